From an optimization exercise on the open Yosys and OpenROAD flow, aimed at small area; shortcuts taken in it are not production practice.
The RTL was checked by simulation tests, not by an equivalence proof against the original design.
Order is by start time. A run may have started before the one above it ended, and the first run may already hold edits.
The series may have gaps, and a smaller design here may also do less where the tests do not look.
Power is estimated from default activity; no workload was simulated.

**config.mk**
```make
export PLATFORM = sky130hd
export DESIGN_NAME = top
export DESIGN_NICKNAME = top
export VERILOG_FILES = /design/flow/design.v
export SDC_FILE = /design/flow/constraint.sdc
export NUM_CORES = 4
export LEC_CHECK = 0
export CAP_MARGIN = 20
export CORE_MARGIN = 2
export CORE_UTILIZATION = 40
export SLEW_MARGIN = 20
```
**constraint.sdc**
```tcl
create_clock -name core_clock -period 10.0 [get_ports {clk}]
set_input_delay 2.0000 -clock core_clock [delete_from_list [all_inputs] [get_ports {clk}]]
set_output_delay 2.0000 -clock core_clock [all_outputs]
set_load 0.01 [all_outputs]
```
**design.v**
```verilog
module top (
	input clk, reset, button, button1, button2, button3,
	output [23:0] HDMI_TX_D, 
	output HDMI_TX_VS,  
	output HDMI_TX_HS, 
	output HDMI_TX_DE, 
	output HDMI_TX_CLK, 
	input HDMI_TX_INT,
	input HDMI_I2C_SDA_I,
	output HDMI_I2C_SDA_O,
	output HDMI_I2C_SCL,
	output READY        
	);
	wire [9:0] x,y;
	wire tick;
	wire [23:0] rgb_paddle1, rgb_paddle2, rgb_ball;
	wire ball_on, paddle1_on, paddle2_on;
	wire [9:0] x_paddle1, x_paddle2, y_paddle1, y_paddle2;
	wire [3:0] p1_score, p2_score;
	wire [1:0] game_state;
	vgaHdmi vgaHdmi (
		.clock      (clk),
		.reset      (~reset),
		.pixelH(x),
		.pixelV(y),
		.hsync      (HDMI_TX_HS),
		.vsync      (HDMI_TX_VS),
		.dataEnable (HDMI_TX_DE),
		.vgaClock   (HDMI_TX_CLK)
	);	
	render r1	(.clk(clk), .reset(reset), .x(x), .y(y), .video_on(HDMI_TX_DE), .rgb(HDMI_TX_D), .clk_1ms(tick),
					.paddle1_on(paddle1_on), .paddle2_on(paddle2_on), .ball_on(ball_on), 
					.rgb_paddle1(rgb_paddle1), .rgb_paddle2(rgb_paddle2), .rgb_ball(rgb_ball),
					.game_state(game_state));
	clock_divider c1 (.clk(clk), .reset(reset), .tick(tick));
	ball b1 	(.clk(clk), .tick(tick), .reset(reset), .x(x), .y(y),  .ball_on(ball_on), .rgb_ball(rgb_ball),
				.x_paddle1(x_paddle1), .x_paddle2(x_paddle2), .y_paddle1(y_paddle1), .y_paddle2(y_paddle2),
				.p1_score(p1_score), .p2_score(p2_score), .game_state(game_state));
	paddle p1	(.clk(clk), .tick(tick), .reset(reset), .x(x), .y(y),
					 .button(button), .button1(button1),  .button2(button2), .button3(button3),
					.paddle1_on(paddle1_on), .rgb_paddle1(rgb_paddle1), .paddle2_on(paddle2_on), .rgb_paddle2(rgb_paddle2),
					.x_paddle1(x_paddle1), .x_paddle2(x_paddle2), .y_paddle1(y_paddle1), .y_paddle2(y_paddle2) );
	game_state gs1 (.clk(clk), .reset(reset), .p1_score(p1_score), .p2_score(p2_score), .game_state(game_state));
	I2C_HDMI_Config #(
	.CLK_Freq (50000000), 
	.I2C_Freq (500000)    
	)
	I2C_HDMI_Config (
	.iCLK        (clk),
	.iRST_N      (reset),
	.I2C_SCLK    (HDMI_I2C_SCL),
	.I2C_SDAO    (HDMI_I2C_SDA_O),
	.I2C_SDAI    (HDMI_I2C_SDA_I),
	.HDMI_TX_INT (HDMI_TX_INT),
	.READY       (READY)
	);
endmodule
module vgaHdmi(
  input clock, reset,
  output reg [9:0]pixelH, pixelV,
  output reg hsync, vsync,
  output reg dataEnable,
  output reg vgaClock
);
wire pixEn = vgaClock;
always @(posedge clock) begin
  if(reset) begin
    hsync  <= 1;
    vsync  <= 1;
    pixelH <= 0;
    pixelV <= 0;
  end
  else if(pixEn) begin
    if(pixelH==0 && pixelV!=524) begin
      pixelH<=pixelH+1'b1;
      pixelV<=pixelV+1'b1;
    end
    else if(pixelH==0 && pixelV==524) begin
      pixelH <= pixelH + 1'b1;
      pixelV <= 0;  
    end
    else if(pixelH<=640) pixelH <= pixelH + 1'b1;
    else if(pixelH<=656) pixelH <= pixelH + 1'b1;
    else if(pixelH<=752) begin
      pixelH <= pixelH + 1'b1;
      hsync  <= 0;
    end
    else if(pixelH<799) begin
      pixelH <= pixelH+1'b1;
      hsync  <= 1;
    end
    else pixelH<=0;  
    if(pixelV == 491 || pixelV == 492)
      vsync <= 0;
    else
      vsync <= 1;
  end
end
always @(posedge clock) begin
  if(reset) dataEnable<= 0;
  else if(pixEn) begin
    if(pixelH >= 0 && pixelH <640 && pixelV >= 0 && pixelV < 480)
      dataEnable <= 1;
    else
      dataEnable <= 0;
  end
end
always @(posedge clock) begin
  if(reset) vgaClock <= 0;
  else      vgaClock <= ~vgaClock;
end
endmodule
module render(
	input clk, reset,
	input [9:0] x, y,
	input video_on,
	output [23:0]rgb,
	input clk_1ms,
	input paddle1_on, paddle2_on, ball_on, 
	input [23:0]rgb_paddle1, rgb_paddle2, rgb_ball,
	input [1:0] game_state
	);
	reg [23:0] rgb_reg;
	always @(posedge clk)
	begin
	if (!reset)
		rgb_reg <= 0;
	else
		begin
			if (game_state == 2'b01)
			begin
				if (paddle1_on)
					rgb_reg <= rgb_paddle1;
				else if (paddle2_on)
					rgb_reg <= rgb_paddle2;
				else if (ball_on)
					rgb_reg <= rgb_ball;
				else
					rgb_reg <= 24'b0;
			end
			else if (game_state == 2'b10)
				rgb_reg <= rgb_paddle1;
			else if (game_state == 2'b11)
				rgb_reg <= rgb_paddle2;
			else rgb_reg <= 0;
		end
	end
	assign rgb = (video_on) ? rgb_reg : 8'b0;
endmodule
module clock_divider(
    input clk, reset,
    output tick
    );
    localparam DIV = 127;
    reg clk_1ms;
    reg [27:0] i;
    assign tick = (i == DIV) && !clk_1ms;
	 always @ (posedge clk)
    begin
        if (!reset)
        begin
            i <= 0;
            clk_1ms <= 0;
        end
        else if (i == DIV)
        begin
            i <= 0;
            clk_1ms <= ~clk_1ms;
        end
        else i <= i+1;
    end
endmodule
module ball(
	input clk,tick,reset,
	input [9:0] x, y,
	output ball_on,
	output [23:0] rgb_ball,
	input [9:0] x_paddle1, x_paddle2, y_paddle1, y_paddle2,
	output reg [3:0]  p1_score, p2_score,
	input [1:0] game_state
	);
	localparam H_ACTIVE	= 640;
	localparam V_ACTIVE	= 480;
	localparam ball_width = 16;  
	localparam ball_height = 16; 
	localparam paddlewidth = 16;
	localparam paddleheight = 80;
	integer dx, dy;
	reg [9:0] x_ball, y_ball;
	always @ (posedge clk)
	begin
		if(!reset)
		begin
			x_ball <= H_ACTIVE/2;
			y_ball <= V_ACTIVE/2;
			p1_score <= 0;
			p2_score <= 0;	
			dx = 1;
			dy = 1;
		end
		else if (tick && game_state == 2'b01)
		begin
			if (y_ball == (ball_height/2)+1) 
				dy = dy*-1;
			if (y_ball == (V_ACTIVE-(ball_height/2)-1)) 
				dy = dy*-1;
			if (x_ball > (x_paddle2-ball_width/2) && y_ball > (y_paddle2 - paddleheight/2) && y_ball < (y_paddle2 + paddleheight/2))
				dx = dx*-1;
			if (x_ball < (x_paddle1+ball_width/2) && y_ball > (y_paddle1 - paddleheight/2) && y_ball < (y_paddle1 + paddleheight/2))
				dx = dx*-1;
			if (x_ball == (H_ACTIVE -ball_width/2)) 
			begin 
				x_ball <= H_ACTIVE/2;
				y_ball <= V_ACTIVE/2;
				dy = dy*-1;
				dx = dx*-1; 
				p1_score <= p1_score+1;
			end
			else if (x_ball == 0) 
			begin 
				x_ball <= H_ACTIVE/2;
				y_ball <= V_ACTIVE/2;
				dy = dy*-1;
				dx = dx*-1;
				p2_score <= p2_score+1;
			end
			else
			begin
				x_ball <= x_ball + dx;
				y_ball <= y_ball - dy;	
			end
		end
		else  
		begin
			x_ball <= x_ball;
			y_ball <= y_ball;
		end	
	end
	assign ball_on = (x >= x_ball-(ball_width/2) && x <= x_ball+(ball_width/2) && y >= y_ball-(ball_height/2) && y <= y_ball+(ball_height/2))?1:0;
	assign rgb_ball = 24'b111111111111111111111111; 
endmodule
module paddle(
	input clk, tick, reset,
	input button, button1, button2, button3,
	input [9:0] x, y,
	output paddle1_on,paddle2_on,
	output [23:0] rgb_paddle1, rgb_paddle2,
	output reg [9:0] x_paddle1,
	output reg [9:0] y_paddle1,
	output reg [9:0] x_paddle2,
	output reg [9:0] y_paddle2
	);
	localparam H_active = 640;
	localparam V_active = 480;
	localparam paddlewidth = 16;
	localparam paddleheight = 80;
	localparam L_position = 20;
	localparam R_position = 20;
	always @ (posedge clk)
	begin
		if(!reset)
		begin	
			x_paddle1 <= L_position + (paddlewidth/2);
			y_paddle1 <= V_active/2;
		end
		else if (tick && !button && y_paddle1-(paddleheight/2) > 0)
			y_paddle1 <= y_paddle1-1;
		else if (tick && !button1 && y_paddle1+(paddleheight/2) < V_active)
			y_paddle1 <= y_paddle1+1;
		else y_paddle1 <= y_paddle1;
	end
	assign paddle1_on = (x >= x_paddle1-(paddlewidth/2) && x <= x_paddle1+(paddlewidth/2) && y >= y_paddle1-(paddleheight/2) && y < y_paddle1+(paddleheight/2))?1:0;
	assign rgb_paddle1 = 24'b111111110000000000000000; 
	always @ (posedge clk)
	begin
		if(!reset)
		begin	
			x_paddle2 <= H_active-(R_position + (paddlewidth/2));
			y_paddle2 <= V_active/2;
		end
		else if (tick && !button2 && y_paddle2-(paddleheight/2) > 0)
			y_paddle2 <= y_paddle2-1;
		else if (tick && !button3 && y_paddle2+(paddleheight/2) < V_active )
			y_paddle2 <= y_paddle2+1;
		else y_paddle2 <= y_paddle2;
	end
	assign paddle2_on = (x >= x_paddle2-(paddlewidth/2) && x <= x_paddle2+(paddlewidth/2) && y >= y_paddle2-(paddleheight/2) && y < y_paddle2+(paddleheight/2))?1:0;
	assign rgb_paddle2 = 24'b000000000000000011111111;  
endmodule
module game_state(
	input clk, reset,
	input [3:0] p1_score, p2_score,
	output reg [1:0] game_state
	);
	localparam [3:0] win = 4'b0101;  
	always @ (posedge clk)
	begin
		if (!reset)
			game_state <= 0;
		else 
		begin
			if ( p1_score == win)
				game_state <= 2'b10; 
			else if ( p2_score == win)
				game_state <= 2'b11; 
			else 
				game_state <= 2'b01; 
		end
	end
endmodule
module I2C_HDMI_Config (	 
					iCLK,
					iRST_N,
					I2C_SCLK,
					I2C_SDAO,
					I2C_SDAI,
					HDMI_TX_INT,
					READY
					 );
input				iCLK;
input				iRST_N;
output			I2C_SCLK;
output			I2C_SDAO;
input				I2C_SDAI;
input				HDMI_TX_INT;
output READY ; 
reg	[15:0]	mI2C_CLK_DIV;
reg	[23:0]	mI2C_DATA;
reg				mI2C_CTRL_CLK;
reg				mI2C_GO;
wire				mI2C_END;
wire				mI2C_ACK;
reg	[15:0]	LUT_DATA;
reg	[5:0]		LUT_INDEX;
reg	[3:0]		mSetup_ST;
reg READY ; 
wire				mI2C_EN;
parameter	CLK_Freq	=	50000000;	 
parameter	I2C_Freq	=	20000;		 
parameter	LUT_SIZE	=	31;
assign	mI2C_EN = !mI2C_CTRL_CLK && !( mI2C_CLK_DIV	< (CLK_Freq/I2C_Freq) );
always@(posedge iCLK)
begin
	if(!iRST_N)
	begin
		mI2C_CTRL_CLK	<=	0;
		mI2C_CLK_DIV	<=	0;
	end
	else
	begin
		if( mI2C_CLK_DIV	< (CLK_Freq/I2C_Freq) )
			mI2C_CLK_DIV	<=	mI2C_CLK_DIV+1'b1;
		else
		begin
			mI2C_CLK_DIV	<=	0;
			mI2C_CTRL_CLK	<=	~mI2C_CTRL_CLK;
		end
	end
end
I2C_Controller 	u0	(	.CLOCK(iCLK),
						.EN(mI2C_EN),						 
						.I2C_SCLK(I2C_SCLK),				 
						.I2C_SDAO(I2C_SDAO),				 
						.I2C_SDAI(I2C_SDAI),				 
						.W_R(1'b0),
						.I2C_DATA(mI2C_DATA),			 
						.GO(mI2C_GO),						 
						.END(mI2C_END),					 
						.ACK(mI2C_ACK),					 
						.RESET(iRST_N)	);
always@(posedge iCLK)
begin
	if(!iRST_N)
	begin
	READY<=0;
		LUT_INDEX	<=	0;
		mSetup_ST	<=	0;
		mI2C_GO		<=	0;
	end
	else if(mI2C_EN)
	begin
		if(LUT_INDEX<LUT_SIZE)
		begin
		READY<=0;
			case(mSetup_ST)
			0:	begin
					mI2C_DATA	<=	{8'h72,LUT_DATA};
					mI2C_GO		<=	1;
					mSetup_ST	<=	1;
				end
			1:	begin
					if(mI2C_END)
					begin
						if(!mI2C_ACK)
						mSetup_ST	<=	2;
						else
						mSetup_ST	<=	0;							
						mI2C_GO		<=	0;
					end
				end
			2:	begin
					LUT_INDEX	<=	LUT_INDEX+1'b1;
					mSetup_ST	<=	0;
				end
			endcase
		end
		else
		begin
		  READY<=1; 
		  if(!HDMI_TX_INT)
		  begin
		    LUT_INDEX <= 0;
		  end
		  else
		    LUT_INDEX <= LUT_INDEX;
		end
	end
end
always @*
begin
	case(LUT_INDEX)
	0	:	LUT_DATA	=	16'h9803;   
	1	:	LUT_DATA	=	16'h0100;   
	2	:	LUT_DATA	=	16'h0218;   
	3	:	LUT_DATA	=	16'h0300;   
	4	:	LUT_DATA	=	16'h1470;   
	5	:	LUT_DATA	=	16'h1520;   
	6	:	LUT_DATA	=	16'h1630;   
	7	:	LUT_DATA	=	16'h1846;   
	8	:	LUT_DATA	=	16'h4080;   
	9	:	LUT_DATA	=	16'h4110;   
	10	:	LUT_DATA	=	16'h49A8;   
	11	:	LUT_DATA	=	16'h5510;   
	12	:	LUT_DATA	=	16'h5608;   
	13	:	LUT_DATA	=	16'h96F6;   
	14	:	LUT_DATA	=	16'h7307;   
	15	:	LUT_DATA	=	16'h761f;   
	16	:	LUT_DATA	=	16'h9803;   
	17	:	LUT_DATA	=	16'h9902;   
	18	:	LUT_DATA	=	16'h9ae0;   
	19	:	LUT_DATA	=	16'h9c30;   
	20	:	LUT_DATA	=	16'h9d61;   
	21	:	LUT_DATA	=	16'ha2a4;   
	22	:	LUT_DATA	=	16'ha3a4;   
	23	:	LUT_DATA	=	16'ha504;   
	24	:	LUT_DATA	=	16'hab40;   
	25	:	LUT_DATA	=	16'haf16;   
	26	:	LUT_DATA	=	16'hba60;   
	27	:	LUT_DATA	=	16'hd1ff;   
	28	:	LUT_DATA	=	16'hde10;   
	29	:	LUT_DATA	=	16'he460;   
	30	:	LUT_DATA	=	16'hfa7d;   
	default:		LUT_DATA	=	16'h9803;
	endcase
end
endmodule
module I2C_Controller (
	input  CLOCK,
	input  EN,
	input  [23:0]I2C_DATA,	
	input  GO,
	input  RESET,	
	input  W_R,
	input  I2C_SDAI,
	output I2C_SDAO,
	output I2C_SCLK,
	output END,	
	output ACK
);
I2C_WRITE_WDATA  wrd(
   .RESET_N  ( RESET),
	.PT_CK    ( CLOCK),
	.EN       ( EN   ),
	.GO       ( GO   ),
	.END_OK   ( END  ),
	.ACK_OK   ( ACK  ),
	.BYTE_NUM ( 8'd2 ),   
	.SDAI     ( I2C_SDAI ), 
	.SDAO     ( I2C_SDAO ), 
	.SCLO     ( I2C_SCLK ),	
	.SLAVE_ADDRESS( I2C_DATA[23:16] ),
	.REG_DATA     ( I2C_DATA[15:0]  ),
	.ST(), .CNT(), .BYTE()
);	
endmodule
module I2C_WRITE_WDATA  (
   input  				RESET_N ,
	input      		  	PT_CK,
	input      		  	EN,
	input      		  	GO,
	input      [15:0] REG_DATA,
	input      [7:0] 	SLAVE_ADDRESS,	
	input            	SDAI,
	output reg       	SDAO,
	output reg       	SCLO,
	output reg       	END_OK,
	output reg [7:0] 	ST ,
	output reg [7:0] 	CNT,
	output reg [7:0] 	BYTE,
	output reg       	ACK_OK,
   input      [7:0]  BYTE_NUM   
);
reg   [8:0]A ;
always @( posedge  PT_CK )begin
if (!RESET_N  ) begin
	  ST     <=0;
	  SDAO   <=1;
	  SCLO   <=1;
	  ACK_OK <=0;
	  CNT    <=0;
	  END_OK <=1;
	  BYTE   <=0;
	end
else if (EN)
	  case (ST)
	    0: begin   
		      SDAO   <=1; 
	         SCLO   <=1;
	         ACK_OK <=0;
	         CNT    <=0;
	         END_OK <=1;
	         BYTE   <=0;	
	         if (GO) ST  <=30 ;  
		    end	  
	    1: begin   
		      ST <=2 ; 
			   { SDAO,  SCLO } <= 2'b01; 
				A <= {SLAVE_ADDRESS ,1'b1 }; 
		    end
	    2: begin   
		      ST <=3 ; 
			   { SDAO,  SCLO } <= 2'b00; 
		    end
	    3: begin  
		      ST <=4 ; 
			   { SDAO, A } <= { A ,1'b0 }; 
		    end
	    4: begin  
		      ST <=5 ; 
			   SCLO <= 1'b1 ; 
				CNT <= CNT +1'b1 ;
		    end
	    5: begin  
			   SCLO <= 1'b0 ; 
			   if (CNT==9) begin
				     if ( BYTE == BYTE_NUM )  ST <= 6 ; 
					  else  begin 
					           CNT <=0 ; 
					           ST <= 2 ;
					                if ( BYTE ==0 ) begin BYTE <=1  ; A <= {REG_DATA[15:8] ,1'b1 }; end 
					           else if ( BYTE ==1 ) begin BYTE <=2  ; A <= {REG_DATA[7:0] ,1'b1 }; end 
							  end
					  if (SDAI ) ACK_OK <=1 ; 
				 end
				 else ST <= 2;
		    end
	    6: begin           
		      ST <=7 ; 
			   { SDAO,  SCLO } <= 2'b00; 
         end
	    7: begin           
		      ST <=8 ; 
			   { SDAO,  SCLO } <= 2'b01; 
         end
	    8: begin           
		      ST <=9 ; 
			   { SDAO,  SCLO } <= 2'b11; 
         end 
		9:	begin
		      ST     <= 30; 
				SDAO   <=1; 
	         SCLO   <=1;
	         CNT    <=0;
	         END_OK <=1;
	         BYTE   <=0;
		     end
		   30: begin
            if (!GO) ST  <=31;
          end			
		   31: begin  
		      END_OK<=0;
				ACK_OK<=0;
				ST    <=1;	
			end	
	  endcase 
 end
endmodule
```
**run.sh**
```bash
#!/bin/bash
# synth_recipe.tcl (not shown) runs the flow's synth.tcl, then flattens the netlist and writes it again
# the make line also repeats each setting of config.mk as NAME=value (left out here)
make -C /OpenROAD-flow-scripts/flow DESIGN_CONFIG=/design/flow/config.mk WORK_HOME=/design/flow/orfs CLKGATE_MAP_FILE= SYNTH_SCRIPT=/design/flow/synth_recipe.tcl finish
```
==> key figures, run 1 <==
Status
  – Status: finished clean

Die
  – # IOs: 39
  – Die width: 194.5 um
  – DIE HEIGHT: 194.5 um
  – Initial Utilization: 0.4073
  – Core region area: 35660 sq um
  – Die Area: 37840 sq um
  – FP Rows: 69

Placed design
  – Post-DP Area: 15070 sq um
  – GP Congestion: 0.8873
  – Final HPWL DP: 25250 um
  – Port-buffer cells: 38
  – Dpl ws: 4865 ps

Logic synthesis
  – Seq/Total Area, Yosys: 0.2861
  – Top-area cell type share of the netlist area: 0.2344
  – Synthesis Warnings: 8
  – Yosys reg bits: 195
  – Primary FF master, synth: dfxtp_1
  – Synth area leader: dfxtp_1
  – Cell variety after synth: 83
  – Mean Syn Cell Area: 8.081 sq um
  – Async SR Flop Fraction: 0
  – Mapped Cells: 1797
  – Synth top cells by count: nor2_1, dfxtp_1, ha_1
  – Cell with the most instances after synthesis: nor2_1
  – Largest cells by area after synthesis: dfxtp_1, ha_1, edfxtp_1, nor2_1, xor2_1
  – Post-synth EDFFs: 25
  – Mapped cell area: 14520 sq um

Route
  – DR iter-0 viols: 787
  – DRC Markers: 0
  – Routed vias/inst: 5.559
  – WL final: 35260 um
  – Routed Antenna Nets: 0
  – Pre-antenna DRT Iters: 5
  – Via count: 12419
  – DR WL/cell: 15.78 um

Pwr
  – Logic pwr share: 0.145
  – Peak VDD IR: 0.0001065 V
  – Cell-internal power: 1.299 mW
  – P_sw: 0.6029 mW
  – Flop pwr share: 0.467
  – P_leak: 6.170 nW
  – Clock group share of total power: 0.388
  – Pwr dens: 121.0 nW/um^2
  – Switch share: 0.3170

STA
  – Final setup margin: 4770 ps
  – RSZ-0062 raised after global routing: no
  – Final setup violation count: 0
  – Max_slew headroom: 0.3674
  – Slew of the pin with the lowest slew margin: 945.4 ps
  – Min cycle time layout: 5230 ps
  – Final slew viol count: 0
  – Period utilization: 0.5230
  – Max Clock Skew: 14.67 ps
  – Max Freq: 0.1912 GHz
  – Hold Fails Final Rpt: 0
  – Total negative slack: 0 ps

GRT
  – First-pass GRT wire length: 58390 um
  – Total GRT Usage: 0.1877
  – Largest net degree at the start of global routing: 54
  – Antenna violations before repair: 0
  – Number of global-route vias before repair: 11350
  – GRT overflow: 0

Finish
  – # diodes: 0
  – Final Instance Area: 15710 sq um
  – Top Registers: c1.i: 28 flops, I2C_HDMI_Config.mI2C_CLK_DIV: 16 flops, I2C_HDMI_Config.mI2C_DATA: 16 flops
  – Max reg flops: 28
  – # nets final: 1926
  – Top reg by flops: c1.i
  – Layout cells sized above 1: 0.03892
  – Synth-to-layout area growth: 8.211%

CTS
  – Root buf cell: clkbuf_16
  – CTS resizes: 0
  – CTS sink cnt: 195
  – H-tree depth: 4
  – Num CTS Buffers: 17
  – Clock transition at path regs: 90 ps
  – Post-CTS Setup Inserts: 0
  – CTS tree: done
  – Hold_buf cts: 0
  – Worst-skew pair later-pin latency: 470 ps
  – Clock Path Buffers: 2

Critical path
  – Data arrival, critical path: 5620 ps
  – Reg2reg start: p1.y_paddle2[3]
  – Crit path kind: register to register
  – Req. time, crit path: 10390 ps
  – Setup crit start: p1.y_paddle2[3]
  – CP Capture Type: register
  – Critical path fanouts, max: 38
  – Critical Path Source Type: register

Worst hold path
  – Min-Delay Startpoint: I2C_HDMI_Config.mI2C_CLK_DIV[0]
  – Tightest Hold Check Type: register to register

Flow run
  – Max-Cap Viols: 0
## critical path: stages (launching register included)
cell	delay (ps)
dfxtp_1	540
inv_1	140
ha_1	220
nor2b_1	210
nand2b_1	160
xnor2_1	150
inv_1	140
ha_1	310
nand3_1	80
nor2_1	130
a41oi_1	130
a21oi_1	280
a2bb2oi_4	190
buf_4	440
xnor2_1	230
ha_1	280
a21o_1	190
a211oi_1	320
o21a_1	220
o21ai_0	100
nand3b_1	160
or4b_1	450
o2111ai_1	90
## metrics by stage
| step | std cells | utilization | power, mW | hold slack, ps |
|---|---|---|---|---|
| 6_report | 2234 | 0.4407 | 1.902 | 444.6 |
| 5_1_grt | 2234 | 0.4407 | 2.003 | 458.2 |
| 4_1_cts | 2234 | 0.4407 | 1.921 | 445.1 |
| 3_5_place_dp | 2202 | 0.4226 | 1.179 | 433.2 |
| 3_3_place_gp | 2202 | 0.4224 | 1.175 | 423.6 |
| 2_1_floorplan | 1805 | - | 1.115 | 413.2 |
## final cells by class
cell class	count	area (sq um)
Clock buffer	17	425.4
Clock inverter	15	220.2
Fill cell	3504	19940
Inverter	75	281.5
Multi-Input combinational cell	1420	9583
Sequential cell	195	4154
Tap cell	461	576.8
Timing Repair Buffer	51	473.0
## kinds of logic (layout without fill, tap and decap cells)
group,Yosys count,after routing,share of synthesized area
AND/OR/NAND/NOR,688,688,0.2348
AO/OA/AOI/OAI,384,384,0.1694
flip-flops,195,195,0.2861
buffers and inverters,190,158,0.05782
adder cells (fa/ha/maj),159,159,0.1389
XOR/XNOR,153,153,0.09418
multiplexers,27,27,0.01861
other,1,9,0.0002582
## worst paths after layout
check | end | cells after the start | slack [ps]
worst max register to register | b1.x_ball[9] | 22 | 4770
worst min register to register | I2C_HDMI_Config.mI2C_CLK_DIV[0] | 1 | 440
worst max-delay path | b1.x_ball[9] | 22 | 4770
worst min-delay path | I2C_HDMI_Config.mI2C_CLK_DIV[0] | 1 | 440
## power groups by stage
stage	sequential (mW)	clock [mW]	combinational [mW]
after floorplan	0.866	0	0.249
after detailed placement	0.905	0	0.273
after global routing	0.897	0.790	0.316
after CTS	0.887	0.759	0.275
final	0.887	0.738	0.276
after global placement	0.905	0	0.270
## layout by cell type, fill, tap and decap left out, drive strengths merged, types with 21 or more instances in the layout
cell type	synthesis	final
nor2	188	188
and3	26	26
a21o	21	21
a21oi	111	111
nor4	26	26
nand2	146	146
nand2b	23	23
nand4	50	50
or3	27	27
mux2i	27	27
clkdlybuf4s50	0	37
nor2b	24	24
edfxtp	25	25
dfxtp	170	170
o21ai	99	99
nand3	52	52
xor2	76	76
nor3	69	69
inv	73	82
ha	154	154
xnor2	75	75
## layer usage
layer	GRT usage	vias up	wire length (um)
met1	0.2665	5785	17280
met5	0	-	0
met2	0.2940	267	15670
met3	0.03002	33	1790
li1	-	6334	-
met4	0.05157	0	514
==> inputs of run 2 (changes only) <==
==> design.v (replaced) <==
module top (
	input clk, reset, button, button1, button2, button3,
	output [23:0] HDMI_TX_D,
	output HDMI_TX_VS,
	output HDMI_TX_HS,
	output HDMI_TX_DE,
	output HDMI_TX_CLK,
	input HDMI_TX_INT,
	input HDMI_I2C_SDA_I,
	output HDMI_I2C_SDA_O,
	output HDMI_I2C_SCL,
	output READY
	);
	wire [9:0] x, y;
	wire tick, pclk;
	wire [8:0] q1, q2;
	wire [9:0] x_ball;
	wire [8:0] yb;
	wire p1_win, p2_win, won;
	wire [2:0] rgb;
	clock_divider c1 (.clk(clk), .reset(reset), .tick(tick), .pclk(pclk));
	vgaHdmi vgaHdmi (
		.clock(clk), .reset(reset), .pixEn(pclk),
		.pixelH(x), .pixelV(y),
		.hsync(HDMI_TX_HS), .vsync(HDMI_TX_VS), .dataEnable(HDMI_TX_DE)
	);
	assign HDMI_TX_CLK = pclk;
	paddle p1 (.clk(clk), .tick(tick), .reset(reset),
		.button(button), .button1(button1), .button2(button2), .button3(button3),
		.q1(q1), .q2(q2));
	ball b1 (.clk(clk), .tick(tick), .reset(reset), .won(won),
		.q1(q1), .q2(q2), .x_ball(x_ball), .yb(yb),
		.p1_win(p1_win), .p2_win(p2_win));
	game_state gs1 (.clk(clk), .reset(reset), .p1_win(p1_win), .p2_win(p2_win), .won(won));
	render r1 (.clk(clk), .reset(reset), .x(x), .y(y), .x_ball(x_ball), .yb(yb),
		.q1(q1), .q2(q2), .won(won), .p1_win(p1_win), .rgb(rgb));
	wire de = HDMI_TX_DE;
	assign HDMI_TX_D = {{8{de & rgb[2]}}, {8{de & rgb[1]}}, {8{de & rgb[0]}}};
	I2C_HDMI_Config I2C_HDMI_Config (
		.iCLK(clk), .iRST_N(reset), .pclk(pclk),
		.I2C_SCLK(HDMI_I2C_SCL), .I2C_SDAO(HDMI_I2C_SDA_O), .I2C_SDAI(HDMI_I2C_SDA_I),
		.HDMI_TX_INT(HDMI_TX_INT), .READY(READY)
	);
endmodule
module vgaHdmi(
  input clock, reset,
  input pixEn,
  output reg [9:0] pixelH, pixelV,
  output hsync, vsync,
  output dataEnable
);
wire h0   = (pixelH == 10'd0);
wire h1   = (pixelH == 10'd1);
wire hEnd = pixelH[9] & pixelH[8] & (&pixelH[4:0]);    
wire vEnd = pixelV[9] & pixelV[3] & pixelV[2];         
always @(posedge clock) begin
  if (!reset) begin
    pixelH <= 10'd0;
    pixelV <= 10'd0;
  end else if (pixEn) begin
    pixelH <= hEnd ? 10'd0 : pixelH + 10'd1;
    if (h0) pixelV <= vEnd ? 10'd0 : pixelV + 10'd1;
  end
end
assign hsync = !(pixelH >= 10'd658 && pixelH <= 10'd753);
assign vsync = h1 ? !(pixelV == 10'd492 || pixelV == 10'd493)
                  : !(pixelV == 10'd491 || pixelV == 10'd492);
assign dataEnable = (pixelH != 10'd0) && (pixelH <= 10'd640) &&
                    (h1 ? (pixelV != 10'd0 && pixelV <= 10'd480) : (pixelV < 10'd480));
endmodule
module render(
	input clk, reset,
	input [9:0] x, y,
	input [9:0] x_ball,
	input [8:0] yb, q1, q2,
	input won, p1_win,
	output reg [2:0] rgb
	);
	wire xp1 = (x >= 10'd20)  && (x <= 10'd36);
	wire xp2 = (x >= 10'd604) && (x <= 10'd620);
	wire [8:0]  qr = x[9] ? q2 : q1;
	wire [10:0] dp = {1'b0, y} - {2'b0, qr};
	wire pon = !dp[10] && (dp < 11'd80);
	wire p1on = xp1 && pon;
	wire p2on = xp2 && pon;
	wire [10:0] dbx = {1'b0, x} - {1'b0, x_ball} + 11'd8;      
	wire [10:0] dby = {1'b0, y} - {2'b0, yb} - 11'd1;          
	wire bon = (x_ball >= 10'd8) && (dbx <= 11'd16) && (dby <= 11'd16);
	always @(posedge clk)
		if (!reset) rgb <= 3'b000;
		else if (won) rgb <= {p1_win, 1'b0, ~p1_win};
		else rgb <= {p1on | (bon & ~p2on), bon & ~p1on & ~p2on, p2on | (bon & ~p1on)};
endmodule
module clock_divider(
    input clk, reset,
    output tick,
    output pclk
    );
    reg [7:0] cnt;
    assign tick = (cnt == 8'd127);
    assign pclk = cnt[0];
    always @(posedge clk)
        if (!reset) cnt <= 8'd0;
        else        cnt <= cnt + 8'd1;
endmodule
module ball(
	input clk, tick, reset, won,
	input [8:0] q1, q2,
	output reg [9:0] x_ball,
	output reg [8:0] yb,
	output p1_win, p2_win
	);
	reg xneg;             
	reg yup;              
	reg [2:0] s1, s2;
	assign p1_win = s1[2] & ~s1[1];
	assign p2_win = s2[2] & ~s2[1];
	wire ytop  = (yb == 9'd0);                                
	wire ybot  = yb[8] & yb[7] & yb[6] & yb[3] & yb[2] & yb[1];  
	wire xr    = x_ball[9] & x_ball[6] & x_ball[5] & x_ball[4] & x_ball[3];  
	wire xl    = (x_ball == 10'd0);
	wire zone  = (x_ball < 10'd36) || (x_ball > 10'd604);
	wire [8:0]  qc = x_ball[9] ? q2 : q1;
	wire [9:0]  dyq = {1'b0, yb} + 10'd8 - {1'b0, qc};
	wire coll  = zone && (dyq <= 10'd78);
	wire yup1  = yup ^ ytop ^ ybot;
	wire xneg1 = xneg ^ coll;
	always @(posedge clk)
	begin
		if (!reset) begin
			x_ball <= 10'd320;
			yb <= 9'd231;
			xneg <= 1'b0;
			yup <= 1'b1;
			s1 <= 3'b000;
			s2 <= 3'b000;
		end else if (tick && !won) begin
			if (xr || xl) begin
				x_ball <= 10'd320;
				yb <= 9'd231;
				yup <= ~yup1;
				xneg <= ~xneg1;
				if (xr) s1 <= {s1[1:0], ~s1[2]};
				else    s2 <= {s2[1:0], ~s2[2]};
			end else begin
				x_ball <= xneg1 ? x_ball - 10'd1 : x_ball + 10'd1;
				yb <= yup1 ? yb - 9'd1 : yb + 9'd1;
				yup <= yup1;
				xneg <= xneg1;
			end
		end
	end
endmodule
module paddle(
	input clk, tick, reset,
	input button, button1, button2, button3,
	output reg [8:0] q1, q2
	);
	wire top1 = (q1 == 9'd0);
	wire bot1 = q1[8] & q1[7] & q1[4];    
	wire top2 = (q2 == 9'd0);
	wire bot2 = q2[8] & q2[7] & q2[4];
	always @(posedge clk)
		if (!reset) q1 <= 9'd200;
		else if (tick && !button && !top1) q1 <= q1 - 9'd1;
		else if (tick && !button1 && !bot1) q1 <= q1 + 9'd1;
	always @(posedge clk)
		if (!reset) q2 <= 9'd200;
		else if (tick && !button2 && !top2) q2 <= q2 - 9'd1;
		else if (tick && !button3 && !bot2) q2 <= q2 + 9'd1;
endmodule
module game_state(
	input clk, reset,
	input p1_win, p2_win,
	output reg won
	);
	always @(posedge clk)
		if (!reset) won <= 1'b0;
		else        won <= p1_win | p2_win;
endmodule
module I2C_HDMI_Config (
	input  iCLK,
	input  iRST_N,
	input  pclk,             
	output I2C_SCLK,
	output I2C_SDAO,
	input  I2C_SDAI,
	input  HDMI_TX_INT,
	output reg READY
	);
	reg  [6:0] div;
	wire divEnd = div[6] & div[5] & div[2];       
	wire EN = (div == 7'd50) && !pclk;
	always @(posedge iCLK)
		if (!iRST_N) div <= 7'd0;
		else if (pclk) div <= divEnd ? 7'd0 : div + 7'd1;
	reg [1:0] st;             
	reg [4:0] idx;
	wire      done = &idx;    
	wire      mEND, mACK;
	wire      GO = (st == 2'd1);
	always @(posedge iCLK)
	begin
		if (!iRST_N) begin
			READY <= 1'b0;
			idx   <= 5'd0;
			st    <= 2'd0;
		end else if (EN) begin
			if (!done) begin
				READY <= 1'b0;
				case (st)
				2'd0: st <= 2'd1;
				2'd1: if (mEND) st <= mACK ? 2'd0 : 2'd2;
				default: begin
					idx <= idx + 5'd1;
					st  <= 2'd0;
				end
				endcase
			end else begin
				READY <= 1'b1;
				if (!HDMI_TX_INT) idx <= 5'd0;
			end
		end
	end
	I2C_Controller u0 (
		.CLOCK(iCLK), .EN(EN), .RESET(iRST_N),
		.GO(GO), .IDX(idx), .LAST(st == 2'd0),
		.I2C_SDAI(I2C_SDAI), .I2C_SDAO(I2C_SDAO), .I2C_SCLK(I2C_SCLK),
		.END(mEND), .ACK(mACK)
	);
endmodule
module I2C_Controller (
	input  CLOCK,
	input  EN,
	input  RESET,
	input  GO,
	input  [4:0] IDX,
	input  LAST,
	input  I2C_SDAI,
	output I2C_SDAO,
	output I2C_SCLK,
	output END,
	output ACK
);
	wire       hi, cap;
	wire [2:0] bitn;
	reg        capLast;
	reg [15:0] d;
	always @(posedge CLOCK)
		if (cap) capLast <= LAST;
	always @* begin
		case ({IDX[4:1] | {4{capLast}}, IDX[0]})
		5'd0 : d = 16'h9803;
		5'd1 : d = 16'h0100;
		5'd2 : d = 16'h0218;
		5'd3 : d = 16'h0300;
		5'd4 : d = 16'h1470;
		5'd5 : d = 16'h1520;
		5'd6 : d = 16'h1630;
		5'd7 : d = 16'h1846;
		5'd8 : d = 16'h4080;
		5'd9 : d = 16'h4110;
		5'd10: d = 16'h49A8;
		5'd11: d = 16'h5510;
		5'd12: d = 16'h5608;
		5'd13: d = 16'h96F6;
		5'd14: d = 16'h7307;
		5'd15: d = 16'h761f;
		5'd16: d = 16'h9803;
		5'd17: d = 16'h9902;
		5'd18: d = 16'h9ae0;
		5'd19: d = 16'h9c30;
		5'd20: d = 16'h9d61;
		5'd21: d = 16'ha2a4;
		5'd22: d = 16'ha3a4;
		5'd23: d = 16'ha504;
		5'd24: d = 16'hab40;
		5'd25: d = 16'haf16;
		5'd26: d = 16'hba60;
		5'd27: d = 16'hd1ff;
		5'd28: d = 16'hde10;
		5'd29: d = 16'he460;
		5'd30: d = 16'hfa7d;
		default: d = 16'hfa7d;    
		endcase
	end
	wire [7:0] byteData = hi ? d[15:8] : d[7:0];
	I2C_WRITE_WDATA wrd (
		.RESET_N(RESET), .PT_CK(CLOCK), .EN(EN), .GO(GO),
		.DBIT(byteData[bitn]), .BITN(bitn), .HI(hi), .CAP(cap),
		.SDAI(I2C_SDAI), .SDAO(I2C_SDAO), .SCLO(I2C_SCLK),
		.END_OK(END), .ACK_OK(ACK)
	);
endmodule
module I2C_WRITE_WDATA (
	input            RESET_N,
	input            PT_CK,
	input            EN,
	input            GO,
	input            DBIT,
	output     [2:0] BITN,
	output           HI,
	output           CAP,
	input            SDAI,
	output reg       SDAO,
	output reg       SCLO,
	output           END_OK,
	output reg       ACK_OK
);
	localparam S0 = 4'd0, S1 = 4'd1, S2 = 4'd2, S3 = 4'd3, S4 = 4'd4,
	           S5 = 4'd5, S6 = 4'd6, S7 = 4'd7, S8 = 4'd8, S9 = 4'd9,
	           S30 = 4'd10, S31 = 4'd11;
	reg [3:0] ST;
	reg [3:0] CNT;       
	reg [1:0] BYTE;      
	assign END_OK = (ST == S0) || (ST == S30) || (ST == S31);
	assign BITN = ~CNT[2:0];      
	assign HI   = ~BYTE[1];
	wire   cnt9 = CNT[3] & CNT[0];
	assign CAP  = EN && (ST == S5) && cnt9 && !BYTE[1];
	wire addrBit = (CNT[2:0] == 3'd1) || (CNT[2:0] == 3'd2) ||
	               (CNT[2:0] == 3'd3) || (CNT[2:0] == 3'd6);    
	wire txBit = CNT[3] ? 1'b1 : (BYTE == 2'd0) ? addrBit : DBIT;
	always @(posedge PT_CK) begin
		if (!RESET_N) begin
			ST     <= S0;
			SDAO   <= 1'b1;
			SCLO   <= 1'b1;
			ACK_OK <= 1'b0;
			CNT    <= 4'd0;
			BYTE   <= 2'd0;
		end else if (EN) begin
			case (ST)
			S0: begin
				SDAO <= 1'b1; SCLO <= 1'b1; ACK_OK <= 1'b0;
				CNT <= 4'd0; BYTE <= 2'd0;
				if (GO) ST <= S30;
			end
			S1: begin ST <= S2; SDAO <= 1'b0; SCLO <= 1'b1; end
			S2: begin ST <= S3; SDAO <= 1'b0; SCLO <= 1'b0; end
			S3: begin ST <= S4; SDAO <= txBit; end
			S4: begin ST <= S5; SCLO <= 1'b1; CNT <= CNT + 4'd1; end
			S5: begin
				SCLO <= 1'b0;
				if (cnt9) begin
					if (BYTE[1]) ST <= S6;
					else begin
						CNT <= 4'd0;
						ST <= S2;
						BYTE <= BYTE + 2'd1;
					end
					if (SDAI) ACK_OK <= 1'b1;
				end else ST <= S2;
			end
			S6: begin ST <= S7; SDAO <= 1'b0; SCLO <= 1'b0; end
			S7: begin ST <= S8; SDAO <= 1'b0; SCLO <= 1'b1; end
			S8: begin ST <= S9; SDAO <= 1'b1; SCLO <= 1'b1; end
			S9: begin
				ST <= S30; SDAO <= 1'b1; SCLO <= 1'b1;
				CNT <= 4'd0; BYTE <= 2'd0;
			end
			S30: if (!GO) ST <= S31;
			S31: begin ACK_OK <= 1'b0; ST <= S1; end
			default: ;
			endcase
		end
	end
endmodule
==> key figures, run 2 <==
Logic synthesis
  – Seq/Total Area, Yosys: 0.2294 (-0.05669)
  – Synthesis Warnings: 9 (+1)
  – Synth top cells by count: nor2_1, dfxtp_1, ha_1
  – Mean Syn Cell Area: 7.765 sq um (-3.9%)
  – Mapped Cells: 1197 (-33%)
  – Cell variety after synth: 82 (-1.2%)
  – Async SR Flop Fraction: 0 (unchanged)
  – Largest cells by area after synthesis: dfxtp_1, ha_1, nor2_1, a21oi_1, nand2_1
  – Synth area leader: dfxtp_1
  – Top-area cell type share of the netlist area: 0.2261 (-0.008221)
  – Mapped cell area: 9295 sq um (-36%)
  – Yosys reg bits: 106 (-46%)
  – Cell with the most instances after synthesis: nor2_1
  – Post-synth EDFFs: 1 (-96%)
  – Primary FF master, synth: dfxtp_1

Route
  – Routed Antenna Nets: 0 (unchanged)
  – DRC Markers: 0 (unchanged)
  – DR WL/cell: 15.30 um (-3.0%)
  – DR iter-0 viols: 452 (-43%)
  – Routed vias/inst: 5.585 (+0.47%)
  – Pre-antenna DRT Iters: 5 (unchanged)
  – WL final: 22540 um (-36%)
  – Via count: 8227 (-34%)

Finish
  – Synth-to-layout area growth: 8.157% (about the same)
  – Commonest non-fill, non-tap cell in the layout: nor2_1
  – Core Util, Final: 0.4427 (+0.001987)
  – Reg area: 2132 sq um (-49%)
  – Filler cells: 2295 (-35%)
  – # diodes: 0 (unchanged)
  – Final Instance Area: 10050 sq um (-36%)
  – # nets final: 1301 (-32%)
  – Layout cells sized above 1: 0.04714 (+0.008221)
  – Commonest cells after routing, fill and taps aside: nor2_1, dfxtp_1, ha_1
  – Top Registers: b1.x_ball: 10 flops, vgaHdmi.pixelH: 10 flops, vgaHdmi.pixelV: 10 flops
  – Area occupied by multi-input gates: 6536 sq um (-32%)

Critical path
  – Req. time, crit path: 10210 ps (-180 ps)
  – Slowest-stage cell, CP: dfxtp_1
  – Critical Path Source Type: register
  – Worst-path cell chain: mux2_2 > ha_1 > inv_1 > ha_1 > a21oi_1 > nand2_1 > or3_1 > a22o_1 > a41oi_2 > and2_4 > xor2_1 > ha_1 > a21o_1 > a211oi_1 > o21ai_0 > a41oi_1 > nor2_1 > nand3_1 > o2111ai_1 > nor2_1 > a21oi_1
  – Buffers & Inverters on Critical Path: 1 (-2)
  – Largest stage delay on the critical path: 760 ps (+220 ps)
  – Data arrival, critical path: 6200 ps (+580 ps)
  – Most used cell, CP: ha_1
  – Crit path kind: register to register
  – Top Family by Delay on Critical Path: compound AO/OA/AOI/OAI gates
  – Critical path fanouts, max: 17 (-55%)
  – CP Capture Type: register

STA
  – Hold Fails Final Rpt: 0 (unchanged)
  – Max_slew headroom: 0.3833 (+0.01594)
  – Slew of the pin with the lowest slew margin: 916.5 ps (-28.88 ps)
  – Max Freq: 0.1671 GHz (-13%)
  – Period utilization: 0.5984 (+0.07541)
  – RSZ-0062 raised after global routing: no
  – Final slew viol count: 0 (unchanged)
  – Final setup violation count: 0 (unchanged)
  – Max Clock Skew: 10.43 ps (-4.243 ps)
  – Total negative slack: 0 ps (unchanged)
  – Min cycle time layout: 5984 ps (+754.1 ps)

CTS
  – CTS resizes: 0 (unchanged)
  – H-tree depth: 3 (-1)
  – CTS tree: done
  – Root buf cell: clkbuf_16
  – Hold_buf cts: 0 (unchanged)
  – Clock transition at path regs: 70 ps (-20 ps)
  – CTS sink cnt: 106 (-46%)
  – Num CTS Buffers: 9 (-8)
  – Worst-skew pair later-pin latency: 360 ps (-110 ps)
  – Clock Path Buffers: 2 (unchanged)
  – Post-CTS Setup Inserts: 0 (unchanged)

Pwr
  – P_leak: 3.914 nW (-37%)
  – Switch share: 0.2527 (-0.06434)
  – Pwr dens: 88.95 nW/um^2 (-26%)
  – Clock group share of total power: 0.420 (+0.032)
  – P_sw: 0.2260 mW (-63%)
  – Cell-internal power: 0.6683 mW (-49%)
  – Peak VDD IR: 0.00007783 V (-27%)
  – Tot Pwr: 0.8943 mW (-53%)
  – Flop pwr share: 0.489 (+0.022)
  – Logic pwr share: 0.091 (-0.054)

Placed design
  – GP Congestion: 0.9052 (+2.0%)
  – Post-DP Area: 9736 sq um (-35%)
  – Port-buffer cells: 38 (unchanged)
  – Final HPWL DP: 16590 um (-34%)

Die
  – FP Rows: 55 (-20%)
  – Core region area: 22710 sq um (-36%)
  – DIE HEIGHT: 156.4 um (-20%)
  – # IOs: 39 (unchanged)
  – Initial Utilization: 0.4093 (+0.002040)
  – Die width: 156.4 um (-20%)
  – Die Area: 24470 sq um (-35%)

GRT
  – Number of global-route vias before repair: 7481 (-34%)
  – Total GRT Usage: 0.1867 (-0.001009)
  – GRT overflow: 0 (unchanged)
  – Antenna violations before repair: 0 (unchanged)
  – First-pass GRT wire length: 37340 um (-36%)
  – Largest net degree at the start of global routing: 56 (+3.7%)

Flow run
  – Max-Cap Viols: 0 (unchanged)

Worst hold path
  – Tightest Hold Check Type: register to register

Status
  – Status: finished clean
run 2: path summary, 6_finish.rpt:
kind | start | to | slack (ps) | depth (start not counted)
worst max register to register | b1.x_ball[9] | b1.x_ball[9] | 4020 | 21
worst min-delay path | b1.s1[0] | b1.s1[1] | 460 | 2
worst max-delay path | b1.x_ball[9] | b1.x_ball[9] | 4020 | 21
worst min register to register | b1.s1[0] | b1.s1[1] | 460 | 2
run 2: metrics by stage:
stage	worst slack, ps	hold WS [ps]	cells
after floorplan	4631	428.5	1197
after global placement	4138	449.4	1456
after detailed placement	4109	444.2	1456
after CTS	4061	459.9	1472
after global routing	3440	486.3	1473
final	4016	458.4	1473
run 2: power by group through the flow:
| stage | sequential, mW | clock [mW] | combinational, mW |
|---|---|---|---|
| 6_report | 0.437 | 0.376 | 0.0813 |
| 3_3_place_gp | 0.447 | 0 | 0.0808 |
| 3_5_place_dp | 0.447 | 0 | 0.0807 |
| 4_1_cts | 0.437 | 0.387 | 0.0812 |
| 2_1_floorplan | 0.441 | 0 | 0.0644 |
| 5_1_grt | 0.439 | 0.401 | 0.0918 |
run 2: per-layer routing:
metal / GRT usage / vias up / wire length (um)
met4: 0.05461 / 0 / 416
met3: 0.02603 / 26 / 792
li1: - / 4258 / -
met5: 0 / - / 0
met2: 0.3065 / 149 / 10270
met1: 0.2549 / 3794 / 11070
run 2: kinds of logic after synthesis:
family	count (synthesis)	share of synthesized area
AND/OR/NAND/NOR	423	0.2256
AO/OA/AOI/OAI	312	0.2226
buffers and inverters	144	0.06784
adder cells (fa/ha/maj)	110	0.1537
flip-flops	106	0.2294
XOR/XNOR	73	0.06879
multiplexers	29	0.03204
run 2: worst min-delay path: stages, from the launching register on:
cell and delay, ps:
dfxtp_1 310, nand2_1 50, a21oi_1 50
run 2: cell type report:
type	count	area share
clock inverter	4	0.004978
clock buffer	12	0.02551
timing repair buffer	48	0.04530
multi-input combinational	947	0.6502
tap	285	0.03547
sequential	106	0.2121
inverter	71	0.02651
==> inputs of run 3 (changes only) <==
--- a/design.v
+++ b/design.v
@@ -20,3 +20,4 @@
 	wire [2:0] rgb;
-	clock_divider c1 (.clk(clk), .reset(reset), .tick(tick), .pclk(pclk));
+	wire lineEnd;
+	clock_divider c1 (.clk(clk), .reset(reset), .pixelH(x[6:0]), .lineEnd(lineEnd), .tick(tick), .pclk(pclk));
 	vgaHdmi vgaHdmi (
@@ -24,3 +25,3 @@
 		.pixelH(x), .pixelV(y),
-		.hsync(HDMI_TX_HS), .vsync(HDMI_TX_VS), .dataEnable(HDMI_TX_DE)
+		.hsync(HDMI_TX_HS), .vsync(HDMI_TX_VS), .dataEnable(HDMI_TX_DE), .lineEnd(lineEnd)
 	);
@@ -49,5 +50,16 @@
   output hsync, vsync,
-  output dataEnable
+  output dataEnable,
+  output lineEnd
 );
-wire h0   = (pixelH == 10'd0);
+function ge10(input [9:0] a, input [9:0] b);
+  integer i;
+  reg c;
+  begin
+    c = 1'b1;
+    for (i = 0; i < 10; i = i + 1)
+      c = (a[i] & ~b[i]) | ((a[i] | ~b[i]) & c);
+    ge10 = c;
+  end
+endfunction
+wire h0   = ~|pixelH;
 wire h1   = (pixelH == 10'd1);
@@ -55,2 +67,12 @@
 wire vEnd = pixelV[9] & pixelV[3] & pixelV[2];         
+assign lineEnd = pixEn & hEnd;
+wire [10:0] th;
+wire [10:0] tv;
+assign th[0] = 1'b1;
+assign tv[0] = 1'b1;
+genvar i;
+generate for (i = 0; i < 10; i = i + 1) begin : g
+  assign th[i+1] = th[i] & pixelH[i];
+  assign tv[i+1] = tv[i] & pixelV[i];
+end endgenerate
 always @(posedge clock) begin
@@ -60,11 +82,11 @@
   end else if (pixEn) begin
-    pixelH <= hEnd ? 10'd0 : pixelH + 10'd1;
-    if (h0) pixelV <= vEnd ? 10'd0 : pixelV + 10'd1;
+    pixelH <= hEnd ? 10'd0 : pixelH ^ th[9:0];
+    if (h0) pixelV <= vEnd ? 10'd0 : pixelV ^ tv[9:0];
   end
 end
-assign hsync = !(pixelH >= 10'd658 && pixelH <= 10'd753);
+assign hsync = !(ge10(pixelH, 10'd658) && !ge10(pixelH, 10'd754));
 assign vsync = h1 ? !(pixelV == 10'd492 || pixelV == 10'd493)
                   : !(pixelV == 10'd491 || pixelV == 10'd492);
-assign dataEnable = (pixelH != 10'd0) && (pixelH <= 10'd640) &&
-                    (h1 ? (pixelV != 10'd0 && pixelV <= 10'd480) : (pixelV < 10'd480));
+assign dataEnable = !h0 && !ge10(pixelH, 10'd641) &&
+                    (h1 ? (pixelV != 10'd0 && !ge10(pixelV, 10'd481)) : !ge10(pixelV, 10'd480));
 endmodule
@@ -78,15 +100,37 @@
 	);
-	wire xp1 = (x >= 10'd20)  && (x <= 10'd36);
-	wire xp2 = (x >= 10'd604) && (x <= 10'd620);
+	function ge10(input [9:0] a, input [9:0] b);
+		integer i;
+		reg c;
+		begin
+			c = 1'b1;
+			for (i = 0; i < 10; i = i + 1)
+				c = (a[i] & ~b[i]) | ((a[i] | ~b[i]) & c);
+			ge10 = c;
+		end
+	endfunction
+	function [10:0] sub11(input [10:0] a, input [10:0] b, input cin);
+		integer i;
+		reg c;
+		begin
+			c = cin;
+			for (i = 0; i < 11; i = i + 1) begin
+				sub11[i] = a[i] ^ ~b[i] ^ c;
+				c = (a[i] & ~b[i]) | ((a[i] | ~b[i]) & c);
+			end
+		end
+	endfunction
+	wire xp1 = ge10(x, 10'd20)  && !ge10(x, 10'd37);
+	wire xp2 = ge10(x, 10'd604) && !ge10(x, 10'd621);
 	wire [8:0]  qr = x[9] ? q2 : q1;
-	wire [10:0] dp = {1'b0, y} - {2'b0, qr};
-	wire pon = !dp[10] && (dp < 11'd80);
+	wire [10:0] dp = sub11({1'b0, y}, {2'b0, qr}, 1'b1);           
+	wire pon = !dp[10] && !dp[9] && !dp[8] && !dp[7] && !(dp[6] && (dp[5] || dp[4]));   
 	wire p1on = xp1 && pon;
 	wire p2on = xp2 && pon;
-	wire [10:0] dbx = {1'b0, x} - {1'b0, x_ball} + 11'd8;      
-	wire [10:0] dby = {1'b0, y} - {2'b0, yb} - 11'd1;          
-	wire bon = (x_ball >= 10'd8) && (dbx <= 11'd16) && (dby <= 11'd16);
+	wire [10:0] dbx = sub11({1'b0, x}, {1'b0, x_ball}, 1'b1);      
+	wire [10:0] dby = sub11({1'b0, y}, {2'b0, yb}, 1'b0);          
+	wire bx  = (&dbx[10:3]) || (~|dbx[10:4] && (!dbx[3] || ~|dbx[2:0]));
+	wire by  = ~|dby[10:5] && (!dby[4] || ~|dby[3:0]);
+	wire bon = ge10(x_ball, 10'd8) && bx && by;
 	always @(posedge clk)
-		if (!reset) rgb <= 3'b000;
-		else if (won) rgb <= {p1_win, 1'b0, ~p1_win};
+		if (won) rgb <= {p1_win, 1'b0, ~p1_win};
 		else rgb <= {p1on | (bon & ~p2on), bon & ~p1on & ~p2on, p2on | (bon & ~p1on)};
@@ -95,11 +139,17 @@
     input clk, reset,
+    input [6:0] pixelH,
+    input lineEnd,            
     output tick,
-    output pclk
+    output reg pclk
     );
-    reg [7:0] cnt;
-    assign tick = (cnt == 8'd127);
-    assign pclk = cnt[0];
+    reg [1:0] kline;
+    assign tick = pclk && (&pixelH[4:0]) && (pixelH[6:5] == kline);
     always @(posedge clk)
-        if (!reset) cnt <= 8'd0;
-        else        cnt <= cnt + 8'd1;
+        if (!reset) begin
+            pclk  <= 1'b0;
+            kline <= 2'd1;
+        end else begin
+            pclk  <= ~pclk;
+            if (lineEnd) kline <= {kline[1] ^ ~kline[0], ~kline[0]};
+        end
 endmodule
@@ -112,2 +162,23 @@
 	);
+	function ge10(input [9:0] a, input [9:0] b);
+		integer i;
+		reg c;
+		begin
+			c = 1'b1;
+			for (i = 0; i < 10; i = i + 1)
+				c = (a[i] & ~b[i]) | ((a[i] | ~b[i]) & c);
+			ge10 = c;
+		end
+	endfunction
+	function [9:0] sub10(input [9:0] a, input [9:0] b);
+		integer i;
+		reg c;
+		begin
+			c = 1'b1;
+			for (i = 0; i < 10; i = i + 1) begin
+				sub10[i] = a[i] ^ ~b[i] ^ c;
+				c = (a[i] & ~b[i]) | ((a[i] | ~b[i]) & c);
+			end
+		end
+	endfunction
 	reg xneg;             
@@ -117,12 +188,24 @@
 	assign p2_win = s2[2] & ~s2[1];
-	wire ytop  = (yb == 9'd0);                                
+	wire ytop  = ~|yb;                                           
 	wire ybot  = yb[8] & yb[7] & yb[6] & yb[3] & yb[2] & yb[1];  
 	wire xr    = x_ball[9] & x_ball[6] & x_ball[5] & x_ball[4] & x_ball[3];  
-	wire xl    = (x_ball == 10'd0);
-	wire zone  = (x_ball < 10'd36) || (x_ball > 10'd604);
-	wire [8:0]  qc = x_ball[9] ? q2 : q1;
-	wire [9:0]  dyq = {1'b0, yb} + 10'd8 - {1'b0, qc};
-	wire coll  = zone && (dyq <= 10'd78);
+	wire xl    = ~|x_ball;
+	wire zone  = !ge10(x_ball, 10'd36) || ge10(x_ball, 10'd605);
+	wire [8:0] qc = x_ball[9] ? q2 : q1;
+	wire [9:0] dyq = sub10({1'b0, yb}, {1'b0, qc});
+	wire coll  = zone && ((dyq[9] && (&dyq[8:3])) ||
+	                      (!dyq[9] && !ge10(dyq, 10'd71)));
 	wire yup1  = yup ^ ytop ^ ybot;
 	wire xneg1 = xneg ^ coll;
+	wire [10:0] tx;
+	wire [9:0]  ty;
+	assign tx[0] = 1'b1;
+	assign ty[0] = 1'b1;
+	genvar i;
+	generate for (i = 0; i < 10; i = i + 1) begin : gx
+		assign tx[i+1] = tx[i] & (x_ball[i] ^ xneg1);
+	end
+	for (i = 0; i < 9; i = i + 1) begin : gy
+		assign ty[i+1] = ty[i] & (yb[i] ^ yup1);
+	end endgenerate
 	always @(posedge clk)
@@ -145,4 +228,4 @@
 			end else begin
-				x_ball <= xneg1 ? x_ball - 10'd1 : x_ball + 10'd1;
-				yb <= yup1 ? yb - 9'd1 : yb + 9'd1;
+				x_ball <= x_ball ^ tx[9:0];
+				yb <= yb ^ ty[8:0];
 				yup <= yup1;
@@ -162,10 +245,20 @@
 	wire bot2 = q2[8] & q2[7] & q2[4];
+	wire dec1 = tick && !button && !top1;
+	wire inc1 = tick && !(!button && !top1) && !button1 && !bot1;
+	wire dec2 = tick && !button2 && !top2;
+	wire inc2 = tick && !(!button2 && !top2) && !button3 && !bot2;
+	wire [9:0] t1, t2;
+	assign t1[0] = dec1 | inc1;
+	assign t2[0] = dec2 | inc2;
+	genvar i;
+	generate for (i = 0; i < 9; i = i + 1) begin : g
+		assign t1[i+1] = t1[i] & (q1[i] ^ dec1);
+		assign t2[i+1] = t2[i] & (q2[i] ^ dec2);
+	end endgenerate
 	always @(posedge clk)
 		if (!reset) q1 <= 9'd200;
-		else if (tick && !button && !top1) q1 <= q1 - 9'd1;
-		else if (tick && !button1 && !bot1) q1 <= q1 + 9'd1;
+		else        q1 <= q1 ^ t1[8:0];
 	always @(posedge clk)
 		if (!reset) q2 <= 9'd200;
-		else if (tick && !button2 && !top2) q2 <= q2 - 9'd1;
-		else if (tick && !button3 && !bot2) q2 <= q2 + 9'd1;
+		else        q2 <= q2 ^ t2[8:0];
 endmodule
@@ -195,3 +288,3 @@
 		if (!iRST_N) div <= 7'd0;
-		else if (pclk) div <= divEnd ? 7'd0 : div + 7'd1;
+		else if (pclk) div <= divEnd ? 7'd0 : div ^ {&div[5:0], &div[4:0], &div[3:0], &div[2:0], &div[1:0], div[0], 1'b1};
 	reg [1:0] st;             
@@ -214,3 +307,3 @@
 				default: begin
-					idx <= idx + 5'd1;
+					idx <= idx ^ {&idx[3:0], &idx[2:0], &idx[1:0], idx[0], 1'b1};
 					st  <= 2'd0;
@@ -341,3 +434,3 @@
 			S3: begin ST <= S4; SDAO <= txBit; end
-			S4: begin ST <= S5; SCLO <= 1'b1; CNT <= CNT + 4'd1; end
+			S4: begin ST <= S5; SCLO <= 1'b1; CNT <= CNT ^ {&CNT[2:0], &CNT[1:0], CNT[0], 1'b1}; end
 			S5: begin
@@ -349,3 +442,3 @@
 						ST <= S2;
-						BYTE <= BYTE + 2'd1;
+						BYTE <= {BYTE[0], ~BYTE[0]};    
 					end
--- a/config.mk
+++ b/config.mk
@@ -9,3 +9,3 @@
 export CORE_MARGIN = 2
-export CORE_UTILIZATION = 40
+export CORE_UTILIZATION = 70
 export SLEW_MARGIN = 20
==> key figures, run 3 <==
GRT
  – Met3 global-route usage: 0.05934 (+0.03330)
  – Antenna violations before repair: 0 (unchanged)
  – Met2 Use GR: 0.5472 (+0.2407)
  – Number of global-route vias before repair: 7116 (-4.9%)
  – Routing usage on met1: 0.4467 (+0.1918)
  – Largest net degree at the start of global routing: 52 (-7.1%)
  – GRT overflow: 0 (unchanged)
  – First-pass GRT wire length: 34440 um (-7.8%)
  – Total GRT Usage: 0.3343 (+0.1477)
  – Most Crowded Layer GR: met2

Critical path
  – Reg2reg start: b1.x_ball[9]
  – Reg2reg setup slack: 3750 ps (-270 ps)
  – Critical Path Source Type: register
  – Crit path kind: register to register
  – CP Capture Type: register
  – Most used cell, CP: fa_1
  – Req. time, crit path: 10300 ps (+90 ps)
  – Largest stage delay on the critical path: 760 ps (about the same)
  – Worst-path cell chain: mux2_2 > ha_1 > inv_1 > fa_1 > inv_1 > fa_1 > inv_1 > fa_1 > inv_1 > fa_1 > fa_1 > fa_1 > fa_1 > fa_1 > nand3b_1 > nor4_1 > o22ai_1 > xnor2_2 > mux2i_1 > mux2i_1
  – WP depth: 20 (-4.8%)
  – Setup crit start: b1.x_ball[9]
  – Data arrival, critical path: 6560 ps (+360 ps)
  – Critical path fanouts, max: 17 (unchanged)
  – Worst r2r dst: b1.x_ball[3]
  – Worst Reg-to-Reg Cells: 20 (-4.8%)
  – Slowest-stage cell, CP: dfxtp_1
  – Top Family by Delay on Critical Path: adder cells
  – Buffers & Inverters on Critical Path: 4 (+3)

Logic synthesis
  – Synth top cells by count: dfxtp_1, nor2_1, nand2_1
  – Largest cells by area after synthesis: dfxtp_1, fa_1, ha_1, mux2i_1, nor2_1
  – Top-area cell type share of the netlist area: 0.2471 (+0.02093)
  – Async SR Flop Fraction: 0 (unchanged)
  – Yosys reg bits: 101 (-4.7%)
  – Seq/Total Area, Yosys: 0.2508 (+0.02140)
  – Post-synth EDFFs: 1 (unchanged)
  – Cell variety after synth: 86 (+4.9%)
  – Mapped cell area: 8103 sq um (-13%)
  – Mean Syn Cell Area: 8.185 sq um (+5.4%)
  – Mapped Cells: 990 (-17%)
  – Primary FF master, synth: dfxtp_1
  – Synth area leader: dfxtp_1
  – Synthesis Warnings: 9 (unchanged)
  – Cell with the most instances after synthesis: dfxtp_1

STA
  – Final setup violation count: 0 (unchanged)
  – Total negative slack: 0 ps (unchanged)
  – Hold Fails Final Rpt: 0 (unchanged)
  – Period utilization: 0.6253 (+0.02697)
  – RSZ-0062 raised after global routing: no
  – Max Freq: 0.1599 GHz (-4.3%)
  – Min cycle time layout: 6253 ps (+269.7 ps)
  – Final slew viol count: 0 (unchanged)
  – Max Clock Skew: 10.82 ps (+0.3903 ps)
  – Slew of the pin with the lowest slew margin: 986.5 ps (+69.99 ps)
  – Max_slew headroom: 0.3379 (-0.04544)
  – WHS: 456.4 ps (-2.026 ps)

Finish
  – Area occupied by multi-input gates: 5430 sq um (-17%)
  – Filler cells: 827 (-64%)
  – Reg area: 2033 sq um (-4.6%)
  – Commonest cells after routing, fill and taps aside: dfxtp_1, nor2_1, nand2_1
  – Top Registers: b1.x_ball: 10 flops, vgaHdmi.pixelH: 10 flops, vgaHdmi.pixelV: 10 flops
  – # diodes: 0 (unchanged)
  – Layout cells sized above 1: 0.05827 (+0.01113)
  – # nets final: 1034 (-21%)
  – Synth-to-layout area growth: 5.899%
  – Commonest non-fill, non-tap cell in the layout: dfxtp_1

Placed design
  – GP Congestion: 0.9368 (+3.5%)
  – Final HPWL DP: 14350 um (-13%)
  – Port-buffer cells: 38 (unchanged)

Pwr
  – Logic pwr share: 0.052 (-0.039)
  – Switch share: 0.2565 (+0.003834)
  – Pwr dens: 97.45 nW/um^2 (+9.5%)
  – Flop pwr share: 0.490 (about the same)
  – Cell-internal power: 0.6216 mW (-7.0%)
  – P_leak: 3.087 nW (-21%)
  – Peak VDD IR: 0.0001425 V (+83%)
  – Clock group share of total power: 0.459 (+0.039)
  – P_sw: 0.2145 mW (-5.1%)

Die
  – Die width: 111.6 um (-29%)
  – Die Area: 12450 sq um (-49%)
  – # IOs: 39 (unchanged)
  – Initial Utilization: 0.7127 (+0.3034)
  – FP Rows: 39 (-29%)
  – DIE HEIGHT: 111.6 um (-29%)
  – Core region area: 11370 sq um (-50%)

Route
  – DR WL/cell: 18.42 um (+20%)
  – Via count: 7501 (-8.8%)
  – Routed Antenna Nets: 0 (unchanged)
  – DR iter-0 viols: 843 (+87%)
  – WL final: 20330 um (-9.8%)
  – Pre-antenna DRT Iters: 7 (+2)
  – DRC Markers: 0 (unchanged)
  – Routed vias/inst: 6.794 (+22%)

Status
  – Status: finished clean

CTS
  – CTS resizes: 0 (unchanged)
  – Post-CTS Setup Inserts: 0 (unchanged)
  – CTS sink cnt: 101 (-4.7%)
  – Worst-skew pair later-pin latency: 370 ps (about the same)
  – Num CTS Buffers: 9 (unchanged)
  – Clock transition at path regs: 80 ps (about the same)
  – H-tree depth: 3 (unchanged)
  – Clock Path Buffers: 2 (unchanged)
  – Root buf cell: clkbuf_16
  – Hold_buf cts: 0 (unchanged)
  – CTS tree: done

Worst hold path
  – Hold Crit Depth: 2 (unchanged)
  – Hold Path Sink: I2C_HDMI_Config.READY
  – Tightest Hold Check Type: register to register
  – Min-Delay Startpoint: I2C_HDMI_Config.READY

Flow run
  – Max-Cap Viols: 0 (unchanged)
-- run 3: logic make-up (layout without fill, tap and decap cells) --
kind of cell,count (synthesis),after routing,share of synthesized area
compound gates,229,229,0.1930
flops,101,101,0.2508
simple gates,348,348,0.2214
fa+ha+maj,73,73,0.1396
xor+xnor,36,36,0.04169
mux,58,58,0.07443
buf+inv,145,116,0.07906
-- run 3: metrics by stage --
| stage | std cells | setup slack [ps] | total power, mW | utilization | cell area (sq um) |
|---|---|---|---|---|---|
| finish | 1104 | 3747 | 0.8362 | 0.7547 | 8581 |
| floorplan | 990 | 4493 | 0.4469 | - | 8103 |
| global route | 1104 | 3437 | 0.8555 | 0.7547 | 8581 |
| CTS | 1104 | 3795 | 0.8347 | 0.7546 | 8579 |
| detailed placement | 1088 | 3858 | 0.4608 | 0.7270 | 8265 |
| global placement | 1088 | 4101 | 0.4582 | 0.7270 | 8265 |
-- run 3: area by class of cell --
type | count | area share
well taps | 143 | 0.02085
flip-flops and latches | 101 | 0.2369
inverters | 59 | 0.02581
clock buffers | 9 | 0.02625
repair buffers | 41 | 0.04695
multi-input cells | 744 | 0.6328
clock inverters | 7 | 0.01035
-- run 3: worst max path at each step --
stage / end / slack [ps]
final: b1.x_ball[3] / 3750
after global routing: b1.x_ball[3] / 3440
after CTS: b1.x_ball[3] / 3800
after detailed placement: b1.x_ball[5] / 3860
after global placement: b1.x_ball[9] / 4100
after floorplan: b1.x_ball[2] / 4490
-- run 3: worst register-to-register path, stage by stage (launching register included) --
cell      delay (ps)
dfxtp_1          760
mux2_2           430
ha_1             180
inv_1             60
fa_1             150
inv_1             50
fa_1             350
inv_1             70
fa_1             160
inv_1             50
fa_1             380
fa_1             400
fa_1             390
fa_1             400
fa_1             520
nand3b_1         110
nor4_1           350
o22ai_1          280
xnor2_2          550
mux2i_1          320
mux2i_1          210
-- run 3: per-layer routing --
| metal | vias to the layer above | wire length [um] |
|---|---|---|
| met5 | - | 0 |
| met4 | 0 | 569 |
| met3 | 63 | 1422 |
| met2 | 377 | 9676 |
| met1 | 3595 | 8663 |
| li1 | 3466 | - |
-- run 3: power by group through the flow --
stage / Combinational (mW) / Clock, mW / Sequential (mW)
global route: 0.0475 / 0.398 / 0.410
floorplan: 0.0309 / 0 / 0.416
detailed placement: 0.0419 / 0 / 0.419
CTS: 0.0424 / 0.383 / 0.409
global placement: 0.0395 / 0 / 0.419
finish: 0.0431 / 0.384 / 0.410
==> inputs of run 4 (changes only) <==
--- a/design.v
+++ b/design.v
@@ -70,4 +70,4 @@
 wire [10:0] tv;
-assign th[0] = 1'b1;
-assign tv[0] = 1'b1;
+assign th[0] = pixEn;
+assign tv[0] = pixEn & h0;
 genvar i;
@@ -81,5 +81,5 @@
     pixelV <= 10'd0;
-  end else if (pixEn) begin
-    pixelH <= hEnd ? 10'd0 : pixelH ^ th[9:0];
-    if (h0) pixelV <= vEnd ? 10'd0 : pixelV ^ tv[9:0];
+  end else begin
+    pixelH <= (pixEn & hEnd) ? 10'd0 : pixelH ^ th[9:0];
+    pixelV <= (pixEn & h0 & vEnd) ? 10'd0 : pixelV ^ tv[9:0];
   end
@@ -199,6 +199,10 @@
 	wire xneg1 = xneg ^ coll;
+	wire run  = tick && !won;
+	wire hit  = xr || xl;
+	wire mv   = run && !hit;
+	wire ld   = run && hit;
 	wire [10:0] tx;
 	wire [9:0]  ty;
-	assign tx[0] = 1'b1;
-	assign ty[0] = 1'b1;
+	assign tx[0] = run;
+	assign ty[0] = run;
 	genvar i;
@@ -212,5 +216,13 @@
 	begin
-		if (!reset) begin
+		if (!reset || ld) begin
 			x_ball <= 10'd320;
 			yb <= 9'd231;
+		end else begin
+			x_ball <= x_ball ^ tx[9:0];
+			yb <= yb ^ ty[8:0];
+		end
+	end
+	always @(posedge clk)
+	begin
+		if (!reset) begin
 			xneg <= 1'b0;
@@ -219,16 +231,7 @@
 			s2 <= 3'b000;
-		end else if (tick && !won) begin
-			if (xr || xl) begin
-				x_ball <= 10'd320;
-				yb <= 9'd231;
-				yup <= ~yup1;
-				xneg <= ~xneg1;
-				if (xr) s1 <= {s1[1:0], ~s1[2]};
-				else    s2 <= {s2[1:0], ~s2[2]};
-			end else begin
-				x_ball <= x_ball ^ tx[9:0];
-				yb <= yb ^ ty[8:0];
-				yup <= yup1;
-				xneg <= xneg1;
-			end
+		end else if (run) begin
+			yup <= yup1 ^ hit;
+			xneg <= xneg1 ^ hit;
+			if (xr) s1 <= {s1[1:0], ~s1[2]};
+			if (xl) s2 <= {s2[1:0], ~s2[2]};
 		end
@@ -288,3 +291,4 @@
 		if (!iRST_N) div <= 7'd0;
-		else if (pclk) div <= divEnd ? 7'd0 : div ^ {&div[5:0], &div[4:0], &div[3:0], &div[2:0], &div[1:0], div[0], 1'b1};
+		else div <= (pclk & divEnd) ? 7'd0 :
+		            div ^ ({&div[5:0], &div[4:0], &div[3:0], &div[2:0], &div[1:0], div[0], 1'b1} & {7{pclk}});
 	reg [1:0] st;             
@@ -298,3 +302,2 @@
 			READY <= 1'b0;
-			idx   <= 5'd0;
 			st    <= 2'd0;
@@ -306,6 +309,3 @@
 				2'd1: if (mEND) st <= mACK ? 2'd0 : 2'd2;
-				default: begin
-					idx <= idx ^ {&idx[3:0], &idx[2:0], &idx[1:0], idx[0], 1'b1};
-					st  <= 2'd0;
-				end
+				default: st <= 2'd0;
 				endcase
@@ -313,3 +313,2 @@
 				READY <= 1'b1;
-				if (!HDMI_TX_INT) idx <= 5'd0;
 			end
@@ -317,2 +316,6 @@
 	end
+	wire inc = EN && !done && (st == 2'd2);
+	always @(posedge iCLK)
+		if (!iRST_N || (EN && done && !HDMI_TX_INT)) idx <= 5'd0;
+		else idx <= idx ^ ({&idx[3:0], &idx[2:0], &idx[1:0], idx[0], 1'b1} & {5{inc}});
 	I2C_Controller u0 (
@@ -340,45 +343,9 @@
 	reg        capLast;
-	reg [15:0] d;
 	always @(posedge CLOCK)
 		if (cap) capLast <= LAST;
-	always @* begin
-		case ({IDX[4:1] | {4{capLast}}, IDX[0]})
-		5'd0 : d = 16'h9803;
-		5'd1 : d = 16'h0100;
-		5'd2 : d = 16'h0218;
-		5'd3 : d = 16'h0300;
-		5'd4 : d = 16'h1470;
-		5'd5 : d = 16'h1520;
-		5'd6 : d = 16'h1630;
-		5'd7 : d = 16'h1846;
-		5'd8 : d = 16'h4080;
-		5'd9 : d = 16'h4110;
-		5'd10: d = 16'h49A8;
-		5'd11: d = 16'h5510;
-		5'd12: d = 16'h5608;
-		5'd13: d = 16'h96F6;
-		5'd14: d = 16'h7307;
-		5'd15: d = 16'h761f;
-		5'd16: d = 16'h9803;
-		5'd17: d = 16'h9902;
-		5'd18: d = 16'h9ae0;
-		5'd19: d = 16'h9c30;
-		5'd20: d = 16'h9d61;
-		5'd21: d = 16'ha2a4;
-		5'd22: d = 16'ha3a4;
-		5'd23: d = 16'ha504;
-		5'd24: d = 16'hab40;
-		5'd25: d = 16'haf16;
-		5'd26: d = 16'hba60;
-		5'd27: d = 16'hd1ff;
-		5'd28: d = 16'hde10;
-		5'd29: d = 16'he460;
-		5'd30: d = 16'hfa7d;
-		default: d = 16'hfa7d;    
-		endcase
-	end
-	wire [7:0] byteData = hi ? d[15:8] : d[7:0];
+	wire dbit;
+	I2C_LUT lut (.e({IDX[4:1] | {4{capLast}}, IDX[0]}), .hi(hi), .b(bitn), .o(dbit));
 	I2C_WRITE_WDATA wrd (
 		.RESET_N(RESET), .PT_CK(CLOCK), .EN(EN), .GO(GO),
-		.DBIT(byteData[bitn]), .BITN(bitn), .HI(hi), .CAP(cap),
+		.DBIT(dbit), .BITN(bitn), .HI(hi), .CAP(cap),
 		.SDAI(I2C_SDAI), .SDAO(I2C_SDAO), .SCLO(I2C_SCLK),
@@ -387,2 +354,391 @@
 endmodule
+module I2C_LUT(input [4:0] e, input hi, input [2:0] b, output o);
+  wire e0 = e[0], e1 = e[1], e2 = e[2], e3 = e[3], e4 = e[4];
+  wire b0 = b[0], b1 = b[1], b2 = b[2];
+  wire n_new_n11;
+  wire n_new_n12;
+  wire n_new_n13;
+  wire n_new_n14;
+  wire n_new_n15;
+  wire n_new_n16;
+  wire n_new_n17;
+  wire n_new_n18;
+  wire n_new_n19;
+  wire n_new_n20;
+  wire n_new_n21;
+  wire n_new_n22;
+  wire n_new_n23;
+  wire n_new_n24;
+  wire n_new_n25;
+  wire n_new_n26;
+  wire n_new_n27;
+  wire n_new_n28;
+  wire n_new_n29;
+  wire n_new_n30;
+  wire n_new_n31;
+  wire n_new_n32;
+  wire n_new_n33;
+  wire n_new_n34;
+  wire n_new_n35;
+  wire n_new_n36;
+  wire n_new_n37;
+  wire n_new_n38;
+  wire n_new_n39;
+  wire n_new_n40;
+  wire n_new_n41;
+  wire n_new_n42;
+  wire n_new_n43;
+  wire n_new_n44;
+  wire n_new_n45;
+  wire n_new_n46;
+  wire n_new_n47;
+  wire n_new_n48;
+  wire n_new_n49;
+  wire n_new_n50;
+  wire n_new_n51;
+  wire n_new_n52;
+  wire n_new_n53;
+  wire n_new_n54;
+  wire n_new_n55;
+  wire n_new_n56;
+  wire n_new_n57;
+  wire n_new_n58;
+  wire n_new_n59;
+  wire n_new_n60;
+  wire n_new_n61;
+  wire n_new_n62;
+  wire n_new_n63;
+  wire n_new_n64;
+  wire n_new_n65;
+  wire n_new_n66;
+  wire n_new_n67;
+  wire n_new_n68;
+  wire n_new_n69;
+  wire n_new_n70;
+  wire n_new_n71;
+  wire n_new_n72;
+  wire n_new_n73;
+  wire n_new_n74;
+  wire n_new_n75;
+  wire n_new_n76;
+  wire n_new_n77;
+  wire n_new_n78;
+  wire n_new_n79;
+  wire n_new_n80;
+  wire n_new_n81;
+  wire n_new_n82;
+  wire n_new_n83;
+  wire n_new_n84;
+  wire n_new_n85;
+  wire n_new_n86;
+  wire n_new_n87;
+  wire n_new_n88;
+  wire n_new_n89;
+  wire n_new_n90;
+  wire n_new_n91;
+  wire n_new_n92;
+  wire n_new_n93;
+  wire n_new_n94;
+  wire n_new_n95;
+  wire n_new_n96;
+  wire n_new_n97;
+  wire n_new_n98;
+  wire n_new_n99;
+  wire n_new_n100;
+  wire n_new_n101;
+  wire n_new_n102;
+  wire n_new_n103;
+  wire n_new_n104;
+  wire n_new_n105;
+  wire n_new_n106;
+  wire n_new_n107;
+  wire n_new_n108;
+  wire n_new_n109;
+  wire n_new_n110;
+  wire n_new_n111;
+  wire n_new_n112;
+  wire n_new_n113;
+  wire n_new_n114;
+  wire n_new_n115;
+  wire n_new_n116;
+  wire n_new_n117;
+  wire n_new_n118;
+  wire n_new_n119;
+  wire n_new_n120;
+  wire n_new_n121;
+  wire n_new_n122;
+  wire n_new_n123;
+  wire n_new_n124;
+  wire n_new_n125;
+  wire n_new_n126;
+  wire n_new_n127;
+  wire n_new_n128;
+  wire n_new_n129;
+  wire n_new_n130;
+  wire n_new_n131;
+  wire n_new_n132;
+  wire n_new_n133;
+  wire n_new_n134;
+  wire n_new_n135;
+  wire n_new_n136;
+  wire n_new_n137;
+  wire n_new_n138;
+  wire n_new_n139;
+  wire n_new_n140;
+  wire n_new_n141;
+  wire n_new_n142;
+  wire n_new_n143;
+  wire n_new_n144;
+  wire n_new_n145;
+  wire n_new_n146;
+  wire n_new_n147;
+  wire n_new_n148;
+  wire n_new_n149;
+  wire n_new_n150;
+  wire n_new_n151;
+  wire n_new_n152;
+  wire n_new_n153;
+  wire n_new_n154;
+  wire n_new_n155;
+  wire n_new_n156;
+  wire n_new_n157;
+  wire n_new_n158;
+  wire n_new_n159;
+  wire n_new_n160;
+  wire n_new_n161;
+  wire n_new_n162;
+  wire n_new_n163;
+  wire n_new_n164;
+  wire n_new_n165;
+  wire n_new_n166;
+  wire n_new_n167;
+  wire n_new_n168;
+  wire n_new_n169;
+  wire n_new_n170;
+  wire n_new_n171;
+  wire n_new_n172;
+  wire n_new_n173;
+  wire n_new_n174;
+  wire n_new_n175;
+  wire n_new_n176;
+  wire n_new_n177;
+  wire n_new_n178;
+  wire n_new_n179;
+  wire n_new_n180;
+  wire n_new_n181;
+  wire n_new_n182;
+  wire n_new_n183;
+  wire n_new_n184;
+  wire n_new_n185;
+  wire n_new_n186;
+  wire n_new_n187;
+  wire n_new_n188;
+  wire n_new_n189;
+  wire n_new_n190;
+  wire n_new_n191;
+  wire n_new_n192;
+  wire n_new_n193;
+  wire n_new_n194;
+  wire n_new_n195;
+  wire n_new_n196;
+  wire n_new_n197;
+  wire n_new_n198;
+  wire n_new_n199;
+  wire n_new_n200;
+  wire n_new_n201;
+  wire n_new_n202;
+  assign n_new_n11 = (~b0 & ~b1);
+  assign n_new_n12 = (b2 & n_new_n11);
+  assign n_new_n13 = (e4 & ~b0);
+  assign n_new_n14 = (e3 & b2);
+  assign n_new_n15 = (n_new_n13 & n_new_n14);
+  assign n_new_n16 = (~e2 & ~hi);
+  assign n_new_n17 = (hi & n_new_n12);
+  assign n_new_n18 = (~e4 & n_new_n17);
+  assign n_new_n19 = (~e4 & b0);
+  assign n_new_n20 = (~b1 & ~b2);
+  assign n_new_n21 = (n_new_n19 & n_new_n20);
+  assign n_new_n22 = (hi & b0);
+  assign n_new_n23 = (e4 & b2);
+  assign n_new_n24 = (n_new_n22 & n_new_n23);
+  assign n_new_n25 = (~n_new_n21 & ~n_new_n24);
+  assign n_new_n26 = (~hi & ~b1);
+  assign n_new_n27 = (~b2 & ~n_new_n26);
+  assign n_new_n28 = (~n_new_n25 & ~n_new_n27);
+  assign n_new_n29 = (e3 & ~b2);
+  assign n_new_n30 = (~hi & b1);
+  assign n_new_n31 = (n_new_n29 & n_new_n30);
+  assign n_new_n32 = (~e3 & ~b2);
+  assign n_new_n33 = (n_new_n13 & n_new_n32);
+  assign n_new_n34 = (~n_new_n31 & ~n_new_n33);
+  assign n_new_n35 = (~n_new_n26 & ~n_new_n34);
+  assign n_new_n36 = (~n_new_n28 & ~n_new_n35);
+  assign n_new_n37 = (~n_new_n18 & n_new_n36);
+  assign n_new_n38 = (~n_new_n16 & ~n_new_n37);
+  assign n_new_n39 = (~n_new_n15 & ~n_new_n38);
+  assign n_new_n40 = (~e2 & ~b1);
+  assign n_new_n41 = (~n_new_n39 & ~n_new_n40);
+  assign n_new_n42 = (~e3 & ~e4);
+  assign n_new_n43 = (~hi & n_new_n42);
+  assign n_new_n44 = (~n_new_n41 & ~n_new_n43);
+  assign n_new_n45 = (n_new_n12 & ~n_new_n44);
+  assign n_new_n46 = (hi & b1);
+  assign n_new_n47 = (~n_new_n26 & ~n_new_n46);
+  assign n_new_n48 = (~e4 & ~n_new_n47);
+  assign n_new_n49 = (~e3 & b2);
+  assign n_new_n50 = (e2 & ~n_new_n49);
+  assign n_new_n51 = (~e3 & e4);
+  assign n_new_n52 = (n_new_n30 & n_new_n51);
+  assign n_new_n53 = (n_new_n50 & ~n_new_n52);
+  assign n_new_n54 = (~n_new_n48 & n_new_n53);
+  assign n_new_n55 = (~b0 & ~n_new_n27);
+  assign n_new_n56 = (~e2 & ~n_new_n20);
+  assign n_new_n57 = (e4 & n_new_n29);
+  assign n_new_n58 = (n_new_n56 & ~n_new_n57);
+  assign n_new_n59 = (b0 & n_new_n27);
+  assign n_new_n60 = (~n_new_n58 & ~n_new_n59);
+  assign n_new_n61 = (~n_new_n55 & n_new_n60);
+  assign n_new_n62 = (~n_new_n54 & n_new_n61);
+  assign n_new_n63 = (b2 & n_new_n26);
+  assign n_new_n64 = (n_new_n19 & ~n_new_n63);
+  assign n_new_n65 = (n_new_n62 & ~n_new_n64);
+  assign n_new_n66 = (e3 & ~n_new_n37);
+  assign n_new_n67 = (~n_new_n65 & ~n_new_n66);
+  assign n_new_n68 = (~n_new_n19 & ~n_new_n62);
+  assign n_new_n69 = (e3 & ~n_new_n68);
+  assign n_new_n70 = (~n_new_n67 & ~n_new_n69);
+  assign n_new_n71 = (b0 & b1);
+  assign n_new_n72 = (n_new_n29 & n_new_n71);
+  assign n_new_n73 = (~b0 & n_new_n47);
+  assign n_new_n74 = (b0 & ~n_new_n47);
+  assign n_new_n75 = (~n_new_n73 & ~n_new_n74);
+  assign n_new_n76 = (n_new_n23 & ~n_new_n75);
+  assign n_new_n77 = (~n_new_n72 & ~n_new_n76);
+  assign n_new_n78 = (~e2 & ~n_new_n77);
+  assign n_new_n79 = (~e1 & ~n_new_n34);
+  assign n_new_n80 = (~n_new_n78 & ~n_new_n79);
+  assign n_new_n81 = (~n_new_n70 & n_new_n80);
+  assign n_new_n82 = (~n_new_n45 & n_new_n81);
+  assign n_new_n83 = (~e1 & ~e2);
+  assign n_new_n84 = (e1 & e2);
+  assign n_new_n85 = (n_new_n70 & ~n_new_n84);
+  assign n_new_n86 = (~n_new_n83 & ~n_new_n85);
+  assign n_new_n87 = (~n_new_n82 & n_new_n86);
+  assign n_new_n88 = (~e1 & ~e3);
+  assign n_new_n89 = (e2 & ~n_new_n71);
+  assign n_new_n90 = (~hi & b2);
+  assign n_new_n91 = (~n_new_n11 & n_new_n90);
+  assign n_new_n92 = (n_new_n89 & n_new_n91);
+  assign n_new_n93 = (n_new_n16 & n_new_n20);
+  assign n_new_n94 = (~n_new_n17 & ~n_new_n93);
+  assign n_new_n95 = (~n_new_n92 & n_new_n94);
+  assign n_new_n96 = (n_new_n88 & ~n_new_n95);
+  assign n_new_n97 = (~e1 & ~n_new_n29);
+  assign n_new_n98 = (~b0 & ~n_new_n51);
+  assign n_new_n99 = (~b1 & ~n_new_n98);
+  assign n_new_n100 = (~n_new_n97 & n_new_n99);
+  assign n_new_n101 = (e1 & ~b2);
+  assign n_new_n102 = (~b0 & ~n_new_n20);
+  assign n_new_n103 = (~n_new_n101 & n_new_n102);
+  assign n_new_n104 = (~n_new_n100 & ~n_new_n103);
+  assign n_new_n105 = (hi & n_new_n50);
+  assign n_new_n106 = (~n_new_n16 & ~n_new_n32);
+  assign n_new_n107 = (~hi & ~n_new_n14);
+  assign n_new_n108 = (b0 & ~n_new_n107);
+  assign n_new_n109 = (~n_new_n106 & n_new_n108);
+  assign n_new_n110 = (~n_new_n105 & ~n_new_n109);
+  assign n_new_n111 = (~n_new_n104 & ~n_new_n110);
+  assign n_new_n112 = (n_new_n46 & ~n_new_n84);
+  assign n_new_n113 = (e1 & e3);
+  assign n_new_n114 = (~n_new_n112 & ~n_new_n113);
+  assign n_new_n115 = (e4 & ~n_new_n114);
+  assign n_new_n116 = (~hi & ~b0);
+  assign n_new_n117 = (e2 & n_new_n116);
+  assign n_new_n118 = (~n_new_n22 & ~n_new_n117);
+  assign n_new_n119 = (n_new_n115 & ~n_new_n118);
+  assign n_new_n120 = (~e0 & ~n_new_n119);
+  assign n_new_n121 = (~n_new_n111 & n_new_n120);
+  assign n_new_n122 = (~n_new_n96 & n_new_n121);
+  assign n_new_n123 = (~n_new_n87 & n_new_n122);
+  assign n_new_n124 = (~e1 & n_new_n65);
+  assign n_new_n125 = (~e1 & n_new_n13);
+  assign n_new_n126 = (n_new_n46 & n_new_n125);
+  assign n_new_n127 = (n_new_n25 & ~n_new_n126);
+  assign n_new_n128 = (e3 & ~n_new_n127);
+  assign n_new_n129 = (~b1 & ~n_new_n107);
+  assign n_new_n130 = (~n_new_n13 & ~n_new_n19);
+  assign n_new_n131 = (~n_new_n14 & ~n_new_n88);
+  assign n_new_n132 = (n_new_n130 & ~n_new_n131);
+  assign n_new_n133 = (n_new_n129 & n_new_n132);
+  assign n_new_n134 = (~e4 & b1);
+  assign n_new_n135 = (n_new_n22 & n_new_n113);
+  assign n_new_n136 = (~n_new_n134 & n_new_n135);
+  assign n_new_n137 = (~n_new_n113 & n_new_n116);
+  assign n_new_n138 = (~n_new_n88 & n_new_n134);
+  assign n_new_n139 = (n_new_n137 & n_new_n138);
+  assign n_new_n140 = (~n_new_n136 & ~n_new_n139);
+  assign n_new_n141 = (~n_new_n133 & n_new_n140);
+  assign n_new_n142 = (~n_new_n128 & n_new_n141);
+  assign n_new_n143 = (e2 & ~n_new_n142);
+  assign n_new_n144 = (e3 & n_new_n12);
+  assign n_new_n145 = (~n_new_n115 & ~n_new_n144);
+  assign n_new_n146 = (~e3 & b0);
+  assign n_new_n147 = (hi & ~n_new_n146);
+  assign n_new_n148 = (~e2 & ~n_new_n147);
+  assign n_new_n149 = (~n_new_n145 & n_new_n148);
+  assign n_new_n150 = (~n_new_n40 & ~n_new_n134);
+  assign n_new_n151 = (~hi & ~n_new_n150);
+  assign n_new_n152 = (hi & n_new_n150);
+  assign n_new_n153 = (~b0 & n_new_n113);
+  assign n_new_n154 = (~n_new_n152 & n_new_n153);
+  assign n_new_n155 = (~n_new_n151 & n_new_n154);
+  assign n_new_n156 = (e0 & ~n_new_n155);
+  assign n_new_n157 = (~n_new_n149 & n_new_n156);
+  assign n_new_n158 = (~n_new_n143 & n_new_n157);
+  assign n_new_n159 = (~n_new_n124 & n_new_n158);
+  assign n_new_n160 = (~n_new_n123 & ~n_new_n159);
+  assign n_new_n161 = (~e4 & ~b2);
+  assign n_new_n162 = (~n_new_n23 & ~n_new_n161);
+  assign n_new_n163 = (hi & n_new_n11);
+  assign n_new_n164 = (~n_new_n63 & ~n_new_n163);
+  assign n_new_n165 = (~e2 & ~n_new_n164);
+  assign n_new_n166 = (~e3 & hi);
+  assign n_new_n167 = (~n_new_n56 & n_new_n166);
+  assign n_new_n168 = (~n_new_n89 & n_new_n167);
+  assign n_new_n169 = (e0 & ~n_new_n168);
+  assign n_new_n170 = (~n_new_n165 & n_new_n169);
+  assign n_new_n171 = (~n_new_n162 & ~n_new_n170);
+  assign n_new_n172 = (~n_new_n41 & ~n_new_n171);
+  assign n_new_n173 = (e3 & ~b1);
+  assign n_new_n174 = (~e2 & ~n_new_n163);
+  assign n_new_n175 = (n_new_n173 & ~n_new_n174);
+  assign n_new_n176 = (~e3 & n_new_n71);
+  assign n_new_n177 = (n_new_n16 & n_new_n176);
+  assign n_new_n178 = (~e0 & ~n_new_n177);
+  assign n_new_n179 = (~n_new_n175 & n_new_n178);
+  assign n_new_n180 = (e1 & ~n_new_n179);
+  assign n_new_n181 = (~n_new_n172 & n_new_n180);
+  assign n_new_n182 = (e0 & ~e1);
+  assign n_new_n183 = (~n_new_n16 & ~n_new_n182);
+  assign n_new_n184 = (e0 & ~e2);
+  assign n_new_n185 = (~n_new_n183 & ~n_new_n184);
+  assign n_new_n186 = (hi & ~n_new_n185);
+  assign n_new_n187 = (n_new_n130 & ~n_new_n186);
+  assign n_new_n188 = (~n_new_n130 & ~n_new_n185);
+  assign n_new_n189 = (b1 & n_new_n14);
+  assign n_new_n190 = (~n_new_n188 & n_new_n189);
+  assign n_new_n191 = (~n_new_n187 & n_new_n190);
+  assign n_new_n192 = (~e0 & n_new_n176);
+  assign n_new_n193 = (~e3 & ~n_new_n11);
+  assign n_new_n194 = (e0 & ~n_new_n193);
+  assign n_new_n195 = (~n_new_n173 & ~n_new_n194);
+  assign n_new_n196 = (e4 & ~n_new_n195);
+  assign n_new_n197 = (~n_new_n192 & ~n_new_n196);
+  assign n_new_n198 = (hi & n_new_n83);
+  assign n_new_n199 = (~n_new_n15 & n_new_n198);
+  assign n_new_n200 = (~n_new_n197 & n_new_n199);
+  assign n_new_n201 = (~n_new_n191 & ~n_new_n200);
+  assign n_new_n202 = (~n_new_n181 & n_new_n201);
+  assign o = ~((~n_new_n160 & n_new_n202));
+endmodule
 module I2C_WRITE_WDATA (
@@ -422,3 +778,2 @@
 			ACK_OK <= 1'b0;
-			CNT    <= 4'd0;
 			BYTE   <= 2'd0;
@@ -428,3 +783,3 @@
 				SDAO <= 1'b1; SCLO <= 1'b1; ACK_OK <= 1'b0;
-				CNT <= 4'd0; BYTE <= 2'd0;
+				BYTE <= 2'd0;
 				if (GO) ST <= S30;
@@ -434,3 +789,3 @@
 			S3: begin ST <= S4; SDAO <= txBit; end
-			S4: begin ST <= S5; SCLO <= 1'b1; CNT <= CNT ^ {&CNT[2:0], &CNT[1:0], CNT[0], 1'b1}; end
+			S4: begin ST <= S5; SCLO <= 1'b1; end
 			S5: begin
@@ -440,3 +795,2 @@
 					else begin
-						CNT <= 4'd0;
 						ST <= S2;
@@ -452,3 +806,3 @@
 				ST <= S30; SDAO <= 1'b1; SCLO <= 1'b1;
-				CNT <= 4'd0; BYTE <= 2'd0;
+				BYTE <= 2'd0;
 			end
@@ -460,2 +814,7 @@
 	end
+	wire cntInc = EN && (ST == S4);
+	wire cntClr = EN && ((ST == S0) || (ST == S9) || ((ST == S5) && cnt9 && !BYTE[1]));
+	always @(posedge PT_CK)
+		if (!RESET_N || cntClr) CNT <= 4'd0;
+		else CNT <= CNT ^ ({&CNT[2:0], &CNT[1:0], CNT[0], 1'b1} & {4{cntInc}});
 endmodule
--- a/config.mk
+++ b/config.mk
@@ -10,2 +10,4 @@
 export CORE_UTILIZATION = 70
+export CTS_BUF_LIST = sky130_fd_sc_hd__clkbuf_8
+export CTS_CLUSTER_SIZE = 30
 export SLEW_MARGIN = 20
==> key figures, run 4 <==
Logic synthesis
  – Cell variety after synth: 77 (-10%)
  – Cell with the most instances after synthesis: dfxtp_1
  – Synthesis Warnings: 9 (unchanged)
  – Mean Syn Cell Area: 8.182 sq um (about the same)
  – Largest cells by area after synthesis: dfxtp_1, fa_1, ha_1, nor2_1, xnor2_1
  – Post-synth EDFFs: 1 (unchanged)
  – Synth area leader: dfxtp_1
  – Top-area cell type share of the netlist area: 0.2662 (+0.01916)
  – Yosys reg bits: 101 (unchanged)
  – Primary FF master, synth: dfxtp_1
  – Mapped cell area: 7520 sq um (-7.2%)
  – Async SR Flop Fraction: 0 (unchanged)
  – Seq/Total Area, Yosys: 0.2702 (+0.01944)
  – Synth top cells by count: dfxtp_1, nor2_1, nand2_1
  – Mapped Cells: 919 (-7.2%)

Placed design
  – Post-Place Cells: 1024 (-5.9%)
  – Final HPWL DP: 13800 um (-3.9%)
  – Port-buffer cells: 38 (unchanged)
  – Post-DP Area: 7744 sq um (-6.3%)
  – Dpl ws: 3462 ps (-395.8 ps)
  – GP Congestion: 0.9578 (+2.2%)

Die
  – Initial Utilization: 0.7251 (+0.01248)
  – Die Area: 11590 sq um (-6.9%)
  – # IOs: 39 (unchanged)
  – Core region area: 10370 sq um (-8.8%)
  – FP Rows: 37 (-5.1%)
  – DIE HEIGHT: 107.6 um (-3.5%)
  – Die width: 107.6 um (-3.5%)

STA
  – RSZ-0062 raised after global routing: no
  – Final setup margin: 3419 ps (-327.4 ps)
  – Final setup violation count: 0 (unchanged)
  – Hold Fails Final Rpt: 0 (unchanged)
  – Max Freq: 0.1520 GHz (-5.0%)
  – Period utilization: 0.6581 (+0.03274)
  – WHS: 497.6 ps (+41.26 ps)
  – Max Clock Skew: 19.53 ps (+8.715 ps)
  – Total negative slack: 0 ps (unchanged)
  – Min cycle time layout: 6581 ps (+327.4 ps)
  – Final slew viol count: 0 (unchanged)
  – Max_slew headroom: 0.4899 (+0.1520)
  – Slew of the pin with the lowest slew margin: 754.5 ps (-232.0 ps)

CTS
  – H-tree depth: 3 (unchanged)
  – Post-CTS Setup Inserts: 0 (unchanged)
  – CTS tree: done
  – Worst-skew pair later-pin latency: 380 ps (about the same)
  – Clock transition at path regs: 110 ps (+30 ps)
  – Clock Path Buffers: 2 (unchanged)
  – Hold_buf cts: 0 (unchanged)
  – CTS sink cnt: 101 (unchanged)
  – Root buf cell: clkbuf_8
  – CTS resizes: 0 (unchanged)
  – Num CTS Buffers: 9 (unchanged)

GRT
  – Largest net degree at the start of global routing: 30 (-42%)
  – First-pass GRT wire length: 30680 um (-11%)
  – Most Crowded Layer GR: met2
  – Met2 Use GR: 0.5602 (+0.01304)
  – GRT overflow: 0 (unchanged)
  – Number of global-route vias before repair: 6566 (-7.7%)
  – Met3 global-route usage: 0.05387 (-0.005462)
  – Routing usage on met1: 0.4101 (-0.03658)
  – Total GRT Usage: 0.3286 (-0.005758)
  – Antenna violations before repair: 0 (unchanged)

Route
  – DR WL/cell: 18.07 um (-1.9%)
  – Routed Antenna Nets: 0 (unchanged)
  – Routed vias/inst: 6.561 (-3.4%)
  – DR iter-0 viols: 568 (-33%)
  – DRC Markers: 0 (unchanged)
  – WL final: 18790 um (-7.6%)
  – Pre-antenna DRT Iters: 5 (-2)
  – Via count: 6823 (-9.0%)

Critical path
  – Top Family by Delay on Critical Path: adder cells
  – Largest stage delay on the critical path: 740 ps (-20 ps)
  – Slowest-stage cell, CP: dfxtp_1
  – Worst-path cell chain: mux2_2 > ha_1 > inv_1 > fa_1 > inv_1 > fa_1 > inv_1 > fa_1 > inv_1 > fa_1 > fa_1 > fa_1 > fa_1 > fa_1 > or4bb_1 > nor4_1 > o32a_2 > xnor2_4 > mux2i_1 > nor3_1 > nand3b_1
  – Req. time, crit path: 10250 ps (-50 ps)
  – Critical Path Source Type: register
  – Worst Reg-to-Reg Cells: 21 (+5.0%)
  – CP Capture Type: register
  – Crit path kind: register to register
  – Buffers & Inverters on Critical Path: 4 (unchanged)
  – Critical path fanouts, max: 15 (-2)
  – WP depth: 21 (+5.0%)
  – Most used cell, CP: fa_1
  – Data arrival, critical path: 6830 ps (+270 ps)

Finish
  – # diodes: 0 (unchanged)
  – # nets final: 967 (-6.5%)
  – Area occupied by multi-input gates: 4917 sq um (-9.4%)
  – Layout cells sized above 1: 0.06084 (+0.002568)
  – Synth-to-layout area growth: 5.491%
  – Reg area: 2032 sq um (about the same)
  – Final Instance Area: 7933 sq um (-7.6%)
  – Commonest cells after routing, fill and taps aside: dfxtp_1, nor2_1, nand2_1
  – Final non-filler cell total: 1040 (-5.8%)
  – Core Util, Final: 0.7650 (+0.01026)
  – Filler cells: 786 (-5.0%)
  – Top Registers: b1.x_ball: 10 flops, vgaHdmi.pixelH: 10 flops, vgaHdmi.pixelV: 10 flops
  – Commonest non-fill, non-tap cell in the layout: dfxtp_1

Flow run
  – Max-Cap Viols: 0 (unchanged)

Pwr
  – Pwr dens: 87.99 nW/um^2 (-9.7%)
  – P_leak: 3.064 nW (-0.73%)
  – Tot Pwr: 0.6980 mW (-17%)
  – Peak VDD IR: 0.00009694 V (-32%)

Worst hold path
  – Hold Crit Depth: 1 (-1)
  – Tightest Hold Check Type: register to register

Status
  – Status: finished clean
-- run 4: changes by cell type after synthesis, sizes merged, moves of 7 or more --
cell,delta
a22o,-10
and3,+12
ha,-10
o21ai,+7
buf,-10
xnor2,+13
nand2,-16
nor2,+8
or3,-8
a31oi,-11
xor2,+9
and2,+10
mux2i,-24
-- run 4: final timing paths --
| path | startpoint | slack (ps) | end |
|---|---|---|---|
| max | b1.x_ball[9] | 3420 | b1.x_ball[6] |
| min | b1.s1[2] | 500 | b1.s1[0] |
| max reg2reg | b1.x_ball[9] | 3420 | b1.x_ball[6] |
| min reg2reg | b1.s1[2] | 500 | b1.s1[0] |
-- run 4: layout make-up --
class | instances | share of cell area
flip-flops and latches | 101 | 0.2562
repair buffers | 43 | 0.05268
inverters | 55 | 0.02603
multi-input cells | 689 | 0.6199
clock inverters | 6 | 0.006467
clock buffers | 10 | 0.01735
well taps | 136 | 0.02145
-- run 4: logic make-up after synthesis --
logic type	count (synthesis)	synth area share
flops	101	0.2702
mux	33	0.04675
fa+ha+maj	62	0.1324
compound gates	184	0.1597
buf+inv	129	0.07654
simple gates	353	0.2454
xor+xnor	57	0.06889
-- run 4: worst reg2reg max path: cells and delay by family (launching register included) --
kind | cells | cell delay (ps)
multiplexers | 2 | 940
AO/OA/AOI/OAI | 1 | 440
adder cells (fa/ha/maj) | 9 | 3120
flip-flops | 1 | 740
buffers and inverters | 4 | 260
XOR/XNOR | 1 | 380
AND/OR/NAND/NOR | 4 | 560
-- run 4: power by group --
part           switching [mW]  internal (mW)  leakage, nW
combinational          0.0176         0.0119         2.15
sequential            0.00453          0.405        0.816
clock                   0.157          0.102       0.0943
-- run 4: layer usage --
layer  share of wire  up-vias
li1                -     3167
met1            0.41     3234
met2            0.48      347
met3           0.070       75
met4           0.037        0
met5               0        -
==> inputs of run 5 (changes only) <==
==> design.v (replaced) <==
module top (
	input clk, reset, button, button1, button2, button3,
	output [23:0] HDMI_TX_D,
	output HDMI_TX_VS,
	output HDMI_TX_HS,
	output HDMI_TX_DE,
	output HDMI_TX_CLK,
	input HDMI_TX_INT,
	input HDMI_I2C_SDA_I,
	output HDMI_I2C_SDA_O,
	output HDMI_I2C_SCL,
	output READY
	);
	wire [9:0] x, y;
	wire tick, pclk;
	wire [8:0] q1, q2;
	wire [9:0] x_ball;
	wire [8:0] yb;
	wire p1_win, p2_win, won;
	wire [1:0] rgb;
	wire coll_y;
	wire lineEnd;
	clock_divider c1 (.clk(clk), .reset(reset), .pixelH(x[6:0]), .lineEnd(lineEnd), .tick(tick), .pclk(pclk));
	vgaHdmi vgaHdmi (
		.clock(clk), .reset(reset), .pixEn(pclk),
		.pixelH(x), .pixelV(y),
		.hsync(HDMI_TX_HS), .vsync(HDMI_TX_VS), .dataEnable(HDMI_TX_DE), .lineEnd(lineEnd)
	);
	assign HDMI_TX_CLK = pclk;
	paddle p1 (.clk(clk), .tick(tick), .reset(reset),
		.button(button), .button1(button1), .button2(button2), .button3(button3),
		.q1(q1), .q2(q2));
	ball b1 (.clk(clk), .tick(tick), .reset(reset), .won(won),
		.coll_y(coll_y), .x_ball(x_ball), .yb(yb),
		.p1_win(p1_win), .p2_win(p2_win));
	game_state gs1 (.clk(clk), .reset(reset), .p1_win(p1_win), .p2_win(p2_win), .won(won));
	render r1 (.clk(clk), .reset(reset), .x(x), .y(y), .x_ball(x_ball), .yb(yb),
		.q1(q1), .q2(q2), .won(won), .p1_win(p1_win), .rgb(rgb), .coll_y(coll_y));
	wire de = HDMI_TX_DE;
	assign HDMI_TX_D = {{8{de & rgb[1]}}, {8{de & rgb[1] & rgb[0]}}, {8{de & rgb[0]}}};
	I2C_HDMI_Config I2C_HDMI_Config (
		.iCLK(clk), .iRST_N(reset), .pclk(pclk),
		.I2C_SCLK(HDMI_I2C_SCL), .I2C_SDAO(HDMI_I2C_SDA_O), .I2C_SDAI(HDMI_I2C_SDA_I),
		.HDMI_TX_INT(HDMI_TX_INT), .READY(READY)
	);
endmodule
module vgaHdmi(
  input clock, reset,
  input pixEn,
  output reg [9:0] pixelH, pixelV,
  output hsync, vsync,
  output dataEnable,
  output lineEnd
);
function ge10(input [9:0] a, input [9:0] b);
  integer i;
  reg c;
  begin
    c = 1'b1;
    for (i = 0; i < 10; i = i + 1)
      c = (a[i] & ~b[i]) | ((a[i] | ~b[i]) & c);
    ge10 = c;
  end
endfunction
wire h0   = ~|pixelH;
wire h1   = (pixelH == 10'd1);
wire hEnd = pixelH[9] & pixelH[8] & (&pixelH[4:0]);    
wire vEnd = pixelV[9] & pixelV[3] & pixelV[2];         
assign lineEnd = pixEn & hEnd;
wire [10:0] th;
wire [10:0] tv;
assign th[0] = pixEn;
assign tv[0] = pixEn & h0;
genvar i;
generate for (i = 0; i < 10; i = i + 1) begin : g
  assign th[i+1] = th[i] & pixelH[i];
  assign tv[i+1] = tv[i] & pixelV[i];
end endgenerate
always @(posedge clock) begin
  if (!reset) begin
    pixelH <= 10'd0;
    pixelV <= 10'd0;
  end else begin
    pixelH <= (pixEn & hEnd) ? 10'd0 : pixelH ^ th[9:0];
    pixelV <= (pixEn & h0 & vEnd) ? 10'd0 : pixelV ^ tv[9:0];
  end
end
assign hsync = !(ge10(pixelH, 10'd658) && !ge10(pixelH, 10'd754));
assign vsync = h1 ? !(pixelV == 10'd492 || pixelV == 10'd493)
                  : !(pixelV == 10'd491 || pixelV == 10'd492);
assign dataEnable = !h0 && !ge10(pixelH, 10'd641) &&
                    (h1 ? (pixelV != 10'd0 && !ge10(pixelV, 10'd481)) : !ge10(pixelV, 10'd480));
endmodule
module render(
	input clk, reset,
	input [9:0] x, y,
	input [9:0] x_ball,
	input [8:0] yb, q1, q2,
	input won, p1_win,
	output reg [1:0] rgb,      
	output reg coll_y          
	);
	function ge10(input [9:0] a, input [9:0] b);
		integer i;
		reg c;
		begin
			c = 1'b1;
			for (i = 0; i < 10; i = i + 1)
				c = (a[i] & ~b[i]) | ((a[i] | ~b[i]) & c);
			ge10 = c;
		end
	endfunction
	function [9:0] sub10(input [9:0] a, input [9:0] b, input cin);
		integer i;
		reg c;
		begin
			c = cin;
			for (i = 0; i < 10; i = i + 1) begin
				sub10[i] = a[i] ^ ~b[i] ^ c;
				c = (a[i] & ~b[i]) | ((a[i] | ~b[i]) & c);
			end
		end
	endfunction
	wire xp1 = ge10(x, 10'd20)  && !ge10(x, 10'd37);
	wire xp2 = ge10(x, 10'd604) && !ge10(x, 10'd621);
	wire busy = xp1 || xp2;
	wire sel2 = busy ? x[9] : x_ball[9];
	wire [8:0] qs = sel2 ? q2 : q1;
	wire [8:0] as = busy ? y[8:0] : yb;
	wire [8:0] dp = sub10({1'b0, as}, {1'b0, qs}, 1'b1);               
	wire pon = !dp[8] && !dp[7] && !(dp[6] && (dp[5] || dp[4]));      
	wire cnow = (&dp[8:3]) || !ge10({1'b0, dp}, 10'd71);
	always @(posedge clk)
		if (!busy) coll_y <= cnow;
	wire p1on = xp1 && pon;
	wire p2on = xp2 && pon;
	wire [9:0] dbx = sub10(x, x_ball, 1'b1);                           
	wire [8:0] dby = sub10({1'b0, y[8:0]}, {1'b0, yb}, 1'b0);          
	wire bx  = (&dbx[9:3]) || (~|dbx[9:4] && (!dbx[3] || ~|dbx[2:0]));    
	wire by  = ~|dby[8:5] && (!dby[4] || ~|dby[3:0]);                  
	wire bon = (|x_ball[9:3]) && bx && by;
	always @(posedge clk)
		if (won) rgb <= {p1_win, ~p1_win};
		else rgb <= {p1on | (bon & ~p2on), p2on | (bon & ~p1on)};
endmodule
module clock_divider(
    input clk, reset,
    input [6:0] pixelH,
    input lineEnd,            
    output tick,
    output reg pclk
    );
    reg [1:0] kline;
    assign tick = pclk && (&pixelH[4:0]) && (pixelH[6:5] == kline);
    always @(posedge clk)
        if (!reset) begin
            pclk  <= 1'b0;
            kline <= 2'd1;
        end else begin
            pclk  <= ~pclk;
            if (lineEnd) kline <= {kline[1] ^ ~kline[0], ~kline[0]};
        end
endmodule
module ball(
	input clk, tick, reset, won,
	input coll_y,
	output reg [9:0] x_ball,
	output reg [8:0] yb,
	output p1_win, p2_win
	);
	function ge10(input [9:0] a, input [9:0] b);
		integer i;
		reg c;
		begin
			c = 1'b1;
			for (i = 0; i < 10; i = i + 1)
				c = (a[i] & ~b[i]) | ((a[i] | ~b[i]) & c);
			ge10 = c;
		end
	endfunction
	function [9:0] sub10(input [9:0] a, input [9:0] b);
		integer i;
		reg c;
		begin
			c = 1'b1;
			for (i = 0; i < 10; i = i + 1) begin
				sub10[i] = a[i] ^ ~b[i] ^ c;
				c = (a[i] & ~b[i]) | ((a[i] | ~b[i]) & c);
			end
		end
	endfunction
	reg xneg;             
	reg yup;              
	reg [2:0] s1, s2;
	assign p1_win = s1[2] & ~s1[1];
	assign p2_win = s2[2] & ~s2[1];
	wire ytop  = ~|yb;                                           
	wire ybot  = yb[8] & yb[7] & yb[6] & yb[3] & yb[2] & yb[1];  
	wire xr    = x_ball[9] & x_ball[6] & x_ball[5] & x_ball[4] & x_ball[3];  
	wire xl    = ~|x_ball;
	wire zone  = !ge10(x_ball, 10'd36) || ge10(x_ball, 10'd605);
	wire coll  = zone && coll_y;
	wire yup1  = yup ^ ytop ^ ybot;
	wire xneg1 = xneg ^ coll;
	wire run  = tick && !won;
	wire hit  = xr || xl;
	wire mv   = run && !hit;
	wire ld   = run && hit;
	wire [10:0] tx;
	wire [9:0]  ty;
	assign tx[0] = run;
	assign ty[0] = run;
	genvar i;
	generate for (i = 0; i < 10; i = i + 1) begin : gx
		assign tx[i+1] = tx[i] & (x_ball[i] ^ xneg1);
	end
	for (i = 0; i < 9; i = i + 1) begin : gy
		assign ty[i+1] = ty[i] & (yb[i] ^ yup1);
	end endgenerate
	always @(posedge clk)
	begin
		if (!reset || ld) begin
			x_ball <= 10'd320;
			yb <= 9'd231;
		end else begin
			x_ball <= x_ball ^ tx[9:0];
			yb <= yb ^ ty[8:0];
		end
	end
	always @(posedge clk)
	begin
		if (!reset) begin
			xneg <= 1'b0;
			yup <= 1'b1;
			s1 <= 3'b000;
			s2 <= 3'b000;
		end else if (run) begin
			yup <= yup1 ^ hit;
			xneg <= xneg1 ^ hit;
			if (xr) s1 <= {s1[1:0], ~s1[2]};
			if (xl) s2 <= {s2[1:0], ~s2[2]};
		end
	end
endmodule
module paddle(
	input clk, tick, reset,
	input button, button1, button2, button3,
	output reg [8:0] q1, q2
	);
	wire top1 = (q1 == 9'd0);
	wire bot1 = q1[8] & q1[7] & q1[4];    
	wire top2 = (q2 == 9'd0);
	wire bot2 = q2[8] & q2[7] & q2[4];
	wire dec1 = tick && !button && !top1;
	wire inc1 = tick && !(!button && !top1) && !button1 && !bot1;
	wire dec2 = tick && !button2 && !top2;
	wire inc2 = tick && !(!button2 && !top2) && !button3 && !bot2;
	wire [9:0] t1, t2;
	assign t1[0] = dec1 | inc1;
	assign t2[0] = dec2 | inc2;
	genvar i;
	generate for (i = 0; i < 9; i = i + 1) begin : g
		assign t1[i+1] = t1[i] & (q1[i] ^ dec1);
		assign t2[i+1] = t2[i] & (q2[i] ^ dec2);
	end endgenerate
	always @(posedge clk)
		if (!reset) q1 <= 9'd200;
		else        q1 <= q1 ^ t1[8:0];
	always @(posedge clk)
		if (!reset) q2 <= 9'd200;
		else        q2 <= q2 ^ t2[8:0];
endmodule
module game_state(
	input clk, reset,
	input p1_win, p2_win,
	output reg won
	);
	always @(posedge clk)
		if (!reset) won <= 1'b0;
		else        won <= p1_win | p2_win;
endmodule
module I2C_HDMI_Config (
	input  iCLK,
	input  iRST_N,
	input  pclk,             
	output I2C_SCLK,
	output I2C_SDAO,
	input  I2C_SDAI,
	input  HDMI_TX_INT,
	output READY
	);
	reg  [6:0] div;
	wire divEnd = ~div[6] & div[5] & div[3] & div[1] & div[0];    
	wire EN = div[6] & div[5] & div[4] & div[3] & ~div[0] && !pclk;   
	always @(posedge iCLK)
		if (!iRST_N || (pclk && divEnd)) div <= 7'd1;
		else if (pclk) div <= {div[5:0], div[6] ^ div[5]};
	reg [1:0] st;
	reg [4:0] idx;
	wire      done = &idx;    
	wire      mEND, mACK;
	wire      GO = (st == 2'b10);
	assign    READY = (st == 2'b01);
	always @(posedge iCLK)
	begin
		if (!iRST_N) st <= 2'b00;
		else if (EN) begin
			if (!done) begin
				case (st)
				2'b10: if (mEND) st <= mACK ? 2'b00 : 2'b11;
				2'b11: st <= 2'b00;
				default: st <= 2'b10;
				endcase
			end else st <= 2'b01;
		end
	end
	wire inc = EN && !done && (st == 2'b11);
	always @(posedge iCLK)
		if (!iRST_N || (EN && done && !HDMI_TX_INT)) idx <= 5'd0;
		else idx <= idx ^ ({&idx[3:0], &idx[2:0], &idx[1:0], idx[0], 1'b1} & {5{inc}});
	I2C_Controller u0 (
		.CLOCK(iCLK), .EN(EN), .RESET(iRST_N),
		.GO(GO), .IDX(idx), .LAST(!st[1]),
		.I2C_SDAI(I2C_SDAI), .I2C_SDAO(I2C_SDAO), .I2C_SCLK(I2C_SCLK),
		.END(mEND), .ACK(mACK)
	);
endmodule
module I2C_Controller (
	input  CLOCK,
	input  EN,
	input  RESET,
	input  GO,
	input  [4:0] IDX,
	input  LAST,
	input  I2C_SDAI,
	output I2C_SDAO,
	output I2C_SCLK,
	output END,
	output ACK
);
	wire       hi, cap;
	wire [2:0] bitn;
	reg        capLast;
	always @(posedge CLOCK)
		if (!RESET) capLast <= 1'b0;     
		else if (cap) capLast <= LAST;
	wire dbit;
	I2C_LUT lut (.e({IDX[4:1] | {4{capLast}}, IDX[0]}), .hi(hi), .b(bitn), .o(dbit));
	I2C_WRITE_WDATA wrd (
		.RESET_N(RESET), .PT_CK(CLOCK), .EN(EN), .GO(GO),
		.DBIT(dbit), .BITN(bitn), .HI(hi), .CAP(cap),
		.SDAI(I2C_SDAI), .SDAO(I2C_SDAO), .SCLO(I2C_SCLK),
		.END_OK(END), .ACK_OK(ACK)
	);
endmodule
module I2C_LUT(input [4:0] e, input hi, input [2:0] b, output o);
	reg [15:0] d;
	always @* begin
		case (e)
	5'd0: d = 16'h9803;
	5'd1: d = 16'h0100;
	5'd2: d = 16'h0218;
	5'd3: d = 16'h0300;
	5'd4: d = 16'h1470;
	5'd5: d = 16'h1520;
	5'd6: d = 16'h1630;
	5'd7: d = 16'h1846;
	5'd8: d = 16'h4080;
	5'd9: d = 16'h4110;
	5'd10: d = 16'h49a8;
	5'd11: d = 16'h5510;
	5'd12: d = 16'h5608;
	5'd13: d = 16'h96f6;
	5'd14: d = 16'h7307;
	5'd15: d = 16'h761f;
	5'd16: d = 16'h9803;
	5'd17: d = 16'h9902;
	5'd18: d = 16'h9ae0;
	5'd19: d = 16'h9c30;
	5'd20: d = 16'h9d61;
	5'd21: d = 16'ha2a4;
	5'd22: d = 16'ha3a4;
	5'd23: d = 16'ha504;
	5'd24: d = 16'hab40;
	5'd25: d = 16'haf16;
	5'd26: d = 16'hba60;
	5'd27: d = 16'hd1ff;
	5'd28: d = 16'hde10;
	5'd29: d = 16'he460;
	5'd30: d = 16'hfa7d;
		default: d = 16'hfa7d;
		endcase
	end
	wire [7:0] by = hi ? d[15:8] : d[7:0];
	assign o = by[b];
endmodule
module I2C_WRITE_WDATA (
	input            RESET_N,
	input            PT_CK,
	input            EN,
	input            GO,
	input            DBIT,
	output     [2:0] BITN,
	output           HI,
	output           CAP,
	input            SDAI,
	output           SDAO,
	output           SCLO,
	output           END_OK,
	output reg       ACK_OK
);
	localparam S30 = 4'b1000, S31 = 4'b1001, S1 = 4'b1011, S2a = 4'b1010,
	           S5  = 4'b1110, S8  = 4'b1100, S9 = 4'b1101, S0  = 4'b1111,
	           S2b = 4'b0010, S3  = 4'b0011, S4 = 4'b0111, S6  = 4'b0110,
	           S7  = 4'b0100;
	reg [3:0] ST;
	reg [3:0] m;         
	reg [1:0] BYTE;      
	wire   last = m[3];               
	assign END_OK = (ST == S0) || (ST == S30) || (ST == S31);
	assign BITN = ~m[2:0];            
	assign HI   = ~BYTE[1];
	assign CAP  = EN && (ST == S5) && last && !BYTE[1];
	wire addrBit = (m[2:0] == 3'd1) || (m[2:0] == 3'd2) ||
	               (m[2:0] == 3'd3) || (m[2:0] == 3'd6);    
	wire txBit = last ? 1'b1 : (BYTE == 2'd0) ? addrBit : DBIT;
	assign SCLO = ST[3];
	assign SDAO = (ST == S0) || (ST == S30) || (ST == S31) || (ST == S1) || (ST == S9) ||
	              (((ST == S2b) || (ST == S4) || (ST == S5) || (ST == S6)) && txBit);
	always @(posedge PT_CK) begin
		if (!RESET_N) begin
			ST     <= S0;
			ACK_OK <= 1'b0;
			BYTE   <= 2'd0;
			m      <= 4'd8;
		end else if (EN) begin
			case (ST)
			S0: begin
				ACK_OK <= 1'b0;
				BYTE <= 2'd0;
				if (GO) ST <= S30;
			end
			S1: ST <= S2a;
			S2a, S2b: begin
				ST <= S3;
				m <= last ? 4'd0 : {m[2] & m[1] & m[0], m[2] ^ (m[1] & m[0]), m[1] ^ m[0], ~m[0]};
			end
			S3: ST <= S4;
			S4: ST <= S5;
			S5: begin
				if (last) begin
					if (BYTE[1]) ST <= S6;
					else begin
						ST <= S2b;
						BYTE <= {BYTE[0], ~BYTE[0]};    
					end
					if (SDAI) ACK_OK <= 1'b1;
				end else ST <= S2b;
			end
			S6: ST <= S7;
			S7: ST <= S8;
			S8: ST <= S9;
			S9: begin
				ST <= S30;
				BYTE <= 2'd0;
			end
			S30: if (!GO) ST <= S31;
			S31: begin ACK_OK <= 1'b0; ST <= S1; end
			default: ;
			endcase
		end
	end
endmodule
==> key figures, run 5 <==
Status
  – Status: finished clean

Pwr
  – Peak VDD IR: 0.0001227 V (+27%)
  – Tot Pwr: 0.7522 mW (+7.8%)
  – Pwr dens: 96.50 nW/um^2 (+9.7%)
  – P_leak: 3.057 nW (-0.25%)

STA
  – Final setup violation count: 0 (unchanged)
  – RSZ-0062 raised after global routing: no
  – Max Freq: 0.1661 GHz (+9.3%)
  – Total negative slack: 0 ps (unchanged)
  – Period utilization: 0.6021 (-0.05598)
  – Hold Fails Final Rpt: 0 (unchanged)
  – Max_slew headroom: 0.4367 (-0.05318)
  – Min cycle time layout: 6021 ps (-559.8 ps)
  – Final slew viol count: 0 (unchanged)
  – Final setup margin: 3979 ps (+559.8 ps)
  – WHS: 482.3 ps (-15.36 ps)
  – Max Clock Skew: 10.06 ps (-9.471 ps)
  – Slew of the pin with the lowest slew margin: 843.8 ps (+89.25 ps)

Route
  – Routed vias/inst: 6.356 (-3.1%)
  – Met3 wire length: 1055 um (-20%)
  – WL met2: 8585 um (-5.0%)
  – WL met1: 7077 um (-8.4%)
  – Routed Antenna Nets: 0 (unchanged)
  – Uppermost layer routed: met4
  – DRC Markers: 0 (unchanged)
  – DR WL/cell: 17.25 um (-4.5%)
  – DR iter-0 viols: 490 (-14%)
  – WL final: 17480 um (-7.0%)
  – Pre-antenna DRT Iters: 5 (unchanged)
  – Via count: 6439 (-5.6%)

CTS
  – Num CTS Buffers: 9 (unchanged)
  – CTS resizes: 0 (unchanged)
  – H-tree depth: 3 (unchanged)
  – CTS tree: done
  – Post-CTS Setup Inserts: 0 (unchanged)
  – Worst-skew pair later-pin latency: 400 ps (+20 ps)
  – Hold_buf cts: 0 (unchanged)
  – CTS sink cnt: 98 (-3.0%)
  – Clock Path Buffers: 2 (unchanged)
  – Root buf cell: clkbuf_8
  – Clock transition at path regs: 100 ps (about the same)

GRT
  – Total GRT Usage: 0.3220 (-0.006614)
  – First-pass GRT wire length: 29270 um (-4.6%)
  – Antenna violations before repair: 0 (unchanged)
  – Largest net degree at the start of global routing: 37 (+23%)
  – GRT overflow: 0 (unchanged)
  – Number of global-route vias before repair: 6190 (-5.7%)

Logic synthesis
  – Seq/Total Area, Yosys: 0.2701 (about the same)
  – Synth area leader: dfxtp_1
  – Cell variety after synth: 82 (+6.5%)
  – Cell with the most instances after synthesis: dfxtp_1
  – Synthesis Warnings: 10 (+1)
  – Synth top cells by count: dfxtp_1, nor2_1, a21oi_1
  – Post-synth EDFFs: 1 (unchanged)
  – Largest cells by area after synthesis: dfxtp_1, fa_1, ha_1, nor2_1, mux2i_1
  – Primary FF master, synth: dfxtp_1
  – Top-area cell type share of the netlist area: 0.2660 (about the same)
  – Async SR Flop Fraction: 0 (unchanged)
  – Mapped Cells: 887 (-3.5%)
  – Mean Syn Cell Area: 8.231 sq um (+0.59%)
  – Yosys reg bits: 98 (-3.0%)
  – Mapped cell area: 7301 sq um (-2.9%)

Finish
  – # diodes: 0 (unchanged)
  – Commonest non-fill, non-tap cell in the layout: dfxtp_1
  – Filler cells: 754 (-4.1%)
  – Core Util, Final: 0.7619 (-0.003068)
  – Top Registers: b1.x_ball: 10 flops, vgaHdmi.pixelH: 10 flops, vgaHdmi.pixelV: 10 flops
  – Synth-to-layout area growth: 6.770%
  – Commonest cells after routing, fill and taps aside: dfxtp_1, nor2_1, a21oi_1
  – Layout cells sized above 1: 0.06956 (+0.008715)
  – # nets final: 935 (-3.3%)

Die
  – Initial Utilization: 0.7136 (-0.01156)
  – # IOs: 39 (unchanged)
  – Die Area: 11260 sq um (-2.8%)
  – FP Rows: 37 (unchanged)
  – DIE HEIGHT: 106.1 um (-1.4%)
  – Core region area: 10230 sq um (-1.3%)
  – Die width: 106.1 um (-1.4%)

Critical path
  – Req. time, crit path: 8000 ps (-2250 ps)
  – Crit path kind: register to output port
  – Reg2reg setup slack: 4330 ps (+910 ps)
  – Data arrival, critical path: 4020 ps (-2810 ps)
  – Critical Path Source Type: register
  – Critical path fanouts, max: 21 (+6)
  – CP Capture Type: output port

Placed design
  – GP Congestion: 0.9735 (+1.6%)
  – Final HPWL DP: 12530 um (-9.2%)
  – Port-buffer cells: 38 (unchanged)
  – Dpl ws: 4409 ps (+946.6 ps)

Worst hold path
  – Tightest Hold Check Type: register to register

Flow run
  – Max-Cap Viols: 0 (unchanged)
-- run 5: cell types whose count changed after synthesis, moves of 5 or more --
cell and delta:
a21oi_1 +17, nand4_1 -5, fa_1 -8, nand3_1 -11, nor2_1 -7, clkbuf_1 -8, o21ai_0 -5, xnor2_1 -9
nor3_1 -8, mux2i_1 +10, nand2b_1 +7, inv_1 -9, a211oi_1 +5
-- run 5: worst paths after layout --
check | from | end | cells after the start
worst max register to register | vgaHdmi.pixelH[9] | r1.rgb[0] | 20
worst min-delay path | b1.s2[2] | b1.s2[0] | 1
worst max-delay path | I2C_HDMI_Config.u0.capLast | HDMI_I2C_SDA_O | 11
worst min register to register | b1.s2[2] | b1.s2[0] | 1
-- run 5: cell type report --
class	instances	area [sq um]	share of cell area
Multi-Input combinational cell	674	4816	0.6178
Sequential cell	98	1972	0.2530
Clock inverter	6	112.6	0.01445
Tap cell	136	170.2	0.02183
Clock buffer	10	137.6	0.01766
Inverter	47	176.4	0.02263
Timing Repair Buffer	42	410.4	0.05265
-- run 5: metal layers --
metal,track usage,up-vias
met5,0,-
met4,0.1664,0
met3,0.06990,61
met2,0.5517,275
met1,0.3775,2991
li1,-,3112
-- run 5: cells by family after synthesis --
family | count (synthesis) | synth area share
AND/OR/NAND/NOR | 325 | 0.2358
multiplexers | 43 | 0.06187
XOR/XNOR | 48 | 0.05758
flip-flops | 98 | 0.2701
AO/OA/AOI/OAI | 203 | 0.1865
buffers and inverters | 115 | 0.07129
adder cells (fa/ha/maj) | 55 | 0.1169
-- run 5: worst max-delay path, cell delays in order, from the launching register on --
cell	delay (ps)
dfxtp_1	790
inv_1	160
nand2_1	210
ha_1	310
nor2b_1	240
or3b_2	150
a21oi_1	50
or4_1	470
a311o_1	360
o311ai_0	120
a31o_2	230
clkdlybuf4s50_1	540
-- run 5: where the power goes --
group / switching [mW] / internal (mW) / total [mW] / leakage [nW]
Clock: 0.152 / 0.174 / 0.326 / 0.127
Combinational: 0.0158 / 0.0116 / 0.0274 / 2.14
Sequential: 0.00522 / 0.393 / 0.398 / 0.791
Total: 0.174 / 0.579 / 0.752 / 3.06
-- run 5: stage by stage --
step	area [sq um]	std cells
final	7795	1013
after global routing	7795	1013
after CTS	7787	1013
after detailed placement	7537	997
after global placement	7537	997
after floorplan	7301	887

-- port drivers added, routing unchanged --
Ports are ideal in the flow. The routed layouts listed here were re-timed in OpenROAD. Step 1 assumes that a clkbuf_16 drives the clock port and a buf_2 every other input. Step 2 times the ports against the registers' clock, not the clock port: input delays grow and output delays shrink by t, the midpoint of the rising clock arrivals with the driver on. Three values: ideal, step 1, step 2; two values: the first two.
run | t, ns | setup slack, ns | worst slew at a driven data input, ns | cell pins on the clock port's net
run 1 | 0.512 | 4.770 / 4.770 / 4.770 | 0.05 | 1
run 2 | 0.398 | 4.016 / 4.016 / 4.016 | 0.03 | 1
run 3 | 0.407 | 3.747 / 3.747 / 3.747 | 0.04 | 1
run 4 | 0.403 | 3.419 / 3.419 / 3.419 | 0.03 | 1
run 5 | 0.434 | 3.979 / 3.940 / 4.335 | 0.04 | 1
After both steps setup and hold are still met in every run listed.
